Context: an optimization exercise on an open-source flow, tuned for small area. The choices shown serve that exercise and are no tape-out recipe.
RTL that was checked went through simulation tests only; none was proved equivalent to the original.
Runs are listed by start time; runs that overlapped did not see each other's results, and the first one shown may already differ from the original design.
Not every run is shown, and edits may drop behaviour that the tests do not exercise.
The RTL of runs 1 and 3 to 7 was laid out without a check of its function.
In runs 6 to 11 the design's own scripts or RTL, not TritonCTS, make the clock network.
The flow treats the clock pin as an ideal source. Dropping or thinning the clock tree relies on that and would not hold on a real chip.
Power is estimated from default activity; no workload was simulated.

===== config.mk =====
export PLATFORM = sky130hd
export DESIGN_NAME = full_bridge_controller
export DESIGN_NICKNAME = full_bridge_controller
export VERILOG_FILES = /design/flow/design.v
export SDC_FILE = /design/flow/constraint.sdc
export NUM_CORES = 4
export LEC_CHECK = 0
export CAP_MARGIN = 20
export CORE_MARGIN = 2
export CORE_UTILIZATION = 40
export SLEW_MARGIN = 20

===== constraint.sdc =====
create_clock -name core_clock -period 10.0 [get_ports {i_clk}]
set_input_delay 2.0000 -clock core_clock [delete_from_list [all_inputs] [get_ports {i_clk}]]
set_output_delay 2.0000 -clock core_clock [all_outputs]
set_load 0.01 [all_outputs]

===== design.v =====
`timescale 1ns / 1ps
module pwm(
    input [9:0] i_duty_cycle,
    input i_clk,
    output o_pwm_signal,
    input i_reset
    );
    reg [9:0] counter;
    reg r_pwm_output;
    always @(posedge i_clk) begin
        if(!i_reset) begin
            if(counter < i_duty_cycle) begin
                r_pwm_output <= 1'b1;
            end else begin
                r_pwm_output <= 1'b0;
            end
            if(counter >= 1022) begin
                counter <= 0;
            end else begin
                counter <= counter + 1;
            end
        end else begin
            counter <= 0;
            r_pwm_output <= 1'b0;
        end
    end
    assign o_pwm_signal = r_pwm_output; 
endmodule
`timescale 1ns / 1ps
module full_bridge_controller
    #(
    parameter dead_time = 5000
    )
    (
    input wire i_clk,
    input wire [10:0] i_signed_val,
    input wire i_reset,
    output wire o_TrPL,
    output wire o_TrNL,
    output wire o_TrPR,
    output wire o_TrNR
    );
    reg [9:0] r_PWM_TrPL;
    reg [10:0] r_signed_val_delayd;
    reg [31:0] r_dead_time_counter;
    reg r_TrNL;
    reg [9:0] r_PWM_TrPR;
    reg r_TrNR;
    reg last_sign;   
    reg [2:0] r_state;  
  pwm TrPL_pwm(
    r_PWM_TrPL,
    i_clk,
    o_TrPL,
    i_reset);
  pwm TrPR_pwm(
    r_PWM_TrPR,
    i_clk,
    o_TrPR,
    i_reset);
    always @(posedge i_clk) begin
        if(!i_reset) begin
            r_signed_val_delayd <= i_signed_val;
            case(r_state) 
                3'b000: begin
                    r_PWM_TrPL <= 0;
                    r_TrNL <= 1'b0;
                    r_PWM_TrPR <= 0;
                    r_TrNR <= 1'b0;   
                end
                3'b001: begin
                    r_PWM_TrPL <= 0;
                    r_TrNL <= 1'b0;
                    r_PWM_TrPR <= 0;
                    r_TrNR <= 1'b0;   
                end
                3'b100: begin
                    r_PWM_TrPL <= 0;
                    r_TrNL <= 1'b1;
                    r_PWM_TrPR <= ~r_signed_val_delayd[9:0];  
                    r_TrNR <= 1'b0;   
                end
                3'b110: begin
                    r_PWM_TrPL <= r_signed_val_delayd[9:0];
                    r_TrNL <= 1'b0;
                    r_PWM_TrPR <= 0;
                    r_TrNR <= 1'b1;   
                end
                default: begin
                    r_PWM_TrPL <= 0;
                    r_TrNL <= 0;
                    r_PWM_TrPR <= 0;
                    r_TrNR <= 0;
                    r_state <= 0;
                end
            endcase
            case(r_state) 
                3'b000: begin
                    r_state <= i_signed_val[10] ? 3'b100 : 3'b110;
                    r_dead_time_counter <= 0;
                    last_sign <= i_signed_val[10];
                end
                3'b001: begin
                    if(r_dead_time_counter >= dead_time) begin
                        if(i_signed_val[10] == 0) begin
                            r_state <= 3'b110;
                        end else begin
                            r_state <= 3'b100;
                        end
                       r_dead_time_counter <= 0;
                       last_sign <= i_signed_val[10];
                    end else begin
                       r_dead_time_counter <= r_dead_time_counter + 1;
                    end
                end
                3'b100: begin
                    if(i_signed_val[10] != last_sign) begin
                        r_state <= 3'b001;
                    end
                end
                3'b110: begin
                    if(i_signed_val[10] != last_sign) begin
                        r_state <= 3'b001;
                    end
                end
                default: begin
                    r_state <= 0;
                end
            endcase
        end else begin
            r_PWM_TrPL <= 0;
            r_TrNL <= 0;
            r_PWM_TrPR <= 0;
            r_TrNR <= 0;
            r_state <= 0;
        end
    end
    assign o_TrNL = r_TrNL;
    assign o_TrNR = r_TrNR;
endmodule

===== run.sh =====
#!/bin/bash
# synth_recipe.tcl (not shown) runs the flow's synth.tcl, then flattens the netlist and writes it again
# the make line also repeats each setting of config.mk as NAME=value (left out here)
make -C /OpenROAD-flow-scripts/flow DESIGN_CONFIG=/design/flow/config.mk WORK_HOME=/design/flow/orfs CLKGATE_MAP_FILE= SYNTH_SCRIPT=/design/flow/synth_recipe.tcl finish

==> results of run 1 <==
[final cells by class]
type	instances	area (sq um)	share of cell area [%]
tap	108	135	3.19
timing repair buffer	17	168	3.96
clock buffer	11	163	3.84
clock inverter	5	57.6	1.36
sequential	90	2230	52.7
inverter	28	105	2.48
multi-input combinational	211	1380	32.5
[kinds of logic after synthesis]
group | count (synthesis)
buf+inv | 33
fa+ha+maj | 24
compound gates | 28
xor+xnor | 25
other cells | 1
simple gates | 115
flops | 90
[report_power, final]
group	switching (W)	leakage, nW	total (W)	internal, W
clock network	0.000128	0.115	0.000267	0.000138
registers	0.0000155	0.796	0.000429	0.000414
logic	0.0000293	0.694	0.0000545	0.0000252
[per-layer routing]
| metal | part of all wire (%) | vias to the layer above | global-route usage, % |
|---|---|---|---|
| li1 | - | 1148 | - |
| met5 | 0 | - | 0 |
| met2 | 48 | 20 | 20.8 |
| met1 | 47 | 1001 | 15.3 |
| met3 | 2.5 | 12 | 2.51 |
| met4 | 2.2 | 0 | 6.64 |
[sequential cells by signal, indices dropped and copies added (netlist names)]
name,count
r_TrNL,1
r_dead_time_counter,32
r_state,3
TrPL_pwm.counter,10
r_PWM_TrPR,10
last_sign,1
TrPR_pwm.counter,10
r_TrNR,1
TrPR_pwm.r_pwm_output,1
r_PWM_TrPL,10
r_signed_val_delayd,10
TrPL_pwm.r_pwm_output,1
[worst max-delay path, cell delays in order]
cell             delay [ns]
clkdlybuf4s50_1        0.65
inv_1                  0.49
nand2_1                0.14
nor2_1                 0.41
and2_1                 0.20
[through the flow]
step | setup slack, ns | utilization [%]
floorplan | 4.91 | -
global placement | 6.06 | 45.6
detailed placement | 5.96 | 45.6
CTS | 6.35 | 48.1
global route | 6.20 | 48.1
finish | 6.40 | 48.1
[placed cells by master, fill, tap and decap left out, drive strengths merged, types with 2 or more instances in the layout]
cell type      Yosys  layout
o2111ai            3       3
a21oi              7       7
dfxtp             47      47
xnor2             11      11
inv               28      29
edfxtp            43      43
a32o               2       2
ha                24      24
nand4              3       3
conb               1      19
clkdlybuf4s50      0      16
nand2b             3       3
and2              10      10
and3               5       5
o21a               3       3
a211o              3       3
nand2             13      13
nor4               8       8
nor3               2       2
and4               2       2
o21ai              6       6
xor2              14      14
clkbuf             2      11
clkinv             0       3
nor2              52      52
nand3             14      14
[worst min path at each step]
stage | startpoint | end | slack, ns | depth (start not counted)
after floorplan | r_signed_val_delayd[0] | r_PWM_TrPR[0] | 0.40 | 1
after global placement | r_signed_val_delayd[8] | r_PWM_TrPR[8] | 0.43 | 1
after detailed placement | r_signed_val_delayd[9] | r_PWM_TrPR[9] | 0.42 | 1
after CTS | r_signed_val_delayd[4] | r_PWM_TrPR[4] | 0.44 | 1
after global routing | r_signed_val_delayd[4] | r_PWM_TrPR[4] | 0.45 | 1
final | r_signed_val_delayd[4] | r_PWM_TrPR[4] | 0.43 | 1
==> flow_metrics.env, run 1 <==
export IMPL_max_freq_ghz=0.278
export IMPL_hold_class="register to register"
export IMPL_drc=0
export IMPL_cp_endpoint="r_PWM_TrPL[0]"
export IMPL_grt_start_max_net_pins=34
export IMPL_dp_hpwl_mm=4.02
export IMPL_tns_ns=0
export IMPL_syn_area_sq_um=3670
export IMPL_postCtsSetupBuffers=0
export IMPL_crit_arrival_ns=3.90
export IMPL_cts_buffers=9
export IMPL_synth_most_common_cell="dfxtp_1"
export IMPL_nFillCells=812
export IMPL_grt_overflow=0
export IMPL_synth_top_cell_area_share_pct=35.2
export IMPL_startpoint="i_reset"
export IMPL_rr_endpoint="last_sign"
export IMPL_grt_pass1_wl_mm=9.68
export IMPL_cts_root_buffer="clkbuf_8"
export IMPL_drv_cap=0
export IMPL_synth_xor_area_share_pct=5.96
export IMPL_critPathMaxFanout=12
export IMPL_cp_end_kind="register"
export IMPL_dieArea_sq_um=9960
export IMPL_irDropWorstVdd_mv=0.0775
export IMPL_syn_inst=316
export IMPL_grt_antenna_before_repair=0
export IMPL_fp_dieH_um=99.8
export IMPL_wl_mm=5.70
export IMPL_cts_reportedPaths_clkPinSlew_ns=0.09
export IMPL_insertion_delay_ns=0.36
export IMPL_rows=34
export IMPL_drtPass1Iterations=4
export IMPL_crit_required_ns=10.31
export IMPL_ant_nets=0
export IMPL_worstMarginPinSlew_ns=0.713
export IMPL_detail_route_wl_per_cell_um=12.1
export IMPL_place_area_sq_um=4020
export IMPL_core_region_area_sq_um=8810
export IMPL_rsz0062_at_grt="no"
export IMPL_fin_skew_ns=0.0114
export IMPL_via_count=2181
export IMPL_path_class="primary input to register"
export IMPL_syn_to_final_growth_pct=15.3
export IMPL_clock_sinks=90
export IMPL_yosysTopAreaCell="edfxtp_1"
export IMPL_synth_compound_area_share_pct=5.55
export IMPL_synthTopCellsByCount="dfxtp_1 (47), edfxtp_1 (43), nor2_1 (42)"
export IMPL_rr_worst_depth=5
export IMPL_ctsHoldBuffers=0
export IMPL_relSlewSlack_pct=52.2
export IMPL_async_reset_ff_share_pct=0
export IMPL_ys_types=37
export IMPL_r2r_start="r_dead_time_counter[6]"
export IMPL_final_cell_count_no_fill=470
export IMPL_ys_seq_area_share_pct=60.8
export IMPL_cts_htree_levels=3
export IMPL_avgSynthCellArea_sq_um=11.6
export IMPL_synthMuxAreaShare_pct=0
export IMPL_cts_buffer_depth=2
export IMPL_nNetsFinal=394
export IMPL_synthFlopType="dfxtp_1"
export IMPL_synth_area_top_cells="edfxtp_1 (35%), dfxtp_1 (26%), ha_1 (8.2%), nor2_1 (4.3%), xor2_1 (3.3%)"
export IMPL_die_x_um=99.8
export IMPL_gp_congestion=0.757
export IMPL_synth_top_family_by_area="simple AND/OR/NAND/NOR gates"
export IMPL_drt_iter0_markers=38
export IMPL_setup_violations=0
export IMPL_min_period_ns=3.60
export IMPL_leakage_nw=1.60
export IMPL_grt_pass1_vias=2156
export IMPL_hold_ws_ns=0.430
export IMPL_startpoint_type="primary input"
export IMPL_cts_tree="done"
export IMPL_place_inst=454
export IMPL_yosysWarnings=2
export IMPL_r2r_slack_ns=8.24
export IMPL_drv_slew=0
export IMPL_postCtsResizedCells=0
export IMPL_ioPinCount=17
export IMPL_vias_per_cell=4.64
export IMPL_n_antenna_cell=0
export IMPL_start_util_pct=41.7
export IMPL_grtUsageTotal_pct=12.5
export IMPL_power_w=0.000750
export IMPL_port_buffers=16
export IMPL_synth_edf_count=43
export IMPL_period_share_pct=36.0
export IMPL_synth_fa_ha_area_share_pct=8.18
export IMPL_finalHoldViolCount=0
export IMPL_design_area_sq_um=4240
export IMPL_p_per_area_nw_per_um2=177
export IMPL_synth_seq_cells=90
export IMPL_status="no timing/DRC/antenna violations"
export IMPL_drive_above_1_share_pct=8.56
export IMPL_synth_simple_gate_area_share_pct=15.7
==> run 2: changes to the inputs <==
==> design.v (replaced) <==
`timescale 1ns / 1ps
module full_bridge_controller
    (
    input wire i_clk,
    input wire [10:0] i_signed_val,
    input wire i_reset,
    output wire o_TrPL,
    output wire o_TrNL,
    output wire o_TrPR,
    output wire o_TrNR
    );
    localparam IDLE = 2'b00, DEAD = 2'b01, NEG = 2'b11, POS = 2'b10;
    reg [9:0]  q;
    reg        cp, c;
    reg        r_pl, r_pr, r_nl, r_nr;
    reg [1:0]  r_state;
    reg [12:0] dc;
    wire       s    = i_signed_val[10];
    wire [9:0] duty = i_signed_val[9:0] ^ {10{s}};
    wire       done = ~dc[2] & ~dc[3] & ~dc[4] & ~dc[5] & ~dc[6] & dc[7]
                    & ~dc[8] & dc[9] & ~dc[10] & ~dc[11];
    wire [1:0] go   = s ? NEG : POS;
    always @(posedge i_clk) begin
        cp <= q < duty;
        c  <= cp;
        dc <= (r_state == DEAD) ? {~dc[11:0], dc[2] ^ dc[12]} : 13'd0;
        if (i_reset) begin
            q       <= 10'd2;
            r_pl    <= 1'b0;
            r_pr    <= 1'b0;
            r_nl    <= 1'b0;
            r_nr    <= 1'b0;
            r_state <= IDLE;
        end else begin
            q    <= (&q[9:1]) ? 10'd0 : q + 10'd1;
            r_pl <= r_nr & c;
            r_pr <= r_nl & c;
            r_nl <= r_state == NEG;
            r_nr <= r_state == POS;
            case (r_state)
                IDLE: r_state <= go;
                DEAD: if (done) r_state <= go;
                NEG:  if (!s) r_state <= DEAD;
                POS:  if (s) r_state <= DEAD;
            endcase
        end
    end
    assign o_TrPL = r_pl;
    assign o_TrPR = r_pr;
    assign o_TrNL = r_nl;
    assign o_TrNR = r_nr;
endmodule
==> run 2 against run 1 <==
Against the previous run: die area decreased by 63%; critical path type unchanged; highest routed layer unchanged; clock-buffer cell count decreased by 5; via count decreased by 57%; cell count decreased by 59%; clock power decreased by 63%; area after synthesis decreased by 65%; first-iteration DRC count increased by 2.6%; worst setup slack got worse by 0.24 ns.
==> flow_metrics.env, run 2 <==
export IMPL_finalHoldViolCount=0
export IMPL_p_per_area_nw_per_um2=169
export IMPL_drtPass1Iterations=4
export IMPL_yosysWarnings=1
export IMPL_min_path_cells=0
export IMPL_nNetsFinal=171
export IMPL_path_class="primary input to register"
export IMPL_dieArea_sq_um=3650
export IMPL_crit_path_cell_trace="clkdlybuf4s50_1, xnor2_1, ha_1, a211o_1, a21oi_1, o31ai_1, a221oi_1"
export IMPL_crit_arrival_ns=4.06
export IMPL_rr_endpoint="cp"
export IMPL_synth_xor_area_share_pct=12.4
export IMPL_rr_worst_depth=5
export IMPL_top_regs="dc x13, q x10, r_state x2"
export IMPL_drv_cap=0
export IMPL_synth_top_cell_area_share_pct=48.7
export IMPL_irDropWorstVdd_mv=0.0854
export IMPL_drc=0
export IMPL_ant_nets=0
export IMPL_postCtsResizedCells=0
export IMPL_cp_end_kind="register"
export IMPL_max_freq_ghz=0.261
export IMPL_rows=20
export IMPL_cts_buffers=5
export IMPL_cts_htree_levels=2
export IMPL_cts_reportedPaths_clkPinSlew_ns=0.09
export IMPL_syn_inst=128
export IMPL_dp_hpwl_mm=1.69
export IMPL_hold_ws_ns=0.337
export IMPL_synth_top_family_by_area="simple AND/OR/NAND/NOR gates"
export IMPL_largest_reg_flops=13
export IMPL_synthTopCellsByCount="dfxtp_1 (31), nor2_1 (25), xnor2_1 (14)"
export IMPL_drv_slew=0
export IMPL_final_cell_mix="dfxtp_1 (31), nor2_1 (25), clkdlybuf4s50_1 (16)"
export IMPL_core_region_area_sq_um=3050
export IMPL_drt_iter0_markers=39
export IMPL_ioPinCount=17
export IMPL_start_util_pct=41.8
export IMPL_cp_top_family="buffers and inverters"
export IMPL_ctsHoldBuffers=0
export IMPL_regMostFlops="dc"
export IMPL_ys_seq_area_share_pct=48.7
export IMPL_crit_required_ns=10.23
export IMPL_max_stage_delay_ns=0.87
export IMPL_synthMuxAreaShare_pct=0
export IMPL_tns_ns=0
export IMPL_die_x_um=60.5
export IMPL_cts_root_buffer="clkbuf_4"
export IMPL_yosysTopAreaCell="dfxtp_1"
export IMPL_clock_sinks=31
export IMPL_synth_seq_cells=31
export IMPL_leakage_nw=0.644
export IMPL_final_common_cell="dfxtp_1"
export IMPL_grt_start_max_net_pins=14
export IMPL_min_period_ns=3.84
export IMPL_synth_edf_count=0
export IMPL_fin_skew_ns=0.00819
export IMPL_min_to="c"
export IMPL_startpoint_type="primary input"
export IMPL_synthFlopType="dfxtp_1"
export IMPL_final_cell_count_no_fill=193
export IMPL_via_count=932
export IMPL_crit_slowest_cell="clkdlybuf4s50_1"
export IMPL_worstMarginPinSlew_ns=0.621
export IMPL_grtUsageTotal_pct=14.8
export IMPL_grt_antenna_before_repair=0
export IMPL_gp_congestion=0.743
export IMPL_fp_dieH_um=60.5
export IMPL_relSlewSlack_pct=58.4
export IMPL_status="no timing/DRC/antenna violations"
export IMPL_synth_simple_gate_area_share_pct=19.9
export IMPL_crit_buf_inv=1
export IMPL_detail_route_wl_per_cell_um=11.6
export IMPL_r2r_slack_ns=8.50
export IMPL_setup_violations=0
export IMPL_power_w=0.000264
export IMPL_syn_area_sq_um=1270
export IMPL_synth_compound_area_share_pct=7.65
export IMPL_synth_fa_ha_area_share_pct=9.81
export IMPL_hp_start="cp"
export IMPL_wl_mm=2.25
export IMPL_postCtsSetupBuffers=0
export IMPL_port_buffers=16
export IMPL_synth_area_top_cells="dfxtp_1 (49%), ha_1 (9.8%), xnor2_1 (9.6%), nor2_1 (7.4%), xor2_1 (2.7%)"
export IMPL_async_reset_ff_share_pct=0
export IMPL_avgSynthCellArea_sq_um=9.96
export IMPL_grt_overflow=0
export IMPL_ys_types=31
export IMPL_grt_pass1_vias=924
export IMPL_n_antenna_cell=0
export IMPL_startpoint="i_signed_val[10]"
export IMPL_critPathMaxFanout=12
export IMPL_drive_above_1_share_pct=7.38
export IMPL_vias_per_cell=4.83
export IMPL_grt_pass1_wl_mm=3.93
export IMPL_syn_to_final_growth_pct=22.7
export IMPL_place_inst=185
export IMPL_cts_tree="done"
export IMPL_hold_class="register to register"
export IMPL_rsz0062_at_grt="no"
export IMPL_r2r_start="q[7]"
export IMPL_cts_buffer_depth=2
export IMPL_period_share_pct=38.4
export IMPL_insertion_delay_ns=0.32
export IMPL_synth_most_common_cell="dfxtp_1"
run 2: report_power, final:
part	switching, W	internal [W]
Clock	0.0000411	0.0000590
Sequential	0.00000532	0.000130
Combinational	0.0000127	0.0000154
run 2: worst max path at each step:
| stage | end | cells past startpoint |
|---|---|---|
| floorplan | cp | 7 |
| global placement | cp | 7 |
| detailed placement | cp | 7 |
| CTS | cp | 7 |
| global route | cp | 7 |
| finish | cp | 7 |
run 2: kinds of logic after synthesis:
family,count (synthesis)
AOI/OAI and AO/OA,13
xor gates and xnor gates,18
adders and majority gates,10
buffers and inverters,5
DFF,31
and+or+nand+nor,51
run 2: routing by layer:
| layer | routed length, um | up-vias | track usage [%] | part of all wire (%) |
|---|---|---|---|---|
| met3 | 146 | 5 | 4.48 | 6.5 |
| met5 | 0 | - | 0 | 0 |
| met4 | 38 | 0 | 7.45 | 1.7 |
| met1 | 1050 | 419 | 18.0 | 47 |
| li1 | - | 477 | - | - |
| met2 | 1010 | 31 | 23.6 | 45 |
run 2: stage by stage:
step	utilization, %	cell area (sq um)	setup slack, ns
global route	51.2	1560	5.98
floorplan	-	1270	6.66
global placement	48.4	1480	5.91
CTS	51.2	1560	6.13
finish	51.2	1560	6.16
detailed placement	48.4	1480	5.79
run 2: final cells by class:
type | instances | area [sq um]
clock buffer | 6 | 51.3
clock inverter | 2 | 35.0
fill | 305 | 1490
inverter | 2 | 7.51
multi-input combinational | 92 | 634
sequential | 31 | 621
tap | 44 | 55.1
timing repair buffer | 16 | 160
run 2: worst reg2reg max path: stages (launching register included):
cell and delay (ns):
dfxtp_1 0.42, ha_1 0.27, a211o_1 0.25, a21oi_1 0.12
o31ai_1 0.08, a221oi_1 0.25
==> run 3: changes to the inputs <==
==> design.v (replaced) <==
`timescale 1ns / 1ps
module full_bridge_controller
    (
    input wire i_clk,
    input wire [10:0] i_signed_val,
    input wire i_reset,
    output wire o_TrPL,
    output wire o_TrNL,
    output wire o_TrPR,
    output wire o_TrNR
    );
    localparam IDLE = 2'b00, DEAD = 2'b01, NEG = 2'b11, POS = 2'b10;
    reg [9:0]  r;
    reg        ncp, nc;
    reg        r_pl, r_pr, r_nl, r_nr;
    reg [1:0]  r_state;
    reg [12:0] dc;
    wire       s     = i_signed_val[10];
    wire [9:0] nduty = ~(i_signed_val[9:0] ^ {10{s}});
    wire       done  = ~dc[2] & ~dc[3] & ~dc[4] & ~dc[5] & ~dc[6] & dc[7]
                     & ~dc[8] & dc[9] & ~dc[10] & ~dc[11];
    wire [1:0] go    = s ? NEG : POS;
    wire [10:0] b;
    wire [10:0] t;
    assign b[0] = 1'b0;
    assign t[0] = 1'b1;
    genvar i;
    generate
        for (i = 0; i < 10; i = i + 1) begin : g_bit
            assign b[i+1] = (nduty[i] & r[i]) | (nduty[i] & b[i]) | (r[i] & b[i]);
            assign t[i+1] = t[i] & r[i];
        end
    endgenerate
    wire [9:0] rinc = (r ^ t[9:0]) | {9'd0, t[10]};
    always @(posedge i_clk) begin
        ncp <= b[10];
        nc  <= ncp;
        dc  <= (r_state == DEAD) ? {~dc[11:0], dc[2] ^ dc[12]} : 13'd0;
        if (i_reset) begin
            r       <= 10'd3;
            r_pl    <= 1'b0;
            r_pr    <= 1'b0;
            r_nl    <= 1'b0;
            r_nr    <= 1'b0;
            r_state <= IDLE;
        end else begin
            r    <= rinc;
            r_pl <= r_nr & ~nc;
            r_pr <= r_nl & ~nc;
            r_nl <= r_state == NEG;
            r_nr <= r_state == POS;
            case (r_state)
                IDLE: r_state <= go;
                DEAD: if (done) r_state <= go;
                NEG:  if (!s) r_state <= DEAD;
                POS:  if (s) r_state <= DEAD;
            endcase
        end
    end
    assign o_TrPL = r_pl;
    assign o_TrPR = r_pr;
    assign o_TrNL = r_nl;
    assign o_TrNR = r_nr;
endmodule
==> flow/run.sh (new file) <==
#!/bin/bash
cp standard.sh flow/standard.sh.copy 2>/dev/null
bash standard.sh > standard.log 2>&1
==> flow/standard.sh.copy (new file) <==
#!/bin/bash
# The standard flow's own layout of this design, on the ORFS make targets given (by default finish). After
# finish it leaves the final layout's DEF at /design/flow/out/final.def.
set -euo pipefail
make -C /OpenROAD-flow-scripts/flow DESIGN_CONFIG=/design/flow/config.mk WORK_HOME=/design/flow/orfs CLKGATE_MAP_FILE= SYNTH_SCRIPT=/design/flow/synth_recipe.tcl CAP_MARGIN=20 CORE_MARGIN=2 CORE_UTILIZATION=40 SLEW_MARGIN=20 "${@:-finish}"
if [[ -f /design/flow/orfs/results/sky130hd/full_bridge_controller/base/6_final.odb ]]; then
  : # left out here: write the final layout as DEF
fi
==> standard.sh (new file) <==
#!/bin/bash
# synth_recipe.tcl (not shown) runs the flow's synth.tcl, then flattens the netlist and writes it again
# the make line also repeats each setting of config.mk as NAME=value (left out here)
make -C /OpenROAD-flow-scripts/flow DESIGN_CONFIG=/design/flow/config.mk WORK_HOME=/design/flow/orfs CLKGATE_MAP_FILE= SYNTH_SCRIPT=/design/flow/synth_recipe.tcl "${@:-finish}"
removed: run.sh
==> run 3 against run 2 <==
Against the previous run: still clean on timing, DRC and antenna; fmax rose by 6.8%; power decreased by 14%; combinational power is 2% lower; clock-buffer cell count unchanged; cell area down 3.6%; die area fell by 0.63%; non-clock buffer count unchanged; utilization shrank 1.4 points; synthesized cell count unchanged.
==> flow_metrics.env, run 3 <==
export IMPL_startpoint_type="primary input"
export IMPL_use_met3_pct=7.36
export IMPL_worstMarginPinSlew_ns=0.585
export IMPL_power_w=0.000226
export IMPL_crit_required_ns=10.21
export IMPL_synth_top_cell_area_share_pct=49.0
export IMPL_avgSynthCellArea_sq_um=9.89
export IMPL_final_cell_mix="dfxtp_1 (31), nor2_1 (18), clkdlybuf4s50_1 (16)"
export IMPL_period_share_pct=35.9
export IMPL_tns_ns=0
export IMPL_register_area_sq_um=621
export IMPL_nFillCells=298
export IMPL_port_buffers=16
export IMPL_finalHoldViolCount=0
export IMPL_start_util_pct=41.8
export IMPL_vias_per_cell=5.06
export IMPL_top_regs="dc x13, r x10, r_state x2"
export IMPL_synth_most_common_cell="dfxtp_1"
export IMPL_critPathMaxFanout=15
export IMPL_irDropWorstVdd_mv=0.0547
export IMPL_detail_route_wl_per_cell_um=11.5
export IMPL_synth_top_family_by_area="compound AO/OA/AOI/OAI gates"
export IMPL_synthMuxAreaShare_pct=0
export IMPL_async_reset_ff_share_pct=0
export IMPL_synth_seq_cells=31
export IMPL_cts_buffers=5
export IMPL_syn_area_sq_um=1270
export IMPL_syn_to_final_growth_pct=19.1
export IMPL_p_per_area_nw_per_um2=150
export IMPL_cts_htree_levels=2
export IMPL_synthFlopType="dfxtp_1"
export IMPL_hold_class="register to register"
export IMPL_largest_reg_flops=13
export IMPL_clock_sinks=31
export IMPL_synth_fa_ha_area_share_pct=8.89
export IMPL_synthTopCellsByCount="dfxtp_1 (31), nor2_1 (18), inv_1 (10)"
export IMPL_rows=20
export IMPL_fin_skew_ns=0.00178
export IMPL_cts_root_buffer="clkbuf_4"
export IMPL_ioPinCount=17
export IMPL_insertion_delay_ns=0.31
export IMPL_synth_compound_area_share_pct=18.0
export IMPL_crit_arrival_ns=3.80
export IMPL_yosysTopAreaCell="dfxtp_1"
export IMPL_postCtsSetupBuffers=0
export IMPL_dp_hpwl_mm=1.60
export IMPL_utilization_pct=49.8
export IMPL_grt_pass1_wl_mm=3.95
export IMPL_core_region_area_sq_um=3030
export IMPL_regMostFlops="dc"
export IMPL_min_period_ns=3.59
export IMPL_fp_dieH_um=60.3
export IMPL_leakage_nw=0.640
export IMPL_cts_reportedPaths_clkPinSlew_ns=0.08
export IMPL_synth_xor_area_share_pct=2.77
export IMPL_yosysWarnings=1
export IMPL_cts_buffer_depth=2
export IMPL_n_antenna_cell=0
export IMPL_ant_nets=0
export IMPL_via_count=966
export IMPL_grt_antenna_before_repair=0
export IMPL_setup_violations=0
export IMPL_ctsHoldBuffers=0
export IMPL_cp_end_kind="register"
export IMPL_postCtsResizedCells=0
export IMPL_place_area_sq_um=1470
export IMPL_drt_iter0_markers=39
export IMPL_drive_above_1_share_pct=6.12
export IMPL_drc=0
export IMPL_use_met2_pct=23.4
export IMPL_dieArea_sq_um=3630
export IMPL_met1_usage_pct=17.6
export IMPL_ys_seq_area_share_pct=49.0
export IMPL_die_x_um=60.3
export IMPL_multi_input_area_sq_um=593
export IMPL_grt_overflow=0
export IMPL_grt_start_max_net_pins=17
export IMPL_gp_congestion=0.709
export IMPL_drv_slew=0
export IMPL_wl_mm=2.20
export IMPL_nNetsFinal=170
export IMPL_cts_tree="done"
export IMPL_max_freq_ghz=0.278
export IMPL_path_class="primary input to register"
export IMPL_status="no timing/DRC/antenna violations"
export IMPL_busiest_layer="met2"
export IMPL_synth_area_top_cells="dfxtp_1 (49%), ha_1 (8.9%), nor2_1 (5.3%), nor2b_1 (4.4%), a221oi_1 (4.2%)"
export IMPL_relSlewSlack_pct=60.9
export IMPL_synth_simple_gate_area_share_pct=17.2
export IMPL_rsz0062_at_grt="no"
export IMPL_grt_pass1_vias=924
export IMPL_syn_inst=128
export IMPL_drtPass1Iterations=4
export IMPL_final_common_cell="dfxtp_1"
export IMPL_synth_edf_count=0
export IMPL_design_area_sq_um=1510
export IMPL_ys_types=31
export IMPL_grtUsageTotal_pct=15.1
export IMPL_drv_cap=0
-- run 3: where the power goes --
group | internal [W] | switching [W]
clock | 0.0000249 | 0.0000363
sequential | 0.000132 | 0.00000614
combinational | 0.0000148 | 0.0000127
total | 0.000171 | 0.0000551
-- run 3: final timing paths --
path | startpoint | endpoint | slack, ns | cells past startpoint
setup / recovery | i_signed_val[10] | ncp | 6.41 | 6
hold / removal | ncp | nc | 0.34 | 0
setup reg to reg | r[1] | r[0] | 7.65 | 11
hold reg to reg | ncp | nc | 0.34 | 0
-- run 3: area by class of cell --
cell class	instances	share of cell area [%]
inverters	10	2.49
multi-input cells	84	39.3
repair buffers	16	10.6
clock buffers	6	2.74
flip-flops and latches	31	41.2
well taps	44	3.65
-- run 3: kinds of logic after synthesis --
logic type,Yosys count
compound gates,29
fa+ha+maj,9
simple gates,42
flops,31
xor+xnor,4
buf+inv,13
-- run 3: per-stage QoR --
stage	std cells	worst slack (ns)	hold WS [ns]
final	191	6.41	0.345
after global routing	191	6.28	0.363
after CTS	191	6.45	0.351
after detailed placement	185	6.11	0.331
after global placement	185	6.17	0.337
after floorplan	128	7.13	0.310
-- run 3: layer usage --
metal  share of wire (%)  vias up
li1                    -      495
met1                  49      444
met2                  45       25
met3                 5.7        2
met4                0.68        0
met5                   0        -
-- run 3: critical path, cell delays in order --
cell             delay (ns)
clkdlybuf4s50_1        0.84
inv_1                  0.27
a221oi_1               0.29
o32ai_1                0.13
a21oi_1                0.19
o31ai_2                0.08
==> run 4: changes to the inputs <==
==> flow/run.sh (replaced) <==
#!/bin/bash
# Own layout flow: the standard ORFS flow with three changes:
#  - synthesis maps logic with an area-oriented ABC script (flow/area.abc)
#    and leaves adders to ABC instead of extracting half/full adder cells;
#  - port buffers are the smallest buffer, sky130_fd_sc_hd__buf_1;
#  - CTS builds a small tree without dummy loads.
# Everything else (floorplan, PDN, tap cells, placement, routing, fill) is
# the standard flow with the standard flow's config.mk and SDC.
set -euo pipefail
W=$(pwd)
F=$W/flow
export FLOW_ABC_SCRIPT=$F/area.abc
source $F/params.sh
make -C "$FLOW_HOME" DESIGN_CONFIG=$W/config.mk WORK_HOME=$W/orfs \
  CLKGATE_MAP_FILE= SYNTH_SCRIPT=$F/synth.tcl ADDER_MAP_FILE= \
  BUFFER_PORTS_ARGS="$BUF_ARGS" CTS_ARGS="$CTS" \
  CAP_MARGIN=20 CORE_MARGIN=2 CORE_UTILIZATION=40 SLEW_MARGIN=20 \
  finish > $W/make.log 2>&1
R=$W/orfs/results/$FLOW_PLATFORM/full_bridge_controller/base
: # left out here: write the final layout as DEF
==> flow/area.abc (new file) <==
strash
&get -n
&st
&dch
&nf -R 1000
&put
==> flow/params.sh (new file) <==
BUF_ARGS="-buffer_cell sky130_fd_sc_hd__buf_1"
CTS="-sink_clustering_enable -repair_clock_nets -dont_use_dummy_load -buf_list sky130_fd_sc_hd__clkbuf_4 -root_buf sky130_fd_sc_hd__clkbuf_4"
==> flow/synth.tcl (new file) <==
# The standard flow's synthesis script, with every ABC call run on flow/area.abc.
proc abc {args} {
  set i [lsearch -exact $args -script]
  if {$i >= 0} {
    set args [lreplace $args $i [expr {$i + 1}] -script $::env(FLOW_ABC_SCRIPT)]
  }
  yosys abc {*}$args
}
source $::env(WORK_HOME)/../synth_recipe.tcl
removed: flow/standard.sh.copy
==> run 4 against run 3 <==
Against the previous run: cell count down 16%; critical path type unchanged; sequential power about the same; die area down 14%; non-clock buffer count unchanged; cell area down 19%; first-iteration DRC count down 59%; routed wire length down 20%; clock skew up 0.013 ns; synthesized cell count down 14%.
==> flow_metrics.env, run 4 <==
export IMPL_status="no timing/DRC/antenna violations"
export IMPL_crit_arrival_ns=3.79
export IMPL_cts_root_buffer="clkbuf_4"
export IMPL_synth_top_family_by_area="simple AND/OR/NAND/NOR gates"
export IMPL_cts_reportedPaths_clkPinSlew_ns=0.07
export IMPL_synthFlopType="dfxtp_1"
export IMPL_largest_reg_flops=13
export IMPL_die_x_um=56.0
export IMPL_grt_pass1_vias=725
export IMPL_postCtsSetupBuffers=0
export IMPL_drtPass1Iterations=4
export IMPL_gp_congestion=0.775
export IMPL_path_class="primary input to register"
export IMPL_synth_simple_gate_area_share_pct=19.4
export IMPL_cts_htree_levels=2
export IMPL_min_to="nc"
export IMPL_hold_class="register to register"
export IMPL_detailedPlace_worstSlack_ns=6.06
export IMPL_insertion_delay_ns=0.31
export IMPL_avgSynthCellArea_sq_um=9.85
export IMPL_vias_per_cell=5.04
export IMPL_grtUsageTotal_pct=12.9
export IMPL_detail_route_wl_per_cell_um=11.0
export IMPL_via_count=811
export IMPL_final_cell_mix="dfxtp_1 (31), nor2_1 (22), buf_1 (16)"
export IMPL_yosysTopAreaCell="dfxtp_1"
export IMPL_fin_skew_ns=0.0152
export IMPL_max_stage_delay_ns=0.53
export IMPL_synth_most_common_cell="dfxtp_1"
export IMPL_multi_input_area_sq_um=459
export IMPL_wl_mm=1.77
export IMPL_critPathMaxFanout=12
export IMPL_cts_buffer_depth=2
export IMPL_top_regs="dc x13, r x10, r_state x2"
export IMPL_register_area_sq_um=621
export IMPL_synth_edf_count=0
export IMPL_min_path_cells=0
export IMPL_ys_types=20
export IMPL_fp_dieH_um=56.0
export IMPL_rows=18
export IMPL_r2r_slack_ns=8.13
export IMPL_yosysWarnings=1
export IMPL_setup_ws_ns=6.40
export IMPL_syn_to_final_growth_pct=12.5
export IMPL_crit_path_cell_trace="buf_1, xnor2_1, a22oi_1, nor2_1, a221oi_1, o21ai_0, o21ai_0, a21oi_1, a221oi_1, o21ai_0"
export IMPL_core_region_area_sq_um=2520
export IMPL_rr_worst_depth=6
export IMPL_max_freq_ghz=0.277
export IMPL_synth_top_cell_area_share_pct=57.3
export IMPL_synth_compound_area_share_pct=10.9
export IMPL_syn_area_sq_um=1080
export IMPL_worstMarginPinSlew_ns=0.712
export IMPL_drt_iter0_markers=16
export IMPL_start_util_pct=43.0
export IMPL_clock_sinks=31
export IMPL_drv_cap=0
export IMPL_cp_end_kind="register"
export IMPL_ant_nets=0
export IMPL_synth_xor_area_share_pct=12.1
export IMPL_cts_buffers=5
export IMPL_dieArea_sq_um=3140
export IMPL_ys_seq_area_share_pct=57.3
export IMPL_period_share_pct=36.0
export IMPL_cp_top_family="compound AO/OA/AOI/OAI gates"
export IMPL_synth_seq_cells=31
export IMPL_cts_tree="done"
export IMPL_postCtsResizedCells=0
export IMPL_r2r_start="r[1]"
export IMPL_p_per_area_nw_per_um2=177
export IMPL_crit_buf_inv=1
export IMPL_port_buffers=16
export IMPL_synth_fa_ha_area_share_pct=0
export IMPL_setup_violations=0
export IMPL_drv_slew=0
export IMPL_drive_above_1_share_pct=3.82
export IMPL_tns_ns=0
export IMPL_relSlewSlack_pct=52.5
export IMPL_grt_antenna_before_repair=0
export IMPL_regMostFlops="dc"
export IMPL_rsz0062_at_grt="no"
export IMPL_syn_inst=110
export IMPL_min_period_ns=3.60
export IMPL_synth_area_top_cells="dfxtp_1 (57%), xnor2_1 (12%), nor2_1 (7.6%), nor3b_1 (2.8%), a21oi_1 (2.3%)"
export IMPL_crit_top_cell="o21ai_0"
export IMPL_startpoint_type="primary input"
export IMPL_leakage_nw=0.447
export IMPL_async_reset_ff_share_pct=0
export IMPL_nFillCells=256
export IMPL_dp_hpwl_mm=1.34
export IMPL_hp_start="ncp"
export IMPL_n_antenna_cell=0
export IMPL_irDropWorstVdd_mv=0.0862
export IMPL_rr_endpoint="r[9]"
export IMPL_crit_slowest_cell="buf_1"
export IMPL_synthMuxAreaShare_pct=0
export IMPL_synthTopCellsByCount="dfxtp_1 (31), nor2_1 (22), xnor2_1 (15)"
export IMPL_grt_start_max_net_pins=16
export IMPL_crit_required_ns=10.18
export IMPL_grt_pass1_wl_mm=3.04
export IMPL_ioPinCount=17
export IMPL_drc=0
export IMPL_ctsHoldBuffers=0
export IMPL_grt_overflow=0
export IMPL_nNetsFinal=146
export IMPL_finalHoldViolCount=0
export IMPL_final_common_cell="dfxtp_1"
-- run 4: through the flow --
| step | instance area, sq um | std cells | util (%) | total power, W | hold slack, ns |
|---|---|---|---|---|---|
| 5_1_grt | 1220 | 161 | 48.3 | 0.000228 | 0.336 |
| 4_1_cts | 1220 | 161 | 48.3 | 0.000220 | 0.329 |
| 3_3_place_gp | 1180 | 156 | 46.8 | 0.000161 | 0.317 |
| 6_report | 1220 | 161 | 48.3 | 0.000216 | 0.328 |
| 2_1_floorplan | 1080 | 110 | - | 0.000154 | 0.310 |
| 3_5_place_dp | 1180 | 156 | 46.8 | 0.000162 | 0.323 |
-- run 4: power breakdown --
group | internal [W] | switching [W] | leakage, nW | total [W]
Combinational | 0.0000108 | 0.0000110 | 0.169 | 0.0000218
Clock | 0.0000234 | 0.0000341 | 0.0230 | 0.0000575
Sequential | 0.000131 | 0.00000558 | 0.255 | 0.000136
Total | 0.000165 | 0.0000506 | 0.447 | 0.000216
-- run 4: kinds of logic (layout without fill, tap and decap cells) --
family          count (synthesis)  in the layout
compound gates                 19             19
xor+xnor                       15             15
buf+inv                         1             22
flops                          31             31
simple gates                   44             44
-- run 4: how the worst max path moves through the flow --
stage	from	endpoint	slack (ns)	depth (start not counted)
after floorplan	i_signed_val[1]	ncp	6.81	9
after detailed placement	i_signed_val[10]	ncp	6.06	10
final	i_signed_val[10]	ncp	6.40	10
after global routing	i_signed_val[10]	ncp	6.19	10
after CTS	i_signed_val[10]	ncp	6.38	10
after global placement	i_signed_val[10]	ncp	6.13	10
-- run 4: area by class of cell --
class,instances,area share [%]
Sequential cell,31,50.9
Multi-Input combinational cell,78,37.7
Timing Repair Buffer,16,4.93
Clock buffer,5,3.08
Tap cell,30,3.08
Inverter,1,0.308
-- run 4: metal layers --
| layer | GRT usage, % | wire length, um |
|---|---|---|
| met5 | 0 | 0 |
| met1 | 16.5 | 856 |
| met2 | 17.5 | 758 |
| met4 | 7.14 | 42 |
| met3 | 6.28 | 108 |
==> run 5: changes to the inputs <==
==> design.v (replaced) <==
`timescale 1ns / 1ps
module full_bridge_controller
    (
    input wire i_clk,
    input wire [10:0] i_signed_val,
    input wire i_reset,
    output wire o_TrPL,
    output wire o_TrNL,
    output wire o_TrPR,
    output wire o_TrNR
    );
    localparam [12:0] DC_END = 13'b0_0010_1000_0000;
    reg [9:0]  r;
    reg        ncp, nc;
    reg        r_pl, r_pr;
    reg        act, sgn, e;
    reg [12:0] dc;
    wire       s     = i_signed_val[10];
    wire [9:0] nduty = ~(i_signed_val[9:0] ^ {10{s}});
    wire       done  = ~dc[2] & ~dc[3] & ~dc[4] & ~dc[5] & ~dc[6] & dc[7]
                     & ~dc[8] & dc[9] & ~dc[10] & ~dc[11];
    wire       nl    = e & sgn;
    wire       nr    = e & ~sgn;
    wire [10:0] b;
    wire [10:0] t;
    assign b[0] = 1'b0;
    assign t[0] = 1'b1;
    genvar i;
    generate
        for (i = 0; i < 10; i = i + 1) begin : g_bit
            assign b[i+1] = (nduty[i] & r[i]) | (nduty[i] & b[i]) | (r[i] & b[i]);
            assign t[i+1] = t[i] & r[i];
        end
    endgenerate
    wire [9:0] rinc = (r ^ t[9:0]) | {9'd0, t[10]};
    always @(posedge i_clk) begin
        ncp <= b[10];
        nc  <= ncp;
        sgn <= act ? sgn : s;
        if (i_reset) begin
            r    <= 10'd3;
            r_pl <= 1'b0;
            r_pr <= 1'b0;
            act  <= 1'b0;
            e    <= 1'b0;
            dc   <= DC_END;
        end else begin
            r    <= rinc;
            r_pl <= nr & ~nc;
            r_pr <= nl & ~nc;
            act  <= act ? (s == sgn) : done;
            e    <= act;
            dc   <= act ? 13'd0 : {~dc[11:0], dc[2] ^ dc[12]};
        end
    end
    assign o_TrPL = r_pl;
    assign o_TrPR = r_pr;
    assign o_TrNL = nl;
    assign o_TrNR = nr;
endmodule
==> flow/run.sh (replaced) <==
#!/bin/bash
# Own layout flow: the standard ORFS flow (the standard flow's config.mk and SDC,
# floorplan, PDN, tap cells, placement, routing and fill unchanged) with
# these changes, set in flow/params.sh:
#  - synthesis maps logic with an area-oriented ABC script (flow/area.abc)
#    and leaves adders to ABC instead of extracting half/full adder cells;
#  - port buffers are the smallest buffer, sky130_fd_sc_hd__buf_1;
#  - CTS uses the buffers in params.sh and inserts no dummy loads.
set -euo pipefail
W=$(pwd)
F=$W/flow
export FLOW_ABC_SCRIPT=$F/area.abc
source $F/params.sh
make -C "$FLOW_HOME" DESIGN_CONFIG=$W/config.mk WORK_HOME=$W/orfs \
  CLKGATE_MAP_FILE= SYNTH_SCRIPT=$F/synth.tcl ADDER_MAP_FILE= \
  BUFFER_PORTS_ARGS="$BUF_ARGS" CTS_ARGS="$CTS" \
  finish > $W/make.log 2>&1
R=$W/orfs/results/$FLOW_PLATFORM/full_bridge_controller/base
: # left out here: write the final layout as DEF
--- a/config.mk
+++ b/config.mk
@@ -7,5 +7,6 @@
 export LEC_CHECK = 0
 export CAP_MARGIN = 20
 export CORE_MARGIN = 2
-export CORE_UTILIZATION = 40
+export CORE_UTILIZATION = 70
+export PLACE_DENSITY = 0.85
 export SLEW_MARGIN = 20
==> run 5 against run 4 <==
Against the previous run: first-iteration DRC count is the same; sequential share of layout area grew 0.39 points; clock power grew 2%; sequential power shrank 3%; area after synthesis shrank 1.0%; routed wire length grew 5.3%; clock skew grew 0.0051 ns; power shrank 1.9%; die area shrank 41%; still clean; combinational power shrank 5%; synthesized cell count shrank 4.5%; critical path depth shrank 1.
==> flow_metrics.env, run 5 <==
export IMPL_tns_ns=0
export IMPL_route_met2_wl_um=892
export IMPL_top_regs="dc x13, r x10"
export IMPL_min_period_ns=3.47
export IMPL_syn_area_sq_um=1070
export IMPL_n_antenna_cell=0
export IMPL_ant_nets=0
export IMPL_synthFlopType="dfxtp_1"
export IMPL_crit_required_ns=10.20
export IMPL_wl_mm=1.86
export IMPL_synth_seq_cells=30
export IMPL_dieArea_sq_um=1860
export IMPL_finalHoldViolCount=0
export IMPL_max_freq_ghz=0.289
export IMPL_path_class="primary input to register"
export IMPL_irDropWorstVdd_mv=0.121
export IMPL_drc=0
export IMPL_grt_overflow=0
export IMPL_register_area_sq_um=611
export IMPL_p_per_area_nw_per_um2=178
export IMPL_cts_buffer_depth=2
export IMPL_dr_max_layer_used="met4"
export IMPL_rsz0062_at_grt="no"
export IMPL_drv_slew=0
export IMPL_utilization_pct=80.9
export IMPL_synth_top_family_by_area="simple AND/OR/NAND/NOR gates"
export IMPL_rows=14
export IMPL_drv_cap=0
export IMPL_cp_end_kind="register"
export IMPL_ys_types=24
export IMPL_grt_antenna_before_repair=0
export IMPL_cts_buffers=5
export IMPL_hp_start="ncp"
export IMPL_synth_area_top_cells="dfxtp_1 (54%), xnor2_1 (12%), nor2_1 (6.3%), a21oi_1 (3.3%), a22oi_1 (2.8%)"
export IMPL_final_cell_mix="dfxtp_1 (29), nor2_1 (18), buf_1 (16)"
export IMPL_nFillCells=106
export IMPL_grt_start_max_net_pins=17
export IMPL_drive_above_1_share_pct=3.97
export IMPL_port_buffers=16
export IMPL_synth_xor_area_share_pct=12.3
export IMPL_status="no timing/DRC/antenna violations"
export IMPL_synth_most_common_cell="dfxtp_1"
export IMPL_p_sw_w=0.0000507
export IMPL_cts_htree_levels=2
export IMPL_met1_length_um=756
export IMPL_p_seq_share_pct=62.5
export IMPL_grtUsageTotal_pct=25.2
export IMPL_r2r_start="r[0]"
export IMPL_synthMuxAreaShare_pct=0
export IMPL_relSlewSlack_pct=50.6
export IMPL_avgSynthCellArea_sq_um=10.2
export IMPL_ctsHoldBuffers=0
export IMPL_detail_route_wl_per_cell_um=13.1
export IMPL_setup_violations=0
export IMPL_start_util_pct=72.9
export IMPL_fp_dieH_um=43.1
export IMPL_cts_tree="done"
export IMPL_startpoint_type="primary input"
export IMPL_gp_congestion=0.813
export IMPL_grt_pass1_wl_mm=3.21
export IMPL_leakage_nw=0.433
export IMPL_detailedPlace_worstSlack_ns=6.24
export IMPL_final_common_cell="dfxtp_1"
export IMPL_async_reset_ff_share_pct=0
export IMPL_clock_sinks=30
export IMPL_syn_inst=105
export IMPL_synthTopCellsByCount="dfxtp_1 (29), nor2_1 (18), xnor2_1 (15)"
export IMPL_grt_pass1_vias=776
export IMPL_routed_wl_met3_um=139
export IMPL_p_sw_share_pct=23.9
export IMPL_multi_input_area_sq_um=458
export IMPL_postCtsResizedCells=0
export IMPL_power_frac_clock_pct=27.7
export IMPL_yosysTopAreaCell="dfxtp_1"
export IMPL_drt_iter0_markers=16
export IMPL_cts_reportedPaths_clkPinSlew_ns=0.07
export IMPL_startpoint="i_signed_val[10]"
export IMPL_core_region_area_sq_um=1470
export IMPL_p_int_w=0.000161
export IMPL_syn_to_final_growth_pct=11.0
export IMPL_largest_reg_flops=13
export IMPL_drtPass1Iterations=4
export IMPL_synth_top_cell_area_share_pct=54.1
export IMPL_insertion_delay_ns=0.33
export IMPL_worstMarginPinSlew_ns=0.741
export IMPL_dp_hpwl_mm=1.33
export IMPL_crit_arrival_ns=3.67
export IMPL_period_share_pct=34.7
export IMPL_vias_per_cell=5.71
export IMPL_fin_skew_ns=0.0203
export IMPL_regMostFlops="dc"
export IMPL_setup_ws_ns=6.53
export IMPL_p_comb_share_pct=9.8
export IMPL_nNetsFinal=141
export IMPL_synth_simple_gate_area_share_pct=18.1
export IMPL_synth_compound_area_share_pct=12.4
export IMPL_ys_seq_area_share_pct=56.9
export IMPL_cts_root_buffer="clkbuf_4"
export IMPL_critPathMaxFanout=12
export IMPL_hold_class="register to register"
export IMPL_yosysWarnings=1
export IMPL_postCtsSetupBuffers=0
export IMPL_via_count=811
export IMPL_die_x_um=43.1
export IMPL_ioPinCount=17
export IMPL_synth_fa_ha_area_share_pct=0
export IMPL_synth_edf_count=1
[run 5: final cells by class]
| cell class | count | area share, % |
|---|---|---|
| multi-input combinational | 74 | 38.5 |
| timing repair buffer | 16 | 5.05 |
| inverter | 1 | 0.315 |
| clock buffer | 5 | 3.15 |
| sequential | 30 | 51.3 |
| tap | 16 | 1.68 |
[run 5: layer usage]
layer / up-vias / global-route usage (%)
li1: 411 / -
met1: 360 / 25.8
met2: 31 / 37.9
met3: 9 / 14.0
met4: 0 / 18.8
met5: - / 0
[run 5: per-stage QoR]
stage                     total power, W  hold WS (ns)  std cells  instance area (sq um)
after floorplan                 0.000149         0.310        105                   1070
after global placement          0.000155         0.315        137                   1150
after detailed placement        0.000156         0.315        137                   1150
after CTS                       0.000213         0.332        142                   1190
after global routing            0.000221         0.335        142                   1190
final                           0.000212         0.331        142                   1190
[run 5: cells by family (layout without fill, tap and decap cells)]
kind of cell / count (synthesis) / after routing
xor+xnor: 15 / 15
buf+inv: 1 / 22
compound gates: 20 / 20
flops: 30 / 30
simple gates: 39 / 39
[run 5: worst max-delay path, cell delays in order]
cell	delay, ns
buf_1	0.55
xnor2_1	0.21
a22oi_1	0.22
o21ai_0	0.10
o221ai_1	0.08
a21oi_1	0.09
a221o_1	0.26
o221ai_1	0.07
a21oi_1	0.09
[run 5: worst paths after layout]
kind / end / slack, ns / depth (start not counted)
worst max-delay path: ncp / 6.53 / 9
worst min-delay path: nc / 0.33 / 0
worst max register to register: r[9] / 7.99 / 7
worst min register to register: nc / 0.33 / 0
[run 5: power groups by stage]
stage	logic (W)	clock network (W)	registers, W
2_1_floorplan	0.0000150	0	0.000134
3_3_place_gp	0.0000199	0	0.000135
3_5_place_dp	0.0000208	0	0.000135
4_1_cts	0.0000209	0.0000599	0.000132
5_1_grt	0.0000238	0.0000645	0.000133
6_report	0.0000208	0.0000585	0.000132
==> run 6: changes to the inputs <==
--- a/flow/run.sh
+++ b/flow/run.sh
@@ -5,7 +5,9 @@
 #  - synthesis maps logic with an area-oriented ABC script (flow/area.abc)
 #    and leaves adders to ABC instead of extracting half/full adder cells;
 #  - port buffers are the smallest buffer, sky130_fd_sc_hd__buf_1;
-#  - CTS uses the buffers in params.sh and inserts no dummy loads.
+#  - after CTS, flow/mytree.tcl replaces the clock tree with FLOW_CLK_N
+#    buffers (params.sh), each driven by the clock port and driving one
+#    cluster of flip-flops.
 set -euo pipefail
 W=$(pwd)
 F=$W/flow
@@ -13,7 +15,7 @@
 source $F/params.sh
 make -C "$FLOW_HOME" DESIGN_CONFIG=$W/config.mk WORK_HOME=$W/orfs \
   CLKGATE_MAP_FILE= SYNTH_SCRIPT=$F/synth.tcl ADDER_MAP_FILE= \
-  BUFFER_PORTS_ARGS="$BUF_ARGS" CTS_ARGS="$CTS" \
+  BUFFER_PORTS_ARGS="$BUF_ARGS" CTS_ARGS="$CTS" POST_CTS_TCL=$F/mytree.tcl \
   finish > $W/make.log 2>&1
 R=$W/orfs/results/$FLOW_PLATFORM/full_bridge_controller/base
 : # left out here: write the final layout as DEF
==> flow/mytree.tcl (new file) <==
# Replace the clock tree that CTS built with FLOW_CLK_N buffers of type
# FLOW_CLK_CELL, each driven by the clock port and driving the clock pins of
# one cluster of flip-flops (clusters by k-means on the flip-flops' places).
set block [ord::get_db_block]
set clknet [$block findNet i_clk]
set ncl $::env(FLOW_CLK_N)
set cell $::env(FLOW_CLK_CELL)
# collect the clock sinks, following the tree down from the port
set sinks {}
set bufs {}
set nets {}
set front [list $clknet]
while {[llength $front]} {
  set net [lindex $front 0]; set front [lrange $front 1 end]
  foreach it [$net getITerms] {
    set inst [$it getInst]
    set m [$inst getMaster]
    if {[$m isSequential]} { lappend sinks $it; continue }
    if {![$it isInputSignal]} continue
    lappend bufs $inst
    foreach o [$inst getITerms] {
      if {[$o isOutputSignal] && [$o getNet] ne "NULL"} { lappend front [$o getNet]; lappend nets [$o getNet] }
    }
  }
}
puts "mytree: [llength $sinks] sinks, removing [llength $bufs] clock cells"
foreach it $sinks { $it disconnect }
foreach inst $bufs { odb::dbInst_destroy $inst }
foreach net $nets { odb::dbNet_destroy $net }
# sink places
set pts {}
foreach it $sinks {
  set b [[$it getInst] getBBox]
  lappend pts [list [expr {([$b xMin] + [$b xMax]) / 2.0}] [expr {([$b yMin] + [$b yMax]) / 2.0}]]
}
# k-means, seeded by sinks spread along x
set sorted [lsort -real -index 0 $pts]
set cent {}
for {set k 0} {$k < $ncl} {incr k} {
  lappend cent [lindex $sorted [expr {int(($k + 0.5) * [llength $sorted] / $ncl)}]]
}
for {set iter 0} {$iter < 50} {incr iter} {
  set asg {}
  foreach p $pts {
    set best 0; set bd 1e30
    for {set k 0} {$k < $ncl} {incr k} {
      set c [lindex $cent $k]
      set d [expr {abs([lindex $p 0] - [lindex $c 0]) + abs([lindex $p 1] - [lindex $c 1])}]
      if {$d < $bd} { set bd $d; set best $k }
    }
    lappend asg $best
  }
  set newc {}
  for {set k 0} {$k < $ncl} {incr k} {
    set sx 0; set sy 0; set n 0
    foreach p $pts a $asg { if {$a == $k} { set sx [expr {$sx + [lindex $p 0]}]; set sy [expr {$sy + [lindex $p 1]}]; incr n } }
    if {$n} { lappend newc [list [expr {$sx / $n}] [expr {$sy / $n}]] } else { lappend newc [lindex $cent $k] }
  }
  set cent $newc
}
set master [[ord::get_db] findMaster $cell]
for {set k 0} {$k < $ncl} {incr k} {
  set inst [odb::dbInst_create $block $master "clkbuf_leaf_$k"]
  set net [odb::dbNet_create $block "clknet_leaf_$k"]
  $net setSigType CLOCK
  [$inst findITerm A] connect $clknet
  [$inst findITerm X] connect $net
  set c [lindex $cent $k]
  $inst setLocation [expr {int([lindex $c 0])}] [expr {int([lindex $c 1])}]
  $inst setPlacementStatus PLACED
  set n 0
  foreach it $sinks a $asg { if {$a == $k} { $it connect $net; incr n } }
  puts "mytree: clkbuf_leaf_$k drives $n sinks"
}
detailed_placement
check_placement -verbose
==> flow/params.sh (replaced) <==
BUF_ARGS="-buffer_cell sky130_fd_sc_hd__buf_1"
CTS="-sink_clustering_enable -repair_clock_nets -dont_use_dummy_load -buf_list sky130_fd_sc_hd__clkbuf_4 -root_buf sky130_fd_sc_hd__clkbuf_4"
export FLOW_CLK_N=3
export FLOW_CLK_CELL=sky130_fd_sc_hd__clkbuf_4
==> run 6 against run 5 <==
Against the previous run: fmax shrank 4.4%; sequential share of layout area grew 0.66 points; largest cell class unchanged; critical path type unchanged; routed wire length shrank 0.11%; utilization shrank 1.0 points; synthesized cell count is the same; worst setup slack lost 0.16 ns; clock skew grew 0.013 ns; still clean on timing, DRC and antenna; cell count shrank 1.4%; clock power shrank about 30%.
==> flow_metrics.env, run 6 <==
export IMPL_max_stage_delay_ns=0.54
export IMPL_relSlewSlack_pct=51.0
export IMPL_rsz0062_at_grt="no"
export IMPL_setup_ws_ns=6.37
export IMPL_grt_pass1_wl_mm=3.21
export IMPL_grt_pass1_vias=740
export IMPL_tns_ns=0
export IMPL_grt_overflow=0
export IMPL_port_buffers=16
export IMPL_power_frac_clock_pct=20.9
export IMPL_fin_skew_ns=0.0335
export IMPL_grt_start_max_net_pins=17
export IMPL_ys_types=24
export IMPL_avgSynthCellArea_sq_um=10.2
export IMPL_gp_congestion=0.813
export IMPL_power_w=0.000194
export IMPL_hold_ws_ns=0.342
export IMPL_startpoint="i_signed_val[10]"
export IMPL_crit_arrival_ns=3.70
export IMPL_setup_violations=0
export IMPL_cp_end_kind="register"
export IMPL_drive_above_1_share_pct=2.42
export IMPL_syn_area_sq_um=1070
export IMPL_ys_seq_area_share_pct=56.9
export IMPL_grtUsageTotal_pct=23.7
export IMPL_regMostFlops="dc"
export IMPL_drt_iter0_markers=6
export IMPL_ant_nets=0
export IMPL_critPathMaxFanout=12
export IMPL_irDropWorstVdd_mv=0.106
export IMPL_yosysTopAreaCell="dfxtp_1"
export IMPL_dieArea_sq_um=1860
export IMPL_rr_endpoint="r[9]"
export IMPL_yosysWarnings=1
export IMPL_synthTopCellsByCount="dfxtp_1 (29), nor2_1 (18), xnor2_1 (15)"
export IMPL_async_reset_ff_share_pct=0
export IMPL_ioPinCount=17
export IMPL_leakage_nw=0.424
export IMPL_nNetsFinal=139
export IMPL_n_antenna_cell=0
export IMPL_top_regs="dc x13, r x10"
export IMPL_crit_path_cell_trace="buf_1, xnor2_1, a22oi_1, o21ai_0, o221ai_1, a21oi_1, a221o_1, o221ai_1, a21oi_1"
export IMPL_drv_slew=0
export IMPL_core_region_area_sq_um=1470
export IMPL_clock_sinks=30
export IMPL_rr_worst_depth=7
export IMPL_hold_class="register to register"
export IMPL_period_share_pct=36.3
export IMPL_startpoint_type="primary input"
export IMPL_synth_area_top_cells="dfxtp_1 (54%), xnor2_1 (12%), nor2_1 (6.3%), a21oi_1 (3.3%), a22oi_1 (2.8%)"
export IMPL_r2r_slack_ns=7.96
export IMPL_finalHoldViolCount=0
export IMPL_final_cell_mix="dfxtp_1 (29), nor2_1 (18), buf_1 (16)"
export IMPL_synth_most_common_cell="dfxtp_1"
export IMPL_rows=14
export IMPL_max_freq_ghz=0.276
export IMPL_final_common_cell="dfxtp_1"
export IMPL_min_period_ns=3.63
export IMPL_synth_seq_cells=30
export IMPL_worstMarginPinSlew_ns=0.735
export IMPL_drtPass1Iterations=5
export IMPL_status="no timing/DRC/antenna violations"
export IMPL_grt_antenna_before_repair=0
export IMPL_drv_cap=0
export IMPL_synth_top_cell_area_share_pct=54.1
export IMPL_r2r_start="r[1]"
export IMPL_p_sw_share_pct=21.8
export IMPL_die_x_um=43.1
export IMPL_crit_slowest_cell="buf_1"
export IMPL_p_seq_share_pct=68.2
export IMPL_p_int_w=0.000152
export IMPL_cts_reportedPaths_clkPinSlew_ns=0.12
export IMPL_crit_required_ns=10.07
export IMPL_syn_to_final_growth_pct=9.57
export IMPL_wl_mm=1.86
export IMPL_largest_reg_flops=13
export IMPL_p_per_area_nw_per_um2=165
export IMPL_syn_inst=105
export IMPL_start_util_pct=72.9
export IMPL_insertion_delay_ns=0.17
export IMPL_synth_edf_count=1
export IMPL_path_class="primary input to register"
export IMPL_cp_endpoint="ncp"
export IMPL_detailedPlace_worstSlack_ns=6.24
export IMPL_nFillCells=107
export IMPL_via_count=780
export IMPL_dp_hpwl_mm=1.33
export IMPL_detail_route_wl_per_cell_um=13.3
export IMPL_vias_per_cell=5.57
export IMPL_p_sw_w=0.0000423
export IMPL_p_comb_share_pct=10.9
export IMPL_synthFlopType="dfxtp_1"
export IMPL_utilization_pct=79.8
export IMPL_drc=0
export IMPL_fp_dieH_um=43.1
run 6: cell count changes in the layout (fill, tap and decap cells not counted):
| cell | change |
|---|---|
| clkbuf_4 | -2 |
run 6: metal layers:
metal / global-route usage (%) / share of wire, %
met1: 25.0 / 39
met2: 43.3 / 54
met3: 8.94 / 5.9
met4: 6.67 / 1.0
met5: 0 / 0
run 6: cell type report:
cell class / instances / area [sq um] / share of cell area [%]
buffer: 3 / 22.5 / 1.92
inverter: 1 / 3.75 / 0.319
multi-input combinational: 74 / 458 / 39.0
sequential: 30 / 611 / 52.0
tap: 16 / 20.0 / 1.70
timing repair buffer: 16 / 60.1 / 5.11
run 6: worst min path at each step:
stage | startpoint | end | slack (ns) | depth (start not counted)
global placement | ncp | nc | 0.32 | 0
finish | ncp | nc | 0.34 | 0
detailed placement | ncp | nc | 0.31 | 0
floorplan | ncp | nc | 0.31 | 0
global route | ncp | nc | 0.35 | 0
run 6: logic make-up after synthesis:
group	Yosys count	synth area share [%]
buffers and inverters	1	0.350
AOI/OAI and AO/OA	20	12.4
and+or+nand+nor	39	18.1
DFF	30	56.9
xor gates and xnor gates	15	12.3
run 6: critical path: cells and delay by family:
family	cells	cell delay, ns
buffers and inverters	1	0.54
AO/OA/AOI/OAI	7	0.89
XOR/XNOR	1	0.25
run 6: per-stage QoR:
step	area [sq um]	cells
after detailed placement	1150	137
final	1170	140
after floorplan	1070	105
after global placement	1150	137
after global routing	1170	140
run 6: power by group through the flow:
stage	registers [W]	logic (W)	clock network, W
final	0.000133	0.0000211	0.0000407
after global routing	0.000133	0.0000240	0.0000448
after floorplan	0.000134	0.0000150	0
after detailed placement	0.000135	0.0000208	0
after global placement	0.000135	0.0000199	0
==> run 7: changes to the inputs <==
==> flow/params.sh (replaced) <==
BUF_ARGS="-buffer_cell sky130_fd_sc_hd__buf_1"
CTS="-sink_clustering_enable -repair_clock_nets -dont_use_dummy_load -buf_list sky130_fd_sc_hd__clkbuf_4 -root_buf sky130_fd_sc_hd__clkbuf_4"
export FLOW_CLK_N=1
export FLOW_CLK_CELL=sky130_fd_sc_hd__clkbuf_16
==> run 7 against run 6 <==
Against the previous run: clock power grew 12%; sequential cell count is the same; critical endpoint unchanged; via count grew 0.38%; area after synthesis is the same; power grew 2.2%; highest routed layer unchanged.
==> flow_metrics.env, run 7 <==
export IMPL_ys_types=24
export IMPL_synth_area_top_cells="dfxtp_1 (54%), xnor2_1 (12%), nor2_1 (6.3%), a21oi_1 (3.3%), a22oi_1 (2.8%)"
export IMPL_p_comb_share_pct=10.5
export IMPL_grtUsageTotal_pct=21.6
export IMPL_top_regs="dc x13, r x10"
export IMPL_power_frac_clock_pct=22.9
export IMPL_startpoint_type="primary input"
export IMPL_insertion_delay_ns=0.16
export IMPL_path_class="primary input to register"
export IMPL_irDropWorstVdd_mv=0.106
export IMPL_wl_mm=1.75
export IMPL_regMostFlops="dc"
export IMPL_syn_area_sq_um=1070
export IMPL_syn_to_final_growth_pct=9.80
export IMPL_drive_above_1_share_pct=0.820
export IMPL_hold_ws_ns=0.337
export IMPL_p_seq_share_pct=66.6
export IMPL_core_region_area_sq_um=1470
export IMPL_synth_edf_count=1
export IMPL_leakage_nw=0.423
export IMPL_gp_congestion=0.813
export IMPL_detail_route_wl_per_cell_um=12.7
export IMPL_cts_reportedPaths_clkPinSlew_ns=0.10
export IMPL_final_cell_mix="dfxtp_1 (29), nor2_1 (18), buf_1 (16)"
export IMPL_die_x_um=43.1
export IMPL_hold_class="register to register"
export IMPL_register_area_sq_um=611
export IMPL_rows=14
export IMPL_start_util_pct=72.9
export IMPL_drv_slew=0
export IMPL_dieArea_sq_um=1860
export IMPL_yosysTopAreaCell="dfxtp_1"
export IMPL_vias_per_cell=5.67
export IMPL_multi_input_area_sq_um=458
export IMPL_rsz0062_at_grt="no"
export IMPL_nNetsFinal=137
export IMPL_crit_required_ns=10.06
export IMPL_worstMarginPinSlew_ns=0.733
export IMPL_avgSynthCellArea_sq_um=10.2
export IMPL_drt_iter0_markers=11
export IMPL_min_period_ns=3.61
export IMPL_grt_pass1_wl_mm=3.06
export IMPL_async_reset_ff_share_pct=0
export IMPL_synth_most_common_cell="dfxtp_1"
export IMPL_status="no timing/DRC/antenna violations"
export IMPL_max_stage_delay_ns=0.54
export IMPL_relSlewSlack_pct=51.1
export IMPL_ioPinCount=17
export IMPL_synthTopCellsByCount="dfxtp_1 (29), nor2_1 (18), xnor2_1 (15)"
export IMPL_crit_buf_inv=1
export IMPL_grt_antenna_before_repair=0
export IMPL_final_common_cell="dfxtp_1"
export IMPL_fin_skew_ns=0.00300
export IMPL_ant_nets=0
export IMPL_syn_inst=105
export IMPL_setup_violations=0
export IMPL_synthFlopType="dfxtp_1"
export IMPL_ys_seq_area_share_pct=56.9
export IMPL_crit_arrival_ns=3.67
export IMPL_p_sw_share_pct=21.4
export IMPL_period_share_pct=36.1
export IMPL_grt_pass1_vias=736
export IMPL_n_antenna_cell=0
export IMPL_clock_sinks=30
export IMPL_port_buffers=16
export IMPL_p_per_area_nw_per_um2=169
export IMPL_p_int_w=0.000156
export IMPL_nFillCells=105
export IMPL_fp_dieH_um=43.1
export IMPL_via_count=783
export IMPL_utilization_pct=80.0
export IMPL_crit_slowest_cell="buf_1"
export IMPL_finalHoldViolCount=0
export IMPL_cp_end_kind="register"
export IMPL_grt_overflow=0
export IMPL_crit_path_cell_trace="buf_1, xnor2_1, a22oi_1, o21ai_0, o221ai_1, a21oi_1, a221o_1, o221ai_1, a21oi_1"
export IMPL_dp_hpwl_mm=1.33
export IMPL_drv_cap=0
export IMPL_synth_top_cell_area_share_pct=54.1
export IMPL_synth_seq_cells=30
export IMPL_yosysWarnings=1
export IMPL_cp_top_family="compound AO/OA/AOI/OAI gates"
export IMPL_drtPass1Iterations=4
export IMPL_max_freq_ghz=0.277
export IMPL_largest_reg_flops=13
export IMPL_critPathMaxFanout=12
export IMPL_drc=0
export IMPL_grt_start_max_net_pins=31
export IMPL_p_sw_w=0.0000425
export IMPL_tns_ns=0
-- run 7: path summary, 6_finish.rpt --
check	startpoint	end	slack [ns]	depth (start not counted)
setup / recovery	i_signed_val[10]	ncp	6.39	9
setup reg to reg	r[0]	r[9]	8.01	7
hold reg to reg	ncp	nc	0.34	0
hold / removal	ncp	nc	0.34	0
-- run 7: cells by family (layout without fill, tap and decap cells) --
group,after synthesis,after routing,synth area share (%)
buffers and inverters,1,18,0.350
XOR/XNOR,15,15,12.3
AO/OA/AOI/OAI,20,20,12.4
AND/OR/NAND/NOR,39,39,18.1
flip-flops,30,30,56.9
-- run 7: layout make-up --
type | count | share of cell area, %
Sequential cell | 30 | 51.9
Multi-Input combinational cell | 74 | 38.9
Timing Repair Buffer | 16 | 5.10
Buffer | 1 | 2.13
Tap cell | 16 | 1.70
Inverter | 1 | 0.319
-- run 7: through the flow --
stage	total power, W	std cells	worst slack (ns)	cell area (sq um)
after global routing	0.000206	138	6.28	1180
final	0.000199	138	6.39	1180
after floorplan	0.000149	105	6.96	1070
after detailed placement	0.000156	137	6.24	1150
after global placement	0.000155	137	6.33	1150
-- run 7: layer usage --
layer,track usage [%],share of wire [%],wire [um]
met1,25.3,41,711
met2,39.7,54,941
met3,3.83,4.5,79
met4,6.06,1.1,19
met5,0,0,0
-- run 7: power groups by stage --
stage | Sequential (W) | Combinational (W) | Clock, W
6_report | 0.000132 | 0.0000209 | 0.0000454
5_1_grt | 0.000133 | 0.0000238 | 0.0000490
3_5_place_dp | 0.000135 | 0.0000208 | 0
3_3_place_gp | 0.000135 | 0.0000199 | 0
2_1_floorplan | 0.000134 | 0.0000150 | 0
==> run 8: changes to the inputs <==
--- a/design.v
+++ b/design.v
@@ -12,7 +12,7 @@
     localparam [12:0] DC_END = 13'b0_0010_1000_0000;
     reg [9:0]  r;
     reg        ncp, nc;
-    reg        r_pl, r_pr;
+    reg        oo;
     reg        act, sgn, e;
     reg [12:0] dc;
     wire       s     = i_signed_val[10];
@@ -36,25 +36,23 @@
     always @(posedge i_clk) begin
         ncp <= b[10];
         nc  <= ncp;
-        sgn <= act ? sgn : s;
+        sgn <= (act | e) ? sgn : s;
         if (i_reset) begin
             r    <= 10'd3;
-            r_pl <= 1'b0;
-            r_pr <= 1'b0;
+            oo   <= 1'b0;
             act  <= 1'b0;
             e    <= 1'b0;
             dc   <= DC_END;
         end else begin
             r    <= rinc;
-            r_pl <= nr & ~nc;
-            r_pr <= nl & ~nc;
+            oo   <= e & ~nc;
             act  <= act ? (s == sgn) : done;
             e    <= act;
             dc   <= act ? 13'd0 : {~dc[11:0], dc[2] ^ dc[12]};
         end
     end
-    assign o_TrPL = r_pl;
-    assign o_TrPR = r_pr;
+    assign o_TrPL = oo & ~sgn;
+    assign o_TrPR = oo & sgn;
     assign o_TrNL = nl;
     assign o_TrNR = nr;
 endmodule
--- a/config.mk
+++ b/config.mk
@@ -6,7 +6,7 @@
 export NUM_CORES = 4
 export LEC_CHECK = 0
 export CAP_MARGIN = 20
-export CORE_MARGIN = 2
-export CORE_UTILIZATION = 70
-export PLACE_DENSITY = 0.85
+export CORE_AREA = 2.3 2.72 58.16 58.16
+export DIE_AREA = 0 0 60.46 60.46
+export PLACE_DENSITY = 0.6
 export SLEW_MARGIN = 20
==> run 8 against run 7 <==
Against the previous run: first-iteration DRC count rose by 27%; area after synthesis fell by 0.82%; cell count up 22%; hold slack gained 0.0010 ns; via count fell by 0.64%; utilization is 40 points lower; clock power is essentially flat; still clean.
==> flow_metrics.env, run 8 <==
export IMPL_status="no timing/DRC/antenna violations"
export IMPL_met1_usage_pct=13.6
export IMPL_drt_iter0_markers=14
export IMPL_fin_skew_ns=0.00230
export IMPL_grt_start_max_net_pins=30
export IMPL_grt_pass1_vias=721
export IMPL_syn_to_final_growth_pct=13.2
export IMPL_critPathMaxFanout=12
export IMPL_async_reset_ff_share_pct=0
export IMPL_insertion_delay_ns=0.16
export IMPL_largest_reg_flops=13
export IMPL_top_regs="dc x13, r x10"
export IMPL_syn_inst=107
export IMPL_synthFlopType="dfxtp_1"
export IMPL_synth_most_common_cell="dfxtp_1"
export IMPL_n_antenna_cell=0
export IMPL_grt_overflow=0
export IMPL_synth_top_cell_area_share_pct=52.7
export IMPL_min_period_ns=3.61
export IMPL_rr_worst_depth=6
export IMPL_ys_types=23
export IMPL_min_path_cells=0
export IMPL_cp_end_kind="register"
export IMPL_hold_class="register to register"
export IMPL_clock_sinks=29
export IMPL_r2r_start="r[0]"
export IMPL_r2r_slack_ns=8.18
export IMPL_ys_seq_area_share_pct=55.5
export IMPL_startpoint_type="primary input"
export IMPL_die_x_um=60.5
export IMPL_utilization_pct=39.8
export IMPL_use_met3_pct=3.20
export IMPL_synth_edf_count=1
export IMPL_final_cell_mix="dfxtp_1 (28), nor2_1 (19), xnor2_1 (16), buf_1 (16), a21oi_1 (7)"
export IMPL_regMostFlops="dc"
export IMPL_dieArea_sq_um=3660
export IMPL_port_buffers=16
export IMPL_dp_hpwl_mm=1.39
export IMPL_finalHoldViolCount=0
export IMPL_crit_buf_inv=1
export IMPL_via_count=778
export IMPL_drive_above_1_share_pct=0.806
export IMPL_start_util_pct=35.1
export IMPL_syn_area_sq_um=1060
export IMPL_crit_path_cell_trace="buf_1, xnor2_1, a22oi_1, nor2_1, a21oi_1, o21ai_0, o221ai_1, a21oi_1, a221oi_1, o21ai_0"
export IMPL_rr_endpoint="r[9]"
export IMPL_tns_ns=0
export IMPL_final_common_cell="dfxtp_1"
export IMPL_ant_nets=0
export IMPL_worstMarginPinSlew_ns=0.713
export IMPL_core_region_area_sq_um=3030
export IMPL_max_stage_delay_ns=0.53
export IMPL_rsz0062_at_grt="no"
export IMPL_max_freq_ghz=0.277
export IMPL_p_per_area_nw_per_um2=162
export IMPL_period_share_pct=36.1
export IMPL_cp_top_family="compound AO/OA/AOI/OAI gates"
export IMPL_cts_reportedPaths_clkPinSlew_ns=0.10
export IMPL_vias_per_cell=4.63
export IMPL_min_to="nc"
export IMPL_drtPass1Iterations=4
export IMPL_register_area_sq_um=591
export IMPL_drv_slew=0
export IMPL_drc=0
export IMPL_irDropWorstVdd_mv=0.0705
export IMPL_rows=20
export IMPL_crit_slowest_cell="buf_1"
export IMPL_busiest_layer="met2"
export IMPL_path_class="primary input to register"
export IMPL_synth_area_top_cells="dfxtp_1 (53%), xnor2_1 (13%), nor2_1 (6.7%), a21oi_1 (3.3%), edfxtp_1 (2.8%)"
export IMPL_use_met2_pct=19.1
export IMPL_startpoint="i_signed_val[10]"
export IMPL_wl_mm=1.79
export IMPL_setup_violations=0
export IMPL_synth_seq_cells=29
export IMPL_nFillCells=309
export IMPL_fp_dieH_um=60.5
export IMPL_synthTopCellsByCount="dfxtp_1 (28), nor2_1 (19), xnor2_1 (16)"
export IMPL_gp_congestion=0.740
export IMPL_crit_arrival_ns=3.67
export IMPL_hp_start="ncp"
export IMPL_drv_cap=0
export IMPL_grt_pass1_wl_mm=3.06
export IMPL_ioPinCount=17
export IMPL_grt_antenna_before_repair=0
export IMPL_grtUsageTotal_pct=11.1
export IMPL_multi_input_area_sq_um=473
export IMPL_relSlewSlack_pct=52.5
export IMPL_yosysTopAreaCell="dfxtp_1"
export IMPL_crit_required_ns=10.05
export IMPL_yosysWarnings=1
export IMPL_nNetsFinal=139
export IMPL_leakage_nw=0.417
export IMPL_detail_route_wl_per_cell_um=10.7
export IMPL_avgSynthCellArea_sq_um=9.94
## run 8: worst reg2reg max path: stages (launching register included)
cell	delay [ns]
dfxtp_1	0.44
and3_1	0.27
and3_1	0.25
and3_1	0.23
and2_0	0.24
a31oi_1	0.13
nor2b_1	0.16
## run 8: cell type report
cell class	instances	share of cell area (%)
multi-input cells	78	39.3
flip-flops and latches	29	49.1
repair buffers	16	4.99
plain buffers	1	2.08
well taps	44	4.57
## run 8: cell families (layout without fill, tap and decap cells)
group / count (synthesis) / after routing / synth area share, %
AO/OA/AOI/OAI: 20 / 20 / 11.8
XOR/XNOR: 16 / 16 / 13.2
buffers and inverters: 0 / 17 / 0
flip-flops: 29 / 29 / 55.5
AND/OR/NAND/NOR: 42 / 42 / 19.5
## run 8: power breakdown
part | leakage, nW | internal (W) | switching [W]
registers | 0.241 | 0.000123 | 0.00000545
clock network | 0.0123 | 0.0000185 | 0.0000270
logic | 0.164 | 0.0000106 | 0.0000107
total | 0.417 | 0.000152 | 0.0000431
## run 8: worst max path at each step
stage / end / cells past startpoint
after floorplan: ncp / 9
after global placement: ncp / 10
after detailed placement: ncp / 10
after global routing: ncp / 10
final: ncp / 10
## run 8: layer usage
layer	wire [um]	up-vias	share of wire [%]
met5	0	-	0
met4	23	0	1.3
met3	91	2	5.1
met2	842	19	47
met1	833	351	47
li1	-	406	-
## run 8: through the flow
step	area (sq um)	power [W]	cells	hold slack (ns)	setup WS, ns
final	1200	0.000196	168	0.338	6.39
after global routing	1200	0.000205	168	0.352	6.08
after detailed placement	1180	0.000153	167	0.316	6.18
after global placement	1180	0.000152	167	0.317	6.31
after floorplan	1060	0.000145	107	0.310	6.94
==> run 9: changes to the inputs <==
--- a/config.mk
+++ b/config.mk
@@ -8,5 +8,5 @@
 export CAP_MARGIN = 20
 export CORE_AREA = 2.3 2.72 58.16 58.16
 export DIE_AREA = 0 0 60.46 60.46
-export PLACE_DENSITY = 0.6
+export PLACE_DENSITY = 0.9
 export SLEW_MARGIN = 20
==> run 9 against run 8 <==
Against the previous run: sequential cell count unchanged; cell area unchanged; fmax is 1.1% lower; clock power barely moved; sequential power is essentially flat; utilization unchanged; clock skew hardly changed; synthesized cell count did not move; routed wire length fell by 2.0%; first-iteration DRC count decreased by 14%; via count is 0.77% lower; sequential share of layout area did not move; largest cell class unchanged; largest power group unchanged.
==> flow_metrics.env, run 9 <==
export IMPL_drt_iter0_markers=12
export IMPL_dp_hpwl_mm=1.33
export IMPL_critPathMaxFanout=12
export IMPL_period_share_pct=36.5
export IMPL_vias_per_cell=4.60
export IMPL_core_region_area_sq_um=3030
export IMPL_dieArea_sq_um=3660
export IMPL_crit_arrival_ns=3.70
export IMPL_avgSynthCellArea_sq_um=9.94
export IMPL_leakage_nw=0.417
export IMPL_drc=0
export IMPL_drv_cap=0
export IMPL_ys_types=23
export IMPL_grt_antenna_before_repair=0
export IMPL_max_freq_ghz=0.274
export IMPL_rows=20
export IMPL_crit_required_ns=10.05
export IMPL_cp_end_kind="register"
export IMPL_clock_sinks=29
export IMPL_syn_inst=107
export IMPL_hold_class="register to register"
export IMPL_yosysWarnings=1
export IMPL_grtUsageTotal_pct=11.0
export IMPL_cts_reportedPaths_clkPinSlew_ns=0.10
export IMPL_fin_skew_ns=0.00198
export IMPL_synth_area_top_cells="dfxtp_1 (53%), xnor2_1 (13%), nor2_1 (6.7%), a21oi_1 (3.3%), edfxtp_1 (2.8%)"
export IMPL_ioPinCount=17
export IMPL_grt_overflow=0
export IMPL_n_antenna_cell=0
export IMPL_die_x_um=60.5
export IMPL_top_regs="dc x13, r x10"
export IMPL_syn_area_sq_um=1060
export IMPL_start_util_pct=35.1
export IMPL_cp_top_family="compound AO/OA/AOI/OAI gates"
export IMPL_synth_seq_cells=29
export IMPL_path_class="primary input to register"
export IMPL_yosysTopAreaCell="dfxtp_1"
export IMPL_wl_mm=1.76
export IMPL_final_cell_mix="dfxtp_1 (28), nor2_1 (19), xnor2_1 (16), buf_1 (16), a21oi_1 (7)"
export IMPL_max_stage_delay_ns=0.59
export IMPL_hold_ws_ns=0.351
export IMPL_port_buffers=16
export IMPL_status="no timing/DRC/antenna violations"
export IMPL_power_w=0.000195
export IMPL_detail_route_wl_per_cell_um=10.4
export IMPL_synth_edf_count=1
export IMPL_crit_path_cell_trace="buf_1, xnor2_1, a22oi_1, nor2_1, a21oi_1, o21ai_0, o221ai_1, a21oi_1, a221oi_1, o21ai_0"
export IMPL_finalHoldViolCount=0
export IMPL_tns_ns=0
export IMPL_syn_to_final_growth_pct=13.2
export IMPL_ys_seq_area_share_pct=55.5
export IMPL_synth_top_cell_area_share_pct=52.7
export IMPL_synthTopCellsByCount="dfxtp_1 (28), nor2_1 (19), xnor2_1 (16)"
export IMPL_gp_congestion=0.771
export IMPL_p_per_area_nw_per_um2=162
export IMPL_rsz0062_at_grt="no"
export IMPL_crit_buf_inv=1
export IMPL_min_period_ns=3.65
export IMPL_drtPass1Iterations=4
export IMPL_synthFlopType="dfxtp_1"
export IMPL_fp_dieH_um=60.5
export IMPL_largest_reg_flops=13
export IMPL_final_common_cell="dfxtp_1"
export IMPL_drive_above_1_share_pct=0.806
export IMPL_grt_pass1_wl_mm=3.03
export IMPL_crit_slowest_cell="buf_1"
export IMPL_irDropWorstVdd_mv=0.0774
export IMPL_regMostFlops="dc"
export IMPL_insertion_delay_ns=0.16
export IMPL_ant_nets=0
export IMPL_relSlewSlack_pct=46.4
export IMPL_nNetsFinal=139
export IMPL_setup_violations=0
export IMPL_multi_input_area_sq_um=473
export IMPL_grt_start_max_net_pins=30
export IMPL_worstMarginPinSlew_ns=0.805
export IMPL_async_reset_ff_share_pct=0
export IMPL_register_area_sq_um=591
export IMPL_nFillCells=311
export IMPL_grt_pass1_vias=739
export IMPL_startpoint_type="primary input"
export IMPL_synth_most_common_cell="dfxtp_1"
export IMPL_via_count=772
export IMPL_drv_slew=0
==> run 9: cell counts after synthesis <==
Identical to the previous run, type by type.
==> run 9: cell type report <==
type	count	share of cell area, %
buffer	1	2.08
multi-input combinational	78	39.3
sequential	29	49.1
tap	44	4.57
timing repair buffer	16	4.99
==> run 9: worst reg2reg max path, stage by stage, from the launching register on <==
cell     delay, ns
dfxtp_1       0.42
and3_1        0.25
and3_1        0.27
and3_1        0.21
and2_0        0.25
a31oi_1       0.14
nor2b_1       0.17
==> run 9: cells by family after synthesis <==
family / count (synthesis) / share of synthesized area [%]
simple gates: 42 / 19.5
flops: 29 / 55.5
compound gates: 20 / 11.8
xor+xnor: 16 / 13.2
==> run 9: layer usage <==
layer  vias up  routed length (um)  track usage (%)
li1        405                   -                -
met1       342                 824             12.8
met2        21                 808             18.9
met3         4                  88             2.77
met4         0                  34             4.97
met5         -                   0                0
==> run 9: final timing paths <==
check / end / cells after the start / slack (ns) / startpoint
worst min register to register: nc / 0 / 0.35 / ncp
worst min-delay path: nc / 0 / 0.35 / ncp
worst max register to register: r[9] / 6 / 8.19 / r[0]
worst max-delay path: ncp / 10 / 6.35 / i_signed_val[10]
==> run 9: power by group <==
group | leakage, nW | internal, W | switching, W | total [W]
logic | 0.164 | 0.0000106 | 0.0000106 | 0.0000212
clock network | 0.0123 | 0.0000185 | 0.0000270 | 0.0000455
registers | 0.241 | 0.000123 | 0.00000517 | 0.000128
total | 0.417 | 0.000152 | 0.0000428 | 0.000195
==> run 9: per-stage QoR <==
stage,util (%),setup slack [ns],area [sq um],cells
after floorplan,-,6.94,1060,107
after global placement,38.9,6.26,1180,167
after detailed placement,38.9,6.12,1180,167
after global routing,39.8,6.07,1200,168
final,39.8,6.35,1200,168
==> run 10: changes to the inputs <==
--- a/design.v
+++ b/design.v
@@ -12,13 +12,15 @@
     localparam [12:0] DC_END = 13'b0_0010_1000_0000;
     reg [9:0]  r;
     reg        ncp, nc;
-    reg        oo;
-    reg        act, sgn, e;
+    reg        noo;      
+    reg        act, sgn, ne;    
     reg [12:0] dc;
     wire       s     = i_signed_val[10];
     wire [9:0] nduty = ~(i_signed_val[9:0] ^ {10{s}});
     wire       done  = ~dc[2] & ~dc[3] & ~dc[4] & ~dc[5] & ~dc[6] & dc[7]
                      & ~dc[8] & dc[9] & ~dc[10] & ~dc[11];
+    wire       e     = ~ne;
+    wire       oo    = ~noo;
     wire       nl    = e & sgn;
     wire       nr    = e & ~sgn;
     wire [10:0] b;
@@ -39,15 +41,15 @@
         sgn <= (act | e) ? sgn : s;
         if (i_reset) begin
             r    <= 10'd3;
-            oo   <= 1'b0;
+            noo  <= 1'b1;
             act  <= 1'b0;
-            e    <= 1'b0;
+            ne   <= 1'b1;
             dc   <= DC_END;
         end else begin
             r    <= rinc;
-            oo   <= e & ~nc;
+            noo  <= ~(e & ~nc);
             act  <= act ? (s == sgn) : done;
-            e    <= act;
+            ne   <= ~act;
             dc   <= act ? 13'd0 : {~dc[11:0], dc[2] ^ dc[12]};
         end
     end
==> flow/params.sh (replaced) <==
BUF_ARGS="-buffer_cell sky130_fd_sc_hd__buf_1"
CTS="-sink_clustering_enable -repair_clock_nets -dont_use_dummy_load -buf_list sky130_fd_sc_hd__clkbuf_4 -root_buf sky130_fd_sc_hd__clkbuf_4"
export FLOW_CLK_N=1
export FLOW_CLK_CELL=sky130_fd_sc_hd__buf_12
==> run 10 against run 9 <==
Against the previous run: still clean on timing, DRC and antenna; register-to-register slack better by 0.02 ns; cell count is 0.60% higher; fmax is 0.24% higher; power is 1.3% lower; hold slack better by 0.0053 ns; die area stayed put; first-iteration DRC count is 140% higher; sequential share of layout area is 0.41 points higher; sequential cell count stayed put.
==> flow_metrics.env, run 10 <==
export IMPL_status="no timing/DRC/antenna violations"
export IMPL_synthTopCellsByCount="dfxtp_1 (28), nor2_1 (20), xnor2_1 (16)"
export IMPL_final_cell_mix="dfxtp_1 (28), nor2_1 (20), xnor2_1 (16), buf_1 (16), a21oi_1 (7)"
export IMPL_tns_ns=0
export IMPL_path_class="primary input to register"
export IMPL_critPathMaxFanout=12
export IMPL_p_int_w=0.000151
export IMPL_r2r_slack_ns=8.21
export IMPL_ant_nets=0
export IMPL_irDropWorstVdd_mv=0.0731
export IMPL_multi_input_area_sq_um=468
export IMPL_p_sw_w=0.0000419
export IMPL_period_share_pct=36.5
export IMPL_nNetsFinal=140
export IMPL_yosysTopAreaCell="dfxtp_1"
export IMPL_p_seq_share_pct=67.0
export IMPL_yosysWarnings=1
export IMPL_gp_congestion=0.730
export IMPL_drive_above_1_share_pct=0.800
export IMPL_synth_top_cell_area_share_pct=53.0
export IMPL_rr_worst_depth=6
export IMPL_drc=0
export IMPL_cp_end_kind="register"
export IMPL_p_per_area_nw_per_um2=161
export IMPL_min_to="nc"
export IMPL_grt_antenna_before_repair=0
export IMPL_route_met2_wl_um=737
export IMPL_synth_edf_count=1
export IMPL_drt_iter0_markers=29
export IMPL_max_freq_ghz=0.274
export IMPL_cts_reportedPaths_clkPinSlew_ns=0.10
export IMPL_core_region_area_sq_um=3030
export IMPL_drv_slew=0
export IMPL_r2r_start="r[1]"
export IMPL_grt_overflow=0
export IMPL_min_period_ns=3.65
export IMPL_grt_pass1_vias=729
export IMPL_crit_arrival_ns=3.67
export IMPL_design_area_sq_um=1190
export IMPL_start_util_pct=35.0
export IMPL_final_common_cell="dfxtp_1"
export IMPL_n_antenna_cell=0
export IMPL_grtUsageTotal_pct=10.6
export IMPL_power_w=0.000193
export IMPL_ys_seq_area_share_pct=55.8
export IMPL_register_area_sq_um=591
export IMPL_dr_max_layer_used="met4"
export IMPL_fp_dieH_um=60.5
export IMPL_insertion_delay_ns=0.13
export IMPL_async_reset_ff_share_pct=0
export IMPL_wl_mm=1.69
export IMPL_rsz0062_at_grt="no"
export IMPL_dieArea_sq_um=3660
export IMPL_synth_most_common_cell="dfxtp_1"
export IMPL_rows=20
export IMPL_hold_class="register to register"
export IMPL_via_count=767
export IMPL_drtPass1Iterations=4
export IMPL_clock_sinks=29
export IMPL_hp_start="ncp"
export IMPL_rr_endpoint="r[9]"
export IMPL_syn_area_sq_um=1060
export IMPL_avgSynthCellArea_sq_um=9.80
export IMPL_largest_reg_flops=13
export IMPL_worstMarginPinSlew_ns=0.732
export IMPL_startpoint_type="primary input"
export IMPL_die_x_um=60.5
export IMPL_ioPinCount=17
export IMPL_min_path_cells=0
export IMPL_nFillCells=304
export IMPL_port_buffers=16
export IMPL_met1_length_um=841
export IMPL_regMostFlops="dc"
export IMPL_routed_wl_met3_um=84
export IMPL_power_frac_clock_pct=21.8
export IMPL_drv_cap=0
export IMPL_setup_violations=0
export IMPL_grt_start_max_net_pins=30
export IMPL_vias_per_cell=4.54
export IMPL_relSlewSlack_pct=51.2
export IMPL_p_comb_share_pct=11.1
export IMPL_place_area_sq_um=1170
export IMPL_synth_area_top_cells="dfxtp_1 (53%), xnor2_1 (13%), nor2_1 (7.1%), a21oi_1 (3.3%), edfxtp_1 (2.8%)"
export IMPL_synthFlopType="dfxtp_1"
export IMPL_crit_required_ns=10.02
export IMPL_detail_route_wl_per_cell_um=10.0
export IMPL_synth_seq_cells=29
export IMPL_syn_to_final_growth_pct=12.8
export IMPL_top_regs="dc x13, r x10"
export IMPL_fin_skew_ns=0.00273
export IMPL_ys_types=22
export IMPL_p_sw_share_pct=21.8
export IMPL_syn_inst=108
export IMPL_leakage_nw=0.417
export IMPL_finalHoldViolCount=0
export IMPL_dp_hpwl_mm=1.27
export IMPL_grt_pass1_wl_mm=2.93
[run 10: cell count changes after synthesis]
cell      change
and2_0        -2
nand2_1       +1
nand2b_1      +1
nand3_1       +1
nor2_1        +1
nor3b_1       -1
nor4_1        +1
nor4b_1       -1
or3_1         +1
or4_1         -1
[run 10: final cells by class]
type / count / share of cell area [%]
Sequential cell: 29 / 49.5
Multi-Input combinational cell: 79 / 39.2
Buffer: 1 / 1.68
Timing Repair Buffer: 16 / 5.03
Tap cell: 44 / 4.61
[run 10: kinds of logic after synthesis]
family           after synthesis  share of synthesized area (%)
XOR/XNOR                      16                           13.2
flip-flops                    29                           55.8
AND/OR/NAND/NOR               43                           19.1
AO/OA/AOI/OAI                 20                           11.8
[run 10: metrics by stage]
step	util (%)	setup WS [ns]	hold slack [ns]	std cells
after global placement	38.8	6.29	0.323	168
after detailed placement	38.8	6.21	0.325	168
after global routing	39.4	6.11	0.364	169
after floorplan	-	6.94	0.310	108
final	39.4	6.35	0.356	169
[run 10: per-layer routing]
metal	up-vias	GRT usage, %
li1	414	-
met1	342	12.8
met2	9	18.2
met3	2	2.99
met4	0	3.73
met5	-	0
[run 10: power by group through the flow]
stage	combinational [W]	sequential, W	clock, W
floorplan	0.0000159	0.000130	0
global placement	0.0000208	0.000131	0
detailed placement	0.0000215	0.000132	0
global route	0.0000246	0.000130	0.0000478
finish	0.0000214	0.000129	0.0000421
[run 10: worst max path at each step]
stage / cells past startpoint / to / start / slack, ns
3_5_place_dp: 10 / ncp / i_signed_val[10] / 6.21
5_1_grt: 10 / ncp / i_signed_val[10] / 6.11
3_3_place_gp: 10 / ncp / i_signed_val[10] / 6.29
2_1_floorplan: 9 / ncp / i_signed_val[0] / 6.94
6_report: 10 / ncp / i_signed_val[10] / 6.35
[run 10: critical path, stage by stage]
cell and delay, ns:
buf_1 0.54, xnor2_1 0.15, a22oi_1 0.21, nor2_1 0.06, a21oi_1 0.11, o21ai_0 0.10
o221ai_1 0.08, a21oi_1 0.09, a221oi_1 0.21, o21ai_0 0.12
==> run 11: changes to the inputs <==
==> flow/area.abc (replaced) <==
strash
&get -n
&st
&dch
&nf -R 1000
&st
&dch
&nf -R 1000
&put
==> run 11 against run 10 <==
Against the previous run: clock skew is essentially flat; synthesized cell count shrank 0.93%; utilization shrank 0.12 points; fmax shrank 3.9%; power grew 0.33%; global-route usage grew 0.54 points; cell count shrank 0.59%; worst setup slack lost 0.15 ns; critical path type unchanged; largest power group unchanged; highest routed layer unchanged.
==> flow_metrics.env, run 11 <==
export IMPL_status="no timing/DRC/antenna violations"
export IMPL_dieArea_sq_um=3660
export IMPL_setup_violations=0
export IMPL_path_class="primary input to register"
export IMPL_startpoint_type="primary input"
export IMPL_drt_iter0_markers=21
export IMPL_grt_pass1_wl_mm=3.17
export IMPL_final_cell_mix="dfxtp_1 (28), nor2_1 (16), buf_1 (16)"
export IMPL_insertion_delay_ns=0.14
export IMPL_largest_reg_flops=13
export IMPL_worstMarginPinSlew_ns=0.781
export IMPL_regMostFlops="dc"
export IMPL_synth_top_cell_area_share_pct=53.1
export IMPL_drv_slew=0
export IMPL_vias_per_cell=4.68
export IMPL_synth_fa_ha_area_share_pct=0
export IMPL_syn_inst=107
export IMPL_drv_cap=0
export IMPL_max_stage_delay_ns=0.57
export IMPL_hold_class="register to register"
export IMPL_ioPinCount=17
export IMPL_synthTopCellsByCount="dfxtp_1 (28), nor2_1 (16), xnor2_1 (11)"
export IMPL_grt_pass1_vias=766
export IMPL_nFillCells=305
export IMPL_leakage_nw=0.426
export IMPL_yosysTopAreaCell="dfxtp_1"
export IMPL_cts_reportedPaths_clkPinSlew_ns=0.10
export IMPL_use_met2_pct=20.0
export IMPL_wl_mm=1.81
export IMPL_fin_skew_ns=0.00291
export IMPL_start_util_pct=34.8
export IMPL_crit_slowest_cell="buf_1"
export IMPL_synth_seq_cells=29
export IMPL_p_comb_share_pct=10.9
export IMPL_p_per_area_nw_per_um2=162
export IMPL_grt_antenna_before_repair=0
export IMPL_rsz0062_at_grt="no"
export IMPL_irDropWorstVdd_mv=0.0823
export IMPL_drtPass1Iterations=4
export IMPL_async_reset_ff_share_pct=0
export IMPL_synth_xor_area_share_pct=9.13
export IMPL_period_share_pct=37.9
export IMPL_fp_dieH_um=60.5
export IMPL_ys_types=27
export IMPL_worst_path_stages=8
export IMPL_p_sw_w=0.0000433
export IMPL_final_common_cell="dfxtp_1"
export IMPL_die_x_um=60.5
export IMPL_synth_area_top_cells="dfxtp_1 (53%), xnor2_1 (9.1%), nor2_1 (5.7%), a21oi_1 (4.7%), edfxtp_1 (2.8%)"
export IMPL_p_int_w=0.000150
export IMPL_synthMuxAreaShare_pct=0
export IMPL_yosysWarnings=1
export IMPL_detail_route_wl_per_cell_um=10.8
export IMPL_crit_buf_inv=1
export IMPL_via_count=786
export IMPL_clock_sinks=29
export IMPL_p_seq_share_pct=66.5
export IMPL_gp_congestion=0.746
export IMPL_synth_simple_gate_area_share_pct=16.3
export IMPL_n_antenna_cell=0
export IMPL_rows=20
export IMPL_grt_overflow=0
export IMPL_relSlewSlack_pct=47.9
export IMPL_met1_usage_pct=14.7
export IMPL_synth_compound_area_share_pct=18.3
export IMPL_busiest_layer="met2"
export IMPL_rr_worst_depth=6
export IMPL_avgSynthCellArea_sq_um=9.86
export IMPL_min_period_ns=3.79
export IMPL_syn_area_sq_um=1050
export IMPL_crit_path_cell_trace="buf_1, xnor2_1, a22oi_1, a21oi_1, a221oi_1, o21ai_0, a222oi_1, o21ai_0"
export IMPL_crit_required_ns=10.03
export IMPL_hp_start="ncp"
export IMPL_critPathMaxFanout=13
export IMPL_p_sw_share_pct=22.4
export IMPL_synth_edf_count=1
export IMPL_core_region_area_sq_um=3030
export IMPL_grt_start_max_net_pins=30
export IMPL_nNetsFinal=139
export IMPL_ys_seq_area_share_pct=56.0
export IMPL_ant_nets=0
export IMPL_max_freq_ghz=0.264
export IMPL_port_buffers=16
export IMPL_tns_ns=0
export IMPL_place_inst=167
export IMPL_synthFlopType="dfxtp_1"
export IMPL_power_w=0.000193
export IMPL_use_met3_pct=1.28
export IMPL_grtUsageTotal_pct=11.2
export IMPL_final_cell_count_no_fill=168
export IMPL_top_regs="dc x13, r x10"
export IMPL_cp_end_kind="register"
export IMPL_syn_to_final_growth_pct=12.8
export IMPL_crit_arrival_ns=3.82
export IMPL_cp_top_family="compound AO/OA/AOI/OAI gates"
export IMPL_power_frac_clock_pct=22.6
export IMPL_startpoint="i_signed_val[10]"
export IMPL_synth_top_family_by_area="compound AO/OA/AOI/OAI gates"
export IMPL_dp_hpwl_mm=1.39
export IMPL_crit_top_cell="o21ai_0"
export IMPL_synth_most_common_cell="dfxtp_1"
export IMPL_min_path_cells=0
export IMPL_drc=0
export IMPL_r2r_start="r[0]"
export IMPL_finalHoldViolCount=0
export IMPL_drive_above_1_share_pct=0.806
run 11: power by group through the flow:
stage,registers (W),logic [W],clock network (W)
floorplan,0.000130,0.0000153,0
global placement,0.000131,0.0000206,0
detailed placement,0.000131,0.0000212,0
global route,0.000130,0.0000241,0.0000502
finish,0.000129,0.0000211,0.0000436
run 11: layout make-up:
type                       instances  area (sq um)  area share (%)
buffer                             1          20.0            1.68
tap                               44          55.1            4.63
sequential                        29           591            49.6
multi-input combinational         77           460            38.7
inverter                           1          3.75           0.315
timing repair buffer              16          60.1            5.05
run 11: worst paths after layout:
| kind | slack [ns] | end |
|---|---|---|
| min | 0.34 | nc |
| max | 6.21 | ncp |
| max reg2reg | 8.17 | r[9] |
| min reg2reg | 0.34 | nc |
run 11: metal layers:
layer  routed length (um)  up-vias  share of wire [%]
met5                    0        -                  0
met4                    8        0               0.44
met3                   59        2                3.3
met2                  867       14                 48
met1                  877      356                 48
li1                     -      414                  -
run 11: through the flow:
stage	cell area (sq um)	util [%]	worst slack (ns)	hold slack [ns]
after detailed placement	1170	38.6	6.05	0.315
final	1190	39.3	6.21	0.338
after global routing	1190	39.3	6.03	0.348
after global placement	1170	38.6	6.12	0.312
after floorplan	1050	-	6.83	0.310
run 11: cell families after synthesis:
family	count (synthesis)
AOI/OAI and AO/OA	30
xor gates and xnor gates	11
buffers and inverters	1
DFF	29
and+or+nand+nor	36

what the ideal ports hide:
No port has a modelled driver above. Below, the same layouts with a new extraction and two added sets of constraints. Step 1, drivers: a clkbuf_16 drives i_clk and a buf_2 each remaining input, both assumed. Step 2 adds t to the input delays and takes it off the output delays; t is the mean of the earliest and latest rising clock arrival at the registers after step 1. Input paths then give back, and output paths get back, about the clock's delay inside the block. Slacks: no drivers / after step 1 / after step 2; pairs: no drivers / after step 1.
run | shift t [ns] | slack for setup (ns) | hold WS [ns]
run 1 | 0.378 | 6.404 / 6.410 / 6.032 | 0.430 / 0.430 / 0.430
run 2 | 0.340 | 6.165 / 6.157 / 5.817 | 0.337 / 0.337 / 0.337
run 3 | 0.334 | 6.409 / 6.407 / 6.073 | 0.345 / 0.345 / 0.345
run 4 | 0.330 | 6.396 / 6.391 / 6.061 | 0.328 / 0.328 / 0.328
run 5 | 0.340 | 6.534 / 6.532 / 6.193 | 0.331 / 0.331 / 0.331
run 6 | 0.190 | 6.375 / 6.385 / 6.195 | 0.342 / 0.342 / 0.342
run 7 | 0.190 | 6.388 / 6.393 / 6.204 | 0.337 / 0.337 / 0.337
run 8 | 0.193 | 6.386 / 6.393 / 6.201 | 0.338 / 0.338 / 0.338
run 9 | 0.191 | 6.346 / 6.347 / 6.157 | 0.351 / 0.351 / 0.351
run 10 | 0.163 | 6.354 / 6.360 / 6.197 | 0.356 / 0.356 / 0.356
run 11 | 0.164 | 6.208 / 6.208 / 6.044 | 0.338 / 0.338 / 0.338
After both steps setup and hold are still met in every run listed. For run 1, which loses most, drivers alone change the setup slack by +0.006 ns; drivers and shift together by -0.372 ns.
